Background: an optimization exercise with open tools, aiming at small area. Do not read the settings as production practice. RTL that was checked went through simulation tests only; none was proved equivalent to the original. Runs are listed by start time; runs that overlapped did not see each other's results, and the first one shown may already differ from the original design. Not every run is shown, and edits may drop behaviour that the tests do not exercise. No functional check of the RTL was part of runs 3 to 9. No activity file was given, so power comes from the tool's default toggle rates.

<file path="design/flow/run.sh">
#!/bin/bash
# synth_recipe.tcl (not shown) runs the flow's synth.tcl, then flattens the netlist and writes it again
# the make line also repeats each setting of config.mk as NAME=value (left out here)
make -C /OpenROAD-flow-scripts/flow DESIGN_CONFIG=/design/flow/config.mk WORK_HOME=/design/flow/orfs CLKGATE_MAP_FILE= SYNTH_SCRIPT=/design/flow/synth_recipe.tcl finish
</file>
<file path="design/flow/config.mk">
export PLATFORM = sky130hd
export DESIGN_NAME = axi_timer_averager
export DESIGN_NICKNAME = axi_timer_averager
export VERILOG_FILES = /design/flow/design.v
export SDC_FILE = /design/flow/constraint.sdc
export NUM_CORES = 4
export LEC_CHECK = 0
export CAP_MARGIN = 20
export CELL_PAD_IN_SITES_DETAIL_PLACEMENT = 1
export CELL_PAD_IN_SITES_GLOBAL_PLACEMENT = 2
export CORE_MARGIN = 2
export CORE_UTILIZATION = 35
export GPL_ROUTABILITY_DRIVEN = 1
export SLEW_MARGIN = 20
</file>
<file path="design/flow/constraint.sdc">
create_clock -name core_clock -period 8.0 [get_ports {CLK}]
set_input_delay 1.6000 -clock core_clock [delete_from_list [all_inputs] [get_ports {CLK}]]
set_output_delay 1.6000 -clock core_clock [all_outputs]
set_load 0.01 [all_outputs]
</file>
<file path="design/flow/design.v">
`timescale 1ns / 1ps
module axi_timer_averager_functional (
    input  logic        CLK            ,
    input  logic        RESET          ,
    input  logic        START_TIMER    ,
    input  logic        STOP_TIMER     ,
    input  logic        AVG_MSMT_ENABLE,
    input  logic [ 4:0] AVG_MSMT_LIMIT ,
    output logic [31:0] MSMT_VALUE     ,
    output logic        MSMT_VALID     ,
    output logic [63:0] AVG_MSMT_VALUE ,
    output logic [31:0] MSMT_COUNT     ,
    input  logic [ 3:0] LOAD_EN        ,
    input  logic [31:0] LOAD_DATA      ,
    input  logic [ 3:0] LOAD_STRB      
);
    function automatic logic [31:0] merge_bytes(input logic [31:0] old_value, input logic [31:0] new_value, input logic [3:0] strb);
        for (int b = 0; b < 4; b++)
            merge_bytes[b*8 +: 8] = strb[b] ? new_value[b*8 +: 8] : old_value[b*8 +: 8];
    endfunction
    logic d_start_timer;
    logic start_event  ;
    logic d_stop_timer;
    logic stop_event  ;
    localparam logic IDLE_ST = 1'b0;
    localparam logic MSMT_ST = 1'b1;
    logic [31:0] measurement_value;
    logic current_state;
    logic [31:0] avg_msmt_count;
    logic [31:0] avg_msmt_limit;
    logic [63:0] avg_msmt_value        ;
    logic [63:0] avg_msmt_value_shifted;
    logic        avg_msmt_value_valid  ;
    logic [31:0] avg_msmt_limit_rom [0:31];
    always_comb begin
        for (int i = 0; i < 32; i++)
            avg_msmt_limit_rom[i] = 32'h00000001 << i;
    end
    logic d_avg_msmt_enable;
    logic avg_msmt_event;
    always_ff @(posedge CLK) begin : MSMT_COUNT_processing  
        if (RESET)
            MSMT_COUNT <= 32'd1;
        else
            MSMT_COUNT <= avg_msmt_count + 1;
    end 
    always_comb begin 
        MSMT_VALUE = measurement_value;
    end 
    always_ff @(posedge CLK) begin 
        if (RESET)
            d_start_timer <= 1'b0;
        else
            d_start_timer <= START_TIMER ;
    end 
    always_ff @(posedge CLK) begin 
        if (RESET) begin 
            start_event <= 1'b0;
        end else if (!d_start_timer & START_TIMER) begin 
            start_event <= 1'b1;
        end else begin 
            start_event <= 1'b0;
        end 
    end 
    always_ff @(posedge CLK) begin 
        if (RESET)
            d_stop_timer <= 1'b0;
        else
            d_stop_timer <= STOP_TIMER;
    end 
    always_ff @(posedge CLK) begin 
        if (RESET) begin 
            stop_event <= 1'b0;
        end else if (!d_stop_timer & STOP_TIMER) begin 
            stop_event <= 1'b1;
        end else begin 
            stop_event <= 1'b0;
        end 
    end 
    always_ff @(posedge CLK) begin : current_state_processing 
        if (RESET) begin 
            current_state <= IDLE_ST;
        end else begin 
            case (current_state)
                IDLE_ST : 
                    if (start_event) begin 
                        current_state <= MSMT_ST;
                    end else begin 
                        current_state <= current_state;
                    end 
                MSMT_ST : 
                    if (stop_event) begin 
                        current_state <= IDLE_ST;
                    end else begin 
                        current_state <= current_state;
                    end 
                default : 
                    current_state <= current_state;
            endcase  
        end 
    end 
    always_ff @(posedge CLK) begin : measurement_value_processing 
        if (RESET) begin 
            measurement_value <= '0;
        end else if (LOAD_EN[3]) begin 
            measurement_value <= merge_bytes(measurement_value, LOAD_DATA, LOAD_STRB);
        end else begin 
            case (current_state)
                MSMT_ST : 
                    measurement_value <= measurement_value + 1;
                default : 
                    measurement_value <= '0;
            endcase  
        end 
    end 
    always_ff @(posedge CLK) begin : MSMT_VALID_processing 
        if (RESET) begin 
            MSMT_VALID <= 1'b0;
        end else begin 
            case (current_state) 
                MSMT_ST : 
                    if (stop_event) begin 
                        MSMT_VALID <= 1'b1;
                    end else begin 
                        MSMT_VALID <= 1'b0;
                    end 
                default : 
                    MSMT_VALID <= 1'b0;
            endcase  
        end 
    end 
    always_ff @(posedge CLK) begin : avg_msmt_count_processing 
        if (RESET) begin 
            avg_msmt_count <= '0;
        end else if (LOAD_EN[2]) begin 
            avg_msmt_count <= merge_bytes(avg_msmt_count, LOAD_DATA, LOAD_STRB);
        end else if ((avg_msmt_count == avg_msmt_limit) | !AVG_MSMT_ENABLE) begin 
            avg_msmt_count <= '0;
        end else begin 
            if (MSMT_VALID) begin 
                avg_msmt_count <= avg_msmt_count + 1;
            end else begin 
                avg_msmt_count <= avg_msmt_count;
            end 
        end 
    end 
    always_ff @(posedge CLK) begin : d_avg_msmt_enable_processing 
        if (RESET)
            d_avg_msmt_enable <= 1'b0;
        else
            d_avg_msmt_enable <= AVG_MSMT_ENABLE;
    end 
    always_ff @(posedge CLK) begin 
        if (RESET) begin 
            avg_msmt_event <= 1'b0;
        end else if (AVG_MSMT_ENABLE & !d_avg_msmt_enable) begin 
            avg_msmt_event <= 1'b1;
        end else begin 
            avg_msmt_event <= 1'b0;
        end 
    end 
    always_ff @(posedge CLK) begin : avg_msmt_limit_processing 
        if (RESET) begin 
            avg_msmt_limit <= '0;
        end else if (avg_msmt_event) begin 
            avg_msmt_limit <= avg_msmt_limit_rom[AVG_MSMT_LIMIT];
        end else begin 
            avg_msmt_limit <= avg_msmt_limit;
        end 
    end 
    always_ff @(posedge CLK) begin : avg_msmt_value_processing 
        if (RESET) begin 
            avg_msmt_value <= '0;
        end else if (LOAD_EN[0]) begin 
            avg_msmt_value[31:0] <= merge_bytes(avg_msmt_value[31:0], LOAD_DATA, LOAD_STRB);
        end else if (LOAD_EN[1]) begin 
            avg_msmt_value[63:32] <= merge_bytes(avg_msmt_value[63:32], LOAD_DATA, LOAD_STRB);
        end else if (avg_msmt_limit == avg_msmt_count) begin 
            avg_msmt_value <= '0;
        end else begin 
            if (AVG_MSMT_ENABLE) begin 
                if (MSMT_VALID) begin 
                        avg_msmt_value <= avg_msmt_value + measurement_value;
                end else begin 
                    avg_msmt_value <= avg_msmt_value;
                end 
            end else begin 
                avg_msmt_value <= '0;
            end 
        end 
    end 
    always_ff @(posedge CLK) begin : avg_msmt_value_shifted_processing 
        if (RESET) begin 
            avg_msmt_value_shifted <= '0;
        end else begin 
            case (AVG_MSMT_LIMIT) 
                5'h00   : avg_msmt_value_shifted <= avg_msmt_value[63:0];
                5'h01   : avg_msmt_value_shifted <= avg_msmt_value[63:1];
                5'h02   : avg_msmt_value_shifted <= avg_msmt_value[63:2];
                5'h03   : avg_msmt_value_shifted <= avg_msmt_value[63:3];
                5'h04   : avg_msmt_value_shifted <= avg_msmt_value[63:4];
                5'h05   : avg_msmt_value_shifted <= avg_msmt_value[63:5];
                5'h06   : avg_msmt_value_shifted <= avg_msmt_value[63:6];
                5'h07   : avg_msmt_value_shifted <= avg_msmt_value[63:7];
                5'h08   : avg_msmt_value_shifted <= avg_msmt_value[63:8];
                5'h09   : avg_msmt_value_shifted <= avg_msmt_value[63:9];
                5'h0a   : avg_msmt_value_shifted <= avg_msmt_value[63:10];
                5'h0b   : avg_msmt_value_shifted <= avg_msmt_value[63:11];
                5'h0c   : avg_msmt_value_shifted <= avg_msmt_value[63:12];
                5'h0d   : avg_msmt_value_shifted <= avg_msmt_value[63:13];
                5'h0e   : avg_msmt_value_shifted <= avg_msmt_value[63:14];
                5'h0f   : avg_msmt_value_shifted <= avg_msmt_value[63:15];
                5'h10   : avg_msmt_value_shifted <= avg_msmt_value[63:16];
                5'h11   : avg_msmt_value_shifted <= avg_msmt_value[63:17];
                5'h12   : avg_msmt_value_shifted <= avg_msmt_value[63:18];
                5'h13   : avg_msmt_value_shifted <= avg_msmt_value[63:19];
                5'h14   : avg_msmt_value_shifted <= avg_msmt_value[63:20];
                5'h15   : avg_msmt_value_shifted <= avg_msmt_value[63:21];
                5'h16   : avg_msmt_value_shifted <= avg_msmt_value[63:22];
                5'h17   : avg_msmt_value_shifted <= avg_msmt_value[63:23];
                5'h18   : avg_msmt_value_shifted <= avg_msmt_value[63:24];
                5'h19   : avg_msmt_value_shifted <= avg_msmt_value[63:25];
                5'h1a   : avg_msmt_value_shifted <= avg_msmt_value[63:26];
                5'h1b   : avg_msmt_value_shifted <= avg_msmt_value[63:27];
                5'h1c   : avg_msmt_value_shifted <= avg_msmt_value[63:28];
                5'h1d   : avg_msmt_value_shifted <= avg_msmt_value[63:29];
                5'h1e   : avg_msmt_value_shifted <= avg_msmt_value[63:30];
                5'h1f   : avg_msmt_value_shifted <= avg_msmt_value[63:31];
                default : avg_msmt_value_shifted <= avg_msmt_value[63:31];
            endcase  
        end 
    end 
    always_ff @(posedge CLK) begin : avg_msmt_value_valid_processing 
        if (RESET) begin 
            avg_msmt_value_valid <= 1'b0;
        end else if (avg_msmt_count == avg_msmt_limit) begin 
            avg_msmt_value_valid <= 1'b1;
        end else begin 
            avg_msmt_value_valid <= 1'b0;
        end 
    end
    always_ff @(posedge CLK) begin 
        if (RESET) begin 
            AVG_MSMT_VALUE <= '0;
        end else if (avg_msmt_value_valid) begin 
            AVG_MSMT_VALUE <= avg_msmt_value_shifted;
        end else begin 
            AVG_MSMT_VALUE <= AVG_MSMT_VALUE;
        end 
    end 
endmodule
`timescale 1 ns / 1 ps
module axi_timer_averager #(
    parameter integer DEFAULT_SAMPLES_SERIE = 2,
    parameter integer S_AXI_LITE_DATA_WIDTH = 32  ,
    parameter integer S_AXI_LITE_ADDR_WIDTH = 32
) (
    input  logic                                 CLK               ,
    input  logic                                 RESETN            ,
    input  logic [    S_AXI_LITE_ADDR_WIDTH-1:0] S_AXI_LITE_AWADDR ,
    input  logic [                          2:0] S_AXI_LITE_AWPROT ,
    input  logic                                 S_AXI_LITE_AWVALID,
    output logic                                 S_AXI_LITE_AWREADY,
    input  logic [    S_AXI_LITE_DATA_WIDTH-1:0] S_AXI_LITE_WDATA  ,
    input  logic [(S_AXI_LITE_DATA_WIDTH/8)-1:0] S_AXI_LITE_WSTRB  ,
    input  logic                                 S_AXI_LITE_WVALID ,
    output logic                                 S_AXI_LITE_WREADY ,
    output logic [                          1:0] S_AXI_LITE_BRESP  ,
    output logic                                 S_AXI_LITE_BVALID ,
    input  logic                                 S_AXI_LITE_BREADY ,
    input  logic [    S_AXI_LITE_ADDR_WIDTH-1:0] S_AXI_LITE_ARADDR ,
    input  logic [                          2:0] S_AXI_LITE_ARPROT ,
    input  logic                                 S_AXI_LITE_ARVALID,
    output logic                                 S_AXI_LITE_ARREADY,
    output logic [    S_AXI_LITE_DATA_WIDTH-1:0] S_AXI_LITE_RDATA  ,
    output logic [                          1:0] S_AXI_LITE_RRESP  ,
    output logic                                 S_AXI_LITE_RVALID ,
    input  logic                                 S_AXI_LITE_RREADY ,
    output logic [                         31:0] MSMT_VALUE        ,
    output logic                                 MSMT_VALID        ,
    input  logic                                 INTR
);
    logic [S_AXI_LITE_ADDR_WIDTH-1:0] axi_awaddr ;
    logic                             axi_awready;
    logic                             axi_wready ;
    logic [                      1:0] axi_bresp  ;
    logic                             axi_bvalid ;
    logic [S_AXI_LITE_ADDR_WIDTH-1:0] axi_araddr ;
    logic                             axi_arready;
    logic [S_AXI_LITE_DATA_WIDTH-1:0] axi_rdata  ;
    logic [                      1:0] axi_rresp  ;
    logic                             axi_rvalid ;
    localparam integer ADDR_LSB          = (S_AXI_LITE_DATA_WIDTH/32) + 1;
    localparam integer OPT_MEM_ADDR_BITS = 5                             ;
    logic                                                            slv_reg_rden                          ;
    logic                                                            slv_reg_wren                          ;
    logic [S_AXI_LITE_DATA_WIDTH-1:0]                                reg_data_out                          ;
    logic                                                            aw_en                                 ;
    logic        start_timer       ;
    logic        stop_timer        ;
    logic        avg_msmt_enable   ;
    logic [ 4:0] avg_msmt_limit    ;
    logic [31:0] msmt_count_reg    ;
    logic [63:0] avg_msmt_value_reg;
    logic [ 3:0] load_en           ;
    always_comb begin : S_AXI_LITE_processing 
        S_AXI_LITE_AWREADY = axi_awready;
        S_AXI_LITE_WREADY  = axi_wready;
        S_AXI_LITE_BRESP   = axi_bresp;
        S_AXI_LITE_BVALID  = axi_bvalid;
        S_AXI_LITE_ARREADY = axi_arready;
        S_AXI_LITE_RDATA   = axi_rdata;
        S_AXI_LITE_RRESP   = axi_rresp;
    end 
    always_ff @( posedge CLK ) begin : S_AXI_LITE_RVALID_proc
        if (~RESETN)
            S_AXI_LITE_RVALID <= 1'b0;
        else
            S_AXI_LITE_RVALID <= axi_rvalid;
    end 
    always_ff @( posedge CLK ) begin : axi_awready_proc
        if (~RESETN)
            axi_awready <= 1'b0;
        else    
            if (~axi_awready & S_AXI_LITE_AWVALID & S_AXI_LITE_WVALID & aw_en)
                axi_awready <= 1'b1;
            else 
                if (S_AXI_LITE_BREADY & axi_bvalid)
                    axi_awready <= 1'b0;
                else
                    axi_awready <= 1'b0;
    end       
    always_ff @( posedge CLK ) begin : aw_en_proc
        if (~RESETN)
            aw_en <= 1'b1;
        else
            if (~axi_awready & S_AXI_LITE_AWVALID & S_AXI_LITE_WVALID & aw_en)
                aw_en <= 1'b0;
            else 
                if (S_AXI_LITE_BREADY & axi_bvalid)
                    aw_en <= 1'b1;
    end       
    always_ff @( posedge CLK ) begin : axi_awaddr_proc
        if (~RESETN)
            axi_awaddr <= '0;
        else
            if (~axi_awready & S_AXI_LITE_AWVALID & S_AXI_LITE_WVALID & aw_en)
                axi_awaddr <= S_AXI_LITE_AWADDR;
    end       
    always_ff @( posedge CLK ) begin : axi_wready_proc
        if (~RESETN)
            axi_wready <= 1'b0;
        else    
            if (~axi_wready & S_AXI_LITE_WVALID & S_AXI_LITE_AWVALID & aw_en )
                axi_wready <= 1'b1;
            else
                axi_wready <= 1'b0;
    end       
    always_comb begin : slv_reg_wren_processing  
        slv_reg_wren = axi_wready & S_AXI_LITE_WVALID & axi_awready & S_AXI_LITE_AWVALID;
    end
    always_ff @( posedge CLK ) begin : axi_bvalid_proc
        if (~RESETN)
            axi_bvalid  <= 1'b0;
        else
            if (axi_awready & S_AXI_LITE_AWVALID & ~axi_bvalid & axi_wready & S_AXI_LITE_WVALID)
                axi_bvalid <= 1'b1;
            else
                if (S_AXI_LITE_BREADY & axi_bvalid)
                    axi_bvalid <= 1'b0; 
    end   
    always_ff @( posedge CLK ) begin : axi_bresp_proc
        if (~RESETN)
            axi_bresp   <= 2'b0;
        else
            if (axi_awready & S_AXI_LITE_AWVALID & ~axi_bvalid & axi_wready & S_AXI_LITE_WVALID)
                axi_bresp  <= 2'b0;  
    end   
    always_ff @( posedge CLK ) begin : axi_arready_proc
        if (~RESETN)
            axi_arready <= 1'b0;
        else    
            if (~axi_arready & S_AXI_LITE_ARVALID)
                axi_arready <= 1'b1;
            else
                axi_arready <= 1'b0;
    end       
    always_ff @( posedge CLK ) begin : axi_araddr_proc
        if (~RESETN)
            axi_araddr  <= 32'b0;
        else    
            if (~axi_arready & S_AXI_LITE_ARVALID)
                axi_araddr  <= S_AXI_LITE_ARADDR;
    end       
    always_ff @( posedge CLK ) begin : axi_rvalid_proc
        if (~RESETN)
            axi_rvalid <= 1'b0;
        else
            if (axi_arready & S_AXI_LITE_ARVALID & ~axi_rvalid)
                axi_rvalid <= 1'b1;
            else 
                if (axi_rvalid & S_AXI_LITE_RREADY)
                    axi_rvalid <= 1'b0;
    end    
    always_ff @( posedge CLK ) begin : axi_rresp_proc
        if (~RESETN)
            axi_rresp  <= '0;
        else
            if (axi_arready & S_AXI_LITE_ARVALID & ~axi_rvalid)
                axi_rresp  <= 2'b0;  
    end    
    always_ff @(posedge CLK) begin : slv_reg_rden_proc
        if (~RESETN)
            slv_reg_rden <= 1'b0;
        else
            slv_reg_rden <= axi_arready & S_AXI_LITE_ARVALID & ~axi_rvalid;
    end 
    always_ff @(posedge CLK) begin
        if (~RESETN)
            reg_data_out <= '0;
        else
        case ( axi_araddr[ADDR_LSB+OPT_MEM_ADDR_BITS:ADDR_LSB] )
            8'h00   : reg_data_out <= {31'b0, stop_timer};
            8'h01   : reg_data_out <= {16'b0, 3'b0, avg_msmt_limit, 7'b0, avg_msmt_enable};
            8'h02   : reg_data_out <= avg_msmt_value_reg[31:0];
            8'h03   : reg_data_out <= avg_msmt_value_reg[63:32];
            8'h04   : reg_data_out <= msmt_count_reg[31:0];
            default : reg_data_out <= '0;
        endcase
    end
    always_ff @(posedge CLK) begin
        if (~RESETN)
            axi_rdata <= '0;
        else if (slv_reg_rden)
            axi_rdata <= reg_data_out;      
    end    
    always_ff @(posedge CLK) begin : stop_timer_processing 
        if (~RESETN) begin 
            stop_timer <= 1'b0;
        end else begin 
            if (slv_reg_wren) begin 
                if (axi_awaddr[ADDR_LSB + OPT_MEM_ADDR_BITS : ADDR_LSB] == 0) begin 
                    if (S_AXI_LITE_WSTRB[0]) begin 
                        stop_timer <= S_AXI_LITE_WDATA[0];
                    end else begin 
                        stop_timer <= 1'b0;
                    end 
                end else begin 
                    stop_timer <= 1'b0;
                end 
            end else begin 
                stop_timer <= 1'b0;
            end 
        end 
    end 
    always_ff @(posedge CLK) begin : avg_msmt_enable_processing 
        if (~RESETN) begin 
            avg_msmt_enable <= 1'b0;
        end else begin 
            if (slv_reg_wren) begin 
                if (axi_awaddr[ADDR_LSB + OPT_MEM_ADDR_BITS : ADDR_LSB] == 1) begin 
                    if (S_AXI_LITE_WSTRB[0]) begin 
                        avg_msmt_enable <= S_AXI_LITE_WDATA[0];
                    end else begin 
                        avg_msmt_enable <= avg_msmt_enable;
                    end 
                end else begin 
                    avg_msmt_enable <= avg_msmt_enable;
                end 
            end else begin 
                avg_msmt_enable <= avg_msmt_enable;
            end 
        end 
    end 
    always_ff @(posedge CLK) begin : avg_msmt_limit_processing 
        if (~RESETN) begin 
            avg_msmt_limit <= DEFAULT_SAMPLES_SERIE;
        end else begin 
            if (slv_reg_wren) begin 
                if (axi_awaddr[ADDR_LSB + OPT_MEM_ADDR_BITS : ADDR_LSB] == 1) begin 
                    if (S_AXI_LITE_WSTRB[1]) begin 
                        avg_msmt_limit <= S_AXI_LITE_WDATA[12:8];
                    end else begin 
                        avg_msmt_limit <= avg_msmt_limit;
                    end 
                end else begin 
                    avg_msmt_limit <= avg_msmt_limit;
                end 
            end else begin 
                avg_msmt_limit <= avg_msmt_limit;
            end 
        end 
    end 
    always_ff @(posedge CLK) begin : start_timer_processing 
        if (~RESETN)
            start_timer <= 1'b0;
        else
            start_timer <= INTR;
    end 
    always_comb begin : load_en_processing 
        load_en[0] = slv_reg_wren & (axi_awaddr[ADDR_LSB + OPT_MEM_ADDR_BITS : ADDR_LSB] == 2);
        load_en[1] = slv_reg_wren & (axi_awaddr[ADDR_LSB + OPT_MEM_ADDR_BITS : ADDR_LSB] == 3);
        load_en[2] = slv_reg_wren & (axi_awaddr[ADDR_LSB + OPT_MEM_ADDR_BITS : ADDR_LSB] == 4);
        load_en[3] = slv_reg_wren & (axi_awaddr[ADDR_LSB + OPT_MEM_ADDR_BITS : ADDR_LSB] == 5);
    end
    axi_timer_averager_functional axi_timer_averager_functional_inst (
        .CLK            (CLK               ),
        .RESET          (~RESETN           ),
        .START_TIMER    (start_timer       ),
        .STOP_TIMER     (stop_timer        ),
        .AVG_MSMT_ENABLE(avg_msmt_enable   ),
        .AVG_MSMT_LIMIT (avg_msmt_limit    ),
        .MSMT_VALUE     (MSMT_VALUE        ),
        .MSMT_VALID     (MSMT_VALID        ),
        .AVG_MSMT_VALUE (avg_msmt_value_reg),
        .MSMT_COUNT     (msmt_count_reg    ),
        .LOAD_EN        (load_en           ),
        .LOAD_DATA      (S_AXI_LITE_WDATA  ),
        .LOAD_STRB      (S_AXI_LITE_WSTRB  )
    );
endmodule
</file>
==> run summary, run 1 <==
WL final=164,000 um; DRC=0; family with the most delay on the worst path=simple AND/OR/NAND/NOR gates; #FFs+latches synth=about 420; Syn Inst Count=3,579; antenna viol nets, final=0; post-CTS resize count=0; Mapped Area=28,400 um^2; post-route cell area=31,900 um^2; Post-synth ARST share=0%; first-pass GRT wire length=237,000 um; die area=83,500 um^2; Post-synth EDFFs=0; max cap viols=0; Peak VDD IR=approximately 0.00015 V; sequential fraction of the synthesis area=between 20% and 30%; setup ws final=3.54 ns; CP peak stage delay=0.77 ns; nets@finish=3,516; DP HPWL=~97,000 um; RSZ-0062 raised after global routing=false; Critical Path RT=approximately 8.5 ns; Hold Fails Final Rpt=0; DR vias/cell=7.35; CP startpoint kind=input pin; worst skew pair latency=0.65 ns; total number of vias=32,852; commonest non-fill, non-tap cells in the layout=416 x dfxtp_1, 391 x nor2_1, 257 x a22oi_1; worst-path maximum fanout=36; crit-path cells=clkdlybuf4s50_1 -> nand4_1 -> or3_1 -> nor2_4 -> nand2_1 -> o21ai_1 -> nand2_1 -> o311ai_1 -> a31oi_1; Layout area overhead=12.3%; Slew Limit Headroom=11.1%; initial antenna violation count=16; commonest non-fill, non-tap cell in the layout=dfxtp_1; Distinct cells, synth=94; Post-DP Area=30,100 um^2; IO buf count=125; Syn Area/Cell=7.94 um^2; Place WS=2.89 ns; pwr dens=150 nW/um^2; TritonCTS clock tree=yes; Setup TNS=0 ns; Yosys Warn Count=3; clock root buffer=clkbuf_16; CTS max path bufs=3; achievable frequency=224 MHz; Hold-fix buffers, CTS=0; Detailed Route Iter0 Violations=between 4,000 and 5,000; worst path bufs/invs=1; DIE WIDTH=between 200 and 300 um; cell mode on critical path=nand2_1; CP Depth=9; total gr overflow=0; global placement routability congestion=0.887; drt wl/cell=approximately 37 um; path depth of the worst reg2reg path=7; layout cell share with drive strength beyond 1=8.30%; vias in the first global route=33,451; Least-Margin Pin Slew=1.33 ns; Num Clock Sinks=421; final setup fails=0; Slowest cell on crit path=nor2_4; Pins Over Slew Limit=0; Cells on Worst Hold Path=1; htree depth=2; gr usage total=38.0%; Worst-path clk slew=0.06 ns; placement row count=around 100; largest net degree at the start of global routing=183; period utilisation layout=a little under three fifths; critical path arrival=a little under 5 ns; worst hold path class=reg2reg; Initial Util=35.3%; Layout Skew=0.0441 ns; minimum clock period=4.46 ns; leakage power total=10.9 nW; status=finished clean; post-CTS setup buffers=0; CP Capture Type=flop; WS Path Type=in2reg; # IOs=188; Num CTS Buffers=51; die height=289 um; drt pass-1 iters=9; ys flop type=dfxtp_1; core box area=80,400 um^2
[per-stage QoR]
step	total power (W)	utilization [%]	hold slack, ns	instances
6_report	0.00479	39.7	0.389	4470
5_1_grt	0.00495	39.7	0.398	4468
4_1_cts	0.00484	39.6	0.394	4466
3_5_place_dp	0.00235	37.4	0.381	4372
3_3_place_gp	0.00234	37.4	0.372	4372
2_1_floorplan	0.00224	-	0.367	3582
[layer usage]
layer / global-route usage (%) / wire length (um)
met1: 48.0 / 64500
met2: 58.3 / 71400
met3: 11.1 / 18600
met4: 19.9 / 9510
met5: 1.08 / 180
[cell usage after synthesis (all sizes together), types with 43 or more instances]
cell type,instances,area [um^2]
clkbuf,393,1480
xor2,48,420
nor2,427,1620
nor3,96,485
a21oi,133,669
o21ai,100,515
nand4,141,882
nand3,86,435
a22oi,257,1930
a22o,210,1840
and3,46,288
buf,101,460
a211oi,46,358
mux2i,161,1610
nand2,143,539
xnor2,43,377
a221oi,226,1980
dfxtp,421,8430
a222oi,78,781
[area by class of cell]
cell class	instances	area, um^2
antenna	2	5.00
fill	9421	48500
inverter	29	116
timing repair buffer	226	2020
clock buffer	68	1430
sequential	421	8440
clock inverter	26	352
tap	1060	1330
multi-input combinational	2638	18200
[final timing paths]
kind	start	slack, ns	to
max	S_AXI_LITE_WVALID	3.54	flop
min	axi_timer_averager_functional_inst.d_start_timer	0.39	axi_timer_averager_functional_inst.start_event
max reg2reg	avg_msmt_limit[1]	3.56	flop
min reg2reg	axi_timer_averager_functional_inst.d_start_timer	0.39	axi_timer_averager_functional_inst.start_event
[logic make-up after synthesis]
logic type	after synthesis	synth area share, %
xor gates and xnor gates	91	2.80
DFF	421	29.7
and+or+nand+nor	1078	18.4
muxes	163	5.75
AOI/OAI and AO/OA	1267	34.6
adders and majority gates	35	1.57
other	1	0.0132
buffers and inverters	523	7.20
[power by group]
group | internal, W | total (W) | switching, W
clock network | 0.00146 | 0.00249 | 0.00103
registers | 0.00210 | 0.00211 | 0.0000107
logic | 0.0000550 | 0.000188 | 0.000133
[worst reg2reg max path: cells and delay by family, from the launching register on]
kind                   cells  cell delay, ns
AO/OA/AOI/OAI              2            1.27
buffers and inverters      1            0.65
flip-flops                 1            0.39
AND/OR/NAND/NOR            4            1.91
==> inputs of run 2 (changes only) <==
==> design/flow/design.v (replaced) <==
`timescale 1ns / 1ps
module axi_timer_averager_functional (
    input  logic        CLK            ,
    input  logic        RESET          ,
    input  logic        START_TIMER    ,
    input  logic        STOP_TIMER     ,
    input  logic        AVG_MSMT_ENABLE,
    input  logic [ 4:0] AVG_MSMT_LIMIT ,
    output logic [31:0] MSMT_VALUE     ,
    output logic        MSMT_VALID     ,
    output logic [63:0] AVG_RAW        ,
    output logic [ 4:0] AVG_SHIFT      ,
    output logic        AVG_READY      ,
    output logic [31:0] MSMT_COUNT     ,
    input  logic [ 3:0] LOAD_EN        ,
    input  logic [31:0] LOAD_DATA      ,
    input  logic [ 3:0] LOAD_STRB
);
    function automatic logic [31:0] merge_bytes(input logic [31:0] old_value, input logic [31:0] new_value, input logic [3:0] strb);
        for (int b = 0; b < 4; b++)
            merge_bytes[b*8 +: 8] = strb[b] ? new_value[b*8 +: 8] : old_value[b*8 +: 8];
    endfunction
    logic        d_start_timer;
    logic        start_event  ;
    logic        stop_event   ;
    logic        current_state;
    logic [31:0] measurement_value;
    logic [31:0] avg_msmt_count;
    logic [31:0] avg_msmt_count_inc;
    logic        d_avg_msmt_enable;
    logic        avg_msmt_event;
    logic        limit_zero;
    logic [ 4:0] limit_exp;
    logic        limit_hit;
    logic [63:0] avg_msmt_value;
    assign MSMT_VALUE         = measurement_value;
    assign avg_msmt_count_inc = avg_msmt_count + 32'd1;
    assign MSMT_COUNT         = avg_msmt_count_inc;
    assign limit_hit          = limit_zero ? (avg_msmt_count == 32'd0)
                                           : (avg_msmt_count == (32'd1 << limit_exp));
    always_ff @(posedge CLK) begin
        if (RESET) begin
            d_start_timer <= 1'b0;
            start_event   <= 1'b0;
            stop_event    <= 1'b0;
        end else begin
            d_start_timer <= START_TIMER;
            start_event   <= START_TIMER & ~d_start_timer;
            stop_event    <= STOP_TIMER;
        end
    end
    always_ff @(posedge CLK) begin
        if (RESET)
            current_state <= 1'b0;
        else if (current_state)
            current_state <= ~stop_event;
        else
            current_state <= start_event;
    end
    always_ff @(posedge CLK) begin
        if (RESET)
            MSMT_VALID <= 1'b0;
        else
            MSMT_VALID <= current_state & stop_event;
    end
    always_ff @(posedge CLK) begin
        if (LOAD_EN[3])
            measurement_value <= merge_bytes(measurement_value, LOAD_DATA, LOAD_STRB);
        else if (current_state)
            measurement_value <= measurement_value + 32'd1;
        else
            measurement_value <= '0;
    end
    always_ff @(posedge CLK) begin
        if (LOAD_EN[2])
            avg_msmt_count <= merge_bytes(avg_msmt_count, LOAD_DATA, LOAD_STRB);
        else if (limit_hit | ~AVG_MSMT_ENABLE)
            avg_msmt_count <= '0;
        else if (MSMT_VALID)
            avg_msmt_count <= avg_msmt_count_inc;
    end
    always_ff @(posedge CLK) begin
        if (RESET) begin
            d_avg_msmt_enable <= 1'b0;
            avg_msmt_event    <= 1'b0;
        end else begin
            d_avg_msmt_enable <= AVG_MSMT_ENABLE;
            avg_msmt_event    <= AVG_MSMT_ENABLE & ~d_avg_msmt_enable;
        end
    end
    always_ff @(posedge CLK) begin
        if (RESET)
            limit_zero <= 1'b1;
        else if (avg_msmt_event)
            limit_zero <= 1'b0;
    end
    always_ff @(posedge CLK) begin
        if (avg_msmt_event)
            limit_exp <= AVG_MSMT_LIMIT;
    end
    always_ff @(posedge CLK) begin
        if (LOAD_EN[0])
            avg_msmt_value[31:0] <= merge_bytes(avg_msmt_value[31:0], LOAD_DATA, LOAD_STRB);
        else if (LOAD_EN[1])
            avg_msmt_value[63:32] <= merge_bytes(avg_msmt_value[63:32], LOAD_DATA, LOAD_STRB);
        else if (limit_hit | ~AVG_MSMT_ENABLE)
            avg_msmt_value <= '0;
        else if (MSMT_VALID)
            avg_msmt_value <= avg_msmt_value + {32'd0, measurement_value};
    end
    always_ff @(posedge CLK) begin
        if (limit_hit) begin
            AVG_RAW   <= avg_msmt_value;
            AVG_SHIFT <= AVG_MSMT_LIMIT;
        end
    end
    always_ff @(posedge CLK) begin
        if (RESET)
            AVG_READY <= 1'b0;
        else
            AVG_READY <= 1'b1;
    end
endmodule
`timescale 1 ns / 1 ps
module axi_timer_averager #(
    parameter integer DEFAULT_SAMPLES_SERIE = 2,
    parameter integer S_AXI_LITE_DATA_WIDTH = 32  ,
    parameter integer S_AXI_LITE_ADDR_WIDTH = 32
) (
    input  logic                                 CLK               ,
    input  logic                                 RESETN            ,
    input  logic [    S_AXI_LITE_ADDR_WIDTH-1:0] S_AXI_LITE_AWADDR ,
    input  logic [                          2:0] S_AXI_LITE_AWPROT ,
    input  logic                                 S_AXI_LITE_AWVALID,
    output logic                                 S_AXI_LITE_AWREADY,
    input  logic [    S_AXI_LITE_DATA_WIDTH-1:0] S_AXI_LITE_WDATA  ,
    input  logic [(S_AXI_LITE_DATA_WIDTH/8)-1:0] S_AXI_LITE_WSTRB  ,
    input  logic                                 S_AXI_LITE_WVALID ,
    output logic                                 S_AXI_LITE_WREADY ,
    output logic [                          1:0] S_AXI_LITE_BRESP  ,
    output logic                                 S_AXI_LITE_BVALID ,
    input  logic                                 S_AXI_LITE_BREADY ,
    input  logic [    S_AXI_LITE_ADDR_WIDTH-1:0] S_AXI_LITE_ARADDR ,
    input  logic [                          2:0] S_AXI_LITE_ARPROT ,
    input  logic                                 S_AXI_LITE_ARVALID,
    output logic                                 S_AXI_LITE_ARREADY,
    output logic [    S_AXI_LITE_DATA_WIDTH-1:0] S_AXI_LITE_RDATA  ,
    output logic [                          1:0] S_AXI_LITE_RRESP  ,
    output logic                                 S_AXI_LITE_RVALID ,
    input  logic                                 S_AXI_LITE_RREADY ,
    output logic [                         31:0] MSMT_VALUE        ,
    output logic                                 MSMT_VALID        ,
    input  logic                                 INTR
);
    logic        axi_awready;    
    logic        aw_en      ;
    logic [ 2:0] wr_sel     ;    
    logic        axi_bvalid ;
    logic        axi_arready;
    logic        axi_rvalid ;
    logic [31:0] axi_rdata  ;
    logic        aw_start   ;
    logic        ar_start   ;
    logic        slv_reg_wren;
    logic        start_timer    ;
    logic        stop_timer     ;
    logic        stop_timer_d   ;
    logic        avg_msmt_enable;
    logic        avg_msmt_enable_d;
    logic [ 4:0] avg_msmt_limit ;
    logic [ 4:0] avg_msmt_limit_d;
    logic [ 3:0] load_en        ;
    logic [63:0] avg_raw   ;
    logic [ 4:0] avg_shift ;
    logic        avg_ready ;
    logic [31:0] msmt_count;
    logic [31:0] avg_word  ;
    assign S_AXI_LITE_AWREADY = axi_awready;
    assign S_AXI_LITE_WREADY  = axi_awready;
    assign S_AXI_LITE_BRESP   = 2'b00;
    assign S_AXI_LITE_BVALID  = axi_bvalid;
    assign S_AXI_LITE_ARREADY = axi_arready;
    assign S_AXI_LITE_RDATA   = axi_rdata;
    assign S_AXI_LITE_RRESP   = 2'b00;
    assign aw_start     = ~axi_awready & S_AXI_LITE_AWVALID & S_AXI_LITE_WVALID & aw_en;
    assign slv_reg_wren = axi_awready & S_AXI_LITE_WVALID & S_AXI_LITE_AWVALID;
    always_ff @(posedge CLK) begin
        if (~RESETN)
            axi_awready <= 1'b0;
        else
            axi_awready <= aw_start;
    end
    always_ff @(posedge CLK) begin
        if (~RESETN)
            aw_en <= 1'b1;
        else if (aw_start)
            aw_en <= 1'b0;
        else if (S_AXI_LITE_BREADY & axi_bvalid)
            aw_en <= 1'b1;
    end
    always_ff @(posedge CLK) begin
        if (aw_start)
            wr_sel <= (S_AXI_LITE_AWADDR[7:2] < 6'd6) ? S_AXI_LITE_AWADDR[4:2] : 3'd7;
    end
    always_ff @(posedge CLK) begin
        if (~RESETN)
            axi_bvalid <= 1'b0;
        else if (slv_reg_wren & ~axi_bvalid)
            axi_bvalid <= 1'b1;
        else if (S_AXI_LITE_BREADY & axi_bvalid)
            axi_bvalid <= 1'b0;
    end
    assign stop_timer_d = slv_reg_wren & (wr_sel == 3'd0) & S_AXI_LITE_WSTRB[0] & S_AXI_LITE_WDATA[0];
    always_comb begin
        avg_msmt_enable_d = avg_msmt_enable;
        avg_msmt_limit_d  = avg_msmt_limit;
        if (slv_reg_wren & (wr_sel == 3'd1)) begin
            if (S_AXI_LITE_WSTRB[0]) avg_msmt_enable_d = S_AXI_LITE_WDATA[0];
            if (S_AXI_LITE_WSTRB[1]) avg_msmt_limit_d  = S_AXI_LITE_WDATA[12:8];
        end
    end
    always_ff @(posedge CLK) begin
        if (~RESETN) begin
            stop_timer      <= 1'b0;
            avg_msmt_enable <= 1'b0;
            avg_msmt_limit  <= 5'(DEFAULT_SAMPLES_SERIE);
            start_timer     <= 1'b0;
        end else begin
            stop_timer      <= stop_timer_d;
            avg_msmt_enable <= avg_msmt_enable_d;
            avg_msmt_limit  <= avg_msmt_limit_d;
            start_timer     <= INTR;
        end
    end
    assign load_en[0] = slv_reg_wren & (wr_sel == 3'd2);
    assign load_en[1] = slv_reg_wren & (wr_sel == 3'd3);
    assign load_en[2] = slv_reg_wren & (wr_sel == 3'd4);
    assign load_en[3] = slv_reg_wren & (wr_sel == 3'd5);
    assign ar_start = ~axi_arready & S_AXI_LITE_ARVALID;
    always_ff @(posedge CLK) begin
        if (~RESETN)
            axi_arready <= 1'b0;
        else
            axi_arready <= ar_start;
    end
    always_ff @(posedge CLK) begin
        if (~RESETN)
            axi_rvalid <= 1'b0;
        else if (axi_arready & S_AXI_LITE_ARVALID & ~axi_rvalid)
            axi_rvalid <= 1'b1;
        else if (axi_rvalid & S_AXI_LITE_RREADY)
            axi_rvalid <= 1'b0;
    end
    always_ff @(posedge CLK) begin
        if (~RESETN)
            S_AXI_LITE_RVALID <= 1'b0;
        else
            S_AXI_LITE_RVALID <= axi_rvalid;
    end
    assign avg_word = avg_ready ? 32'({avg_raw} >> {S_AXI_LITE_ARADDR[2], avg_shift}) : 32'd0;
    always_ff @(posedge CLK) begin
        if (ar_start) begin
            case (S_AXI_LITE_ARADDR[7:2])
                6'd0    : axi_rdata <= {31'b0, stop_timer_d};
                6'd1    : axi_rdata <= {19'b0, avg_msmt_limit_d, 7'b0, avg_msmt_enable_d};
                6'd2    : axi_rdata <= avg_word;
                6'd3    : axi_rdata <= avg_word;
                6'd4    : axi_rdata <= msmt_count;
                default : axi_rdata <= '0;
            endcase
        end
    end
    axi_timer_averager_functional axi_timer_averager_functional_inst (
        .CLK            (CLK               ),
        .RESET          (~RESETN           ),
        .START_TIMER    (start_timer       ),
        .STOP_TIMER     (stop_timer        ),
        .AVG_MSMT_ENABLE(avg_msmt_enable   ),
        .AVG_MSMT_LIMIT (avg_msmt_limit    ),
        .MSMT_VALUE     (MSMT_VALUE        ),
        .MSMT_VALID     (MSMT_VALID        ),
        .AVG_RAW        (avg_raw           ),
        .AVG_SHIFT      (avg_shift         ),
        .AVG_READY      (avg_ready         ),
        .MSMT_COUNT     (msmt_count        ),
        .LOAD_EN        (load_en           ),
        .LOAD_DATA      (S_AXI_LITE_WDATA  ),
        .LOAD_STRB      (S_AXI_LITE_WSTRB  )
    );
endmodule
==> run 2 against run 1 <==
Compared with the run above:
- hold slack lost 0.0050 ns
- first-iteration DRC count shrank 79%
- total power shrank 29%
- combinational power grew 83%
- cell area shrank 35%
- die area shrank 37%
- clock power shrank 39%
- critical path type is now reg2reg
- largest cell class unchanged
- largest power group is now registers
==> run summary, run 2 <==
DP HPWL=50,600 um; antenna viol nets, final=0; Post-synth top cells=251 x nand2_1, 237 x edfxtp_1, 139 x o21ai_0; WS Path Type=reg2reg; global placement routability congestion=0.868; layout cell share with drive strength beyond 1=between 10% and 20%; setup ws final=2.89 ns; Antenna diodes=0; Hold-fix buffers, CTS=0; Synth Area in Adders=under 10%; minimum clock period=between 5 and 6 ns; IO buf count=between 100 and 150; Setup TNS=0 ns; Critical Path RT=8.31 ns; Cells on Worst Hold Path=1; Syn Area/Cell=roughly 10 um^2; die area=52,900 um^2; CP Capture Type=flop; DRC=0; leakage power total=a little over 7 nW; worst hold path class=reg2reg; nets@finish=about 2,000; Layout area overhead=15.2%; core box area=around 50,000 um^2; xor/xnor share of the synthesized area=under 10%; achievable frequency=196 MHz; RSZ-0062 raised after global routing=false; Detailed Route Iter0 Violations=between 900 and 1,000; Yosys Warn Count=2; total power after layout=between 0.003 and 0.004 W; htree depth=2; DR vias/cell=5.76; post-route cell area=20,600 um^2; largest family of logic cells by synthesized area=simple AND/OR/NAND/NOR gates; Pins Over Slew Limit=0; gr usage total=24.5%; max cap viols=0; pwr dens=165 nW/um^2; Synth top area share=39.8%; initial antenna violation count=0; Post-DP Area=19,500 um^2; CTS max path bufs=3; total number of vias=14,471; post-CTS resize count=0; leading area contributor after synthesis=edfxtp_1; first-pass GRT wire length=97,100 um; Mapped Area=17,900 um^2; total gr overflow=0; ys flop type=edfxtp_1; Initial Util=35.6%; # IOs=188; TritonCTS clock tree=yes; Compound-Gate Fraction of Synth Area=~15%; Post-synth EDFFs=237; critical path arrival=5.42 ns; path depth of the worst reg2reg path=11; Num CTS Buffers=34; WL final=approximately 65,000 um; period utilisation layout=a little under two thirds; Peak VDD IR=between 0.0001 and 0.00015 V; Place WS=2.92 ns; Worst-path clk slew=0.06 ns; worst-path maximum fanout=71; sequential fraction of the synthesis area=42.3%; die height=about 230 um; Post-synth ARST share=0%; Hold Fails Final Rpt=0; clock root buffer=clkbuf_16; Distinct cells, synth=83; post-synthesis simple-gate area fraction=between 10% and 20%; most common cell in the netlist=nand2_1; Least-Margin Pin Slew=0.981 ns; post-CTS setup buffers=0; vias in the first global route=14,859; Layout Skew=0.0238 ns; DIE WIDTH=~230 um; commonest non-fill, non-tap cells in the layout=251 x nand2_1, 237 x edfxtp_1, 139 x o21ai_0; largest net degree at the start of global routing=72; Num Clock Sinks=260; drt pass-1 iters=5; mux cell area share after synthesis=15.0%; status=finished clean; Synth area leaders=edfxtp_1 40%, mux4_2 7.6%, nand2_1 5.3%, mux2i_1 4.1%, o21ai_0 3.9%; CP startpoint kind=flop; commonest non-fill, non-tap cell in the layout=nand2_1; drt wl/cell=26.0 um; Slew Limit Headroom=32.9%; Largest regs=axi_timer_averager_functional_inst.AVG_RAW: 64 flops, axi_timer_averager_functional_inst.avg_msmt_value: 64 flops; final setup fails=0; placement row count=between 80 and 90; #FFs+latches synth=260; worst skew pair latency=approximately 0.55 ns; Syn Inst Count=1,765
## run 2: power breakdown
group	total, W	internal, W	leakage [nW]	switching [W]
logic	0.000344	0.000146	3.68	0.000198
clock network	0.00152	0.000906	0.522	0.000612
registers	0.00154	0.00151	2.98	0.0000324
## run 2: final cells by class
type / count / area (um^2)
Inverter: 47 / 176
Timing Repair Buffer: 139 / 1360
Tap cell: 672 / 841
Clock inverter: 9 / 82.6
Multi-Input combinational cell: 1334 / 9570
Fill cell: 5559 / 29700
Clock buffer: 51 / 1010
Sequential cell: 260 / 7580
## run 2: logic make-up (layout without fill, tap and decap cells)
group | Yosys count | in the layout
compound gates | 409 | 409
xor+xnor | 120 | 120
fa+ha+maj | 36 | 36
buf+inv | 174 | 246
flops | 260 | 260
mux | 186 | 186
other cells | 1 | 4
simple gates | 579 | 579
## run 2: path summary, 6_finish.rpt
kind                                                         start  slack, ns                                             end
setup / recovery   axi_timer_averager_functional_inst.limit_exp[4]       2.89                                            flop
hold / removal    axi_timer_averager_functional_inst.d_start_timer       0.38  axi_timer_averager_functional_inst.start_event
setup reg to reg   axi_timer_averager_functional_inst.limit_exp[4]       2.89                                            flop
hold reg to reg   axi_timer_averager_functional_inst.d_start_timer       0.38  axi_timer_averager_functional_inst.start_event
## run 2: per-layer routing
| layer | routed length (um) | vias up | track usage [%] |
|---|---|---|---|
| li1 | - | 6744 | - |
| met1 | 30000 | 7301 | 33.3 |
| met2 | 30100 | 339 | 39.3 |
| met3 | 3250 | 87 | 4.72 |
| met4 | 2020 | 0 | 7.82 |
| met5 | 0 | - | 0 |
## run 2: metrics by stage
stage	utilization [%]	hold slack, ns	std cells
2_1_floorplan	-	0.367	1768
3_3_place_gp	38.8	0.375	2452
3_5_place_dp	38.8	0.381	2452
4_1_cts	41.0	0.387	2512
5_1_grt	41.0	0.409	2512
6_report	41.0	0.384	2512
## run 2: worst max-delay path, stage by stage, from the launching register on
cell,delay (ns)
edfxtp_1,0.91
or3b_1,0.49
o21a_1,0.20
o32ai_1,0.14
o21ai_0,0.19
nand4b_1,0.32
o41ai_4,0.38
buf_4,0.71
or2_2,0.30
buf_4,0.61
nor2_2,0.27
a22o_1,0.27
==> inputs of run 3 (changes only) <==
--- a/design/flow/design.v
+++ b/design/flow/design.v
@@ -20,6 +20,26 @@
         for (int b = 0; b < 4; b++)
             merge_bytes[b*8 +: 8] = strb[b] ? new_value[b*8 +: 8] : old_value[b*8 +: 8];
     endfunction
+    function automatic logic [31:0] inc32(input logic [31:0] a);
+        logic c;
+        c = 1'b1;
+        for (int i = 0; i < 32; i++) begin
+            inc32[i] = a[i] ^ c;
+            c = c & a[i];
+        end
+    endfunction
+    function automatic logic [63:0] add64_32(input logic [63:0] a, input logic [31:0] b);
+        logic c;
+        c = 1'b0;
+        for (int i = 0; i < 32; i++) begin
+            add64_32[i] = a[i] ^ b[i] ^ c;
+            c = (a[i] & b[i]) | (c & (a[i] ^ b[i]));
+        end
+        for (int i = 32; i < 64; i++) begin
+            add64_32[i] = a[i] ^ c;
+            c = c & a[i];
+        end
+    endfunction
     logic        d_start_timer;
     logic        start_event  ;
     logic        stop_event   ;
@@ -34,7 +54,7 @@
     logic        limit_hit;
     logic [63:0] avg_msmt_value;
     assign MSMT_VALUE         = measurement_value;
-    assign avg_msmt_count_inc = avg_msmt_count + 32'd1;
+    assign avg_msmt_count_inc = inc32(avg_msmt_count);
     assign MSMT_COUNT         = avg_msmt_count_inc;
     assign limit_hit          = limit_zero ? (avg_msmt_count == 32'd0)
                                            : (avg_msmt_count == (32'd1 << limit_exp));
@@ -67,7 +87,7 @@
         if (LOAD_EN[3])
             measurement_value <= merge_bytes(measurement_value, LOAD_DATA, LOAD_STRB);
         else if (current_state)
-            measurement_value <= measurement_value + 32'd1;
+            measurement_value <= inc32(measurement_value);
         else
             measurement_value <= '0;
     end
@@ -106,7 +126,7 @@
         else if (limit_hit | ~AVG_MSMT_ENABLE)
             avg_msmt_value <= '0;
         else if (MSMT_VALID)
-            avg_msmt_value <= avg_msmt_value + {32'd0, measurement_value};
+            avg_msmt_value <= add64_32(avg_msmt_value, measurement_value);
     end
     always_ff @(posedge CLK) begin
         if (limit_hit) begin
==> run 3 against run 2 <==
Compared with the run above:
- setup slack lost 11 ns
- largest power group unchanged
- first-iteration DRC count grew 11%
- count of clock-buffer cells in the layout shrank 12
- sequential power is essentially flat
- final cell count shrank 6.6%
- hold slack lost 0.00090 ns
- clock power shrank 11%
- flip-flop and latch count is the same
- combinational power grew 4%
- core utilization grew 1.6 points
- now fails the layout checks on negative setup slack
- non-clock buffer count grew 59
- area after synthesis shrank 4.2%
==> run summary, run 3 <==
status=finished with violations; Failed Checks=negative setup slack; core box area=48,600 um^2; Critical Path RT=8.36 ns; Peak VDD IR=0.000138 V; minimum clock period=between 15 and 20 ns; DR vias/cell=5.69; Worst-path clk slew=0.06 ns; Distinct cells, synth=75; Multi-input gate area=9300 um^2; Largest regs=axi_timer_averager_functional_inst.AVG_RAW: 64 flops, axi_timer_averager_functional_inst.avg_msmt_value: 64 flops; xor/xnor share of the synthesized area=0.204%; mux cell area share after synthesis=13.8%; Detailed Route Iter0 Violations=1,091; drt wl/cell=26.7 um; Initial Util=between 30% and 40%; IO buf count=125; Slew Limit Headroom=approximately a third; leading area contributor after synthesis=edfxtp_1; CTS max path bufs=3; Antenna diodes=0; Hold Fails Final Rpt=0; pwr dens=157 nW/um^2; CP startpoint kind=flop; initial antenna violation count=0; worst hold path class=reg2reg; Synth area leaders=edfxtp_1 42%, mux4_2 8.0%, ha_1 6.8%, nand2_1 5.8%, mux2i_1 4.3%; commonest non-fill, non-tap cell in the layout=nand2_1; DRC=0; first-pass GRT wire length=92,600 um; ys flop type=edfxtp_1; sequential fraction of the synthesis area=44.2%; CP peak stage delay=0.37 ns; nets@finish=around 1,900; Syn Area/Cell=between 10 and 15 um^2; total power after layout=0.00325 W; Num Clock Sinks=260; most common cell in the netlist=nand2_1; Place WS=-8.07 ns; achievable frequency=between 60 and 70 MHz; WL final=62,600 um; Synth top area share=41.5%; WS Path Type=reg2reg; Least-Margin Pin Slew=1.02 ns; gr usage total=24.8%; global placement routability congestion=0.856; clock root buffer=clkbuf_16; leakage power total=7.84 nW; Yosys Warn Count=2; Num CTS Buffers=31; post-synthesis simple-gate area fraction=13.9%; # IOs=around 190; Syn Inst Count=1,585; critical path arrival=16.20 ns; antenna viol nets, final=0; largest net degree at the start of global routing=74; Post-synth ARST share=0%; drt pass-1 iters=7; setup ws final=-7.84 ns; TritonCTS clock tree=yes; commonest non-fill, non-tap cells in the layout=263 x nand2_1, 237 x edfxtp_1, 129 x o21ai_0; Pins Over Slew Limit=0; Layout Skew=roughly 0.011 ns; largest family of logic cells by synthesized area=simple AND/OR/NAND/NOR gates; final setup fails=44; met1 global-route usage=36.7%; global route hottest layer=met2; DIE WIDTH=225 um; total gr overflow=0; total number of vias=13,364; DP HPWL=between 40,000 and 50,000 um; layout cell share with drive strength beyond 1=between 10% and 20%; Post-DP Area=19,700 um^2; Layout area overhead=20.9%; fill count=5,251; CP Capture Type=flop; vias in the first global route=13,758; worst skew pair latency=~0.60 ns; die area=50,800 um^2; Synth Area in Adders=10.4%; Post-synth EDFFs=237; max cap viols=0; Slowest cell on crit path=fa_2; die height=225 um; Post-synth top cells=264 x nand2_1, 237 x edfxtp_1, 130 x o21ai_0; #FFs+latches synth=260; post-route cell area=20,700 um^2; Mapped Area=17,100 um^2; period utilisation layout=198%; total area of sequential cells=between 7000 and 8000 um^2; RSZ-0062 raised after global routing=true; met2 Track Usage GR=38.7%; global routing met3 resource utilization=around 2.4%; post-CTS setup buffers=0; Compound-Gate Fraction of Synth Area=12.6%; htree depth=1; worst-path maximum fanout=2; Fin Hold WS=0.383 ns; placement row count=81
## run 3: cell types whose count changed in the layout (fill, tap and decap cells not counted), moves of 37 or more
cell,before,now
xnor2_1,75,0
buf_4,14,72
nor2_1,103,47
o31ai_1,53,5
xor2_1,45,4
inv_1,46,83
## run 3: cell type report
class	count	area share (%)
inverters	87	1.58
flip-flops and latches	260	36.5
repair buffers	198	8.71
multi-input cells	1123	44.8
well taps	622	3.75
clock buffers	39	4.08
clock inverters	18	0.495
## run 3: worst max-delay path: cells and delay by family (launching register included)
family / cells / cell delay [ns]
flip-flops: 1 / 0.36
adder cells (fa/ha/maj): 63 / 14.87
AO/OA/AOI/OAI: 1 / 0.19
XOR/XNOR: 1 / 0.07
buffers and inverters: 2 / 0.10
## run 3: timing repair
item / in CTS / in global routing
gates cloned: 0 / 0
gates resized for setup: 6 / 6
hold buffers: 0 / 0
pin swaps: 5 / 7
setup endpoints to repair: 44 / 44
## run 3: kinds of logic after synthesis
family | after synthesis
multiplexers | 158
AO/OA/AOI/OAI | 338
XOR/XNOR | 4
flip-flops | 260
AND/OR/NAND/NOR | 495
buffers and inverters | 205
other | 1
adder cells (fa/ha/maj) | 124
## run 3: through the flow
| stage | TNS (ns) | util (%) | std cells |
|---|---|---|---|
| final | -215.25 | 42.6 | 2347 |
| after global routing | -229.83 | 42.6 | 2347 |
| after CTS | -219.62 | 42.5 | 2346 |
| after detailed placement | -219.70 | 40.5 | 2289 |
| after global placement | -214.85 | 40.5 | 2289 |
| after floorplan | -201.88 | - | 1588 |
## run 3: power by group
group,internal (W),switching (W)
Combinational,0.000138,0.000219
Clock,0.000746,0.000600
Sequential,0.00151,0.0000394
## run 3: path summary, 6_finish.rpt
path                                                                        to  cells past startpoint                                              from  slack [ns]
worst min-delay path            axi_timer_averager_functional_inst.start_event                      1  axi_timer_averager_functional_inst.d_start_timer        0.38
worst max-delay path                                                      flop                     67                                              flop       -7.84
worst min register to register  axi_timer_averager_functional_inst.start_event                      1  axi_timer_averager_functional_inst.d_start_timer        0.38
worst max register to register                                            flop                     67                                              flop       -7.84
## run 3: layer usage
metal / wire [um] / vias up
met3: 2620 / 76
met5: 0 / -
met4: 1800 / 0
met1: 30200 / 6775
li1: - / 6160
met2: 28000 / 353
==> inputs of run 4 (changes only) <==
--- a/design/flow/config.mk
+++ b/design/flow/config.mk
@@ -5,6 +5,7 @@
 export SDC_FILE = /design/flow/constraint.sdc
 export NUM_CORES = 4
 export LEC_CHECK = 0
+export ABC_AREA = 1
 export CAP_MARGIN = 20
 export CELL_PAD_IN_SITES_DETAIL_PLACEMENT = 1
 export CELL_PAD_IN_SITES_GLOBAL_PLACEMENT = 2
==> run 4 against run 3 <==
Compared with the run above:
- the layout still fails its checks (negative setup slack)
- core utilization increased by 0.69 points
- flip-flop and latch count unchanged
- synthesized cell count increased by 24%
- sequential share of layout area increased by 0.95 points
- combinational power increased by 4%
- setup slack got worse by 0.032 ns
- critical path type unchanged
- die area decreased by 3.1%
- total power increased by 2.6%
==> run summary, run 4 <==
switch share=25.4%; Logic pwr share=11.1%; Flop pwr share=roughly 46%; Num CTS Buffers=31; die area=~50,000 um^2; Worst-path clk slew=0.06 ns; Hold-fix buffers, CTS=0; commonest non-fill, non-tap cells in the layout=556 x nand2_1, 237 x edfxtp_1, 187 x inv_1; Place WS=-8.00 ns; largest net degree at the start of global routing=70; Hold Fails Final Rpt=0; leading area contributor after synthesis=edfxtp_1; Initial Util=between 30% and 40%; Distinct cells, synth=between 40 and 50; Mapped Area=16,600 um^2; Post-synth EDFFs=237; Pins Over Slew Limit=0; sequential fraction of the synthesis area=45.6%; pwr dens=165 nW/um^2; Antenna diodes=0; worst hold path class=reg2reg; post-layout util=43.3%; Failed Checks=negative setup slack; total gr overflow=0; placement row count=slightly below 80; Fin Hold WS=0.386 ns; DRC=0; core box area=46,700 um^2; Synth area leaders=edfxtp_1 43%, nand2_1 13%, ha_1 7.0%, inv_1 5.1%, o21ai_0 4.9%; fill count=5,487; clock root buffer=clkbuf_16; nets@finish=2,320; status=finished with violations; IO buf count=125; minimum clock period=roughly 16 ns; CP startpoint kind=flop; Least-Margin Pin Slew=1.07 ns; achievable frequency=63.0 MHz; Synth top area share=between 40 and 50%; Net Switching=0.000845 W; worst skew pair latency=0.57 ns; period utilisation layout=198%; leakage power total=8.33 nW; Layout Skew=0.00987 ns; TritonCTS clock tree=yes; Largest regs=axi_timer_averager_functional_inst.AVG_RAW: 64 flops, axi_timer_averager_functional_inst.avg_msmt_value: 64 flops; # IOs=188; die height=222 um; WS Path Type=reg2reg; final setup fails=44; DP HPWL=about 47,000 um; htree depth=1; first-pass GRT wire length=91,000 um; gr usage total=24.7%; WL final=61,000 um; commonest non-fill, non-tap cell in the layout=nand2_1; post-CTS setup buffers=0; Detailed Route Iter0 Violations=1,014; post-route cell area=20,200 um^2; layout cell share with drive strength beyond 1=12.5%; setup ws final=-7.87 ns; Peak VDD IR=approximately 0.00015 V; global placement routability congestion=0.858; CP peak stage delay=0.37 ns; Slowest cell on crit path=fa_2; DIE WIDTH=222 um; Slew Limit Headroom=28.3%; CP Capture Type=flop; Num Clock Sinks=260; drt pass-1 iters=16; Critical Path RT=a little over 8 ns; worst-path maximum fanout=2; CTS max path bufs=3; most common cell in the netlist=nand2_1; total number of vias=14,167; Int Power=approximately 0.0025 W; max cap viols=0; Post-synth ARST share=0%; antenna viol nets, final=0; critical path arrival=around 16 ns; initial antenna violation count=2; Post-DP Area=19,100 um^2; Setup TNS=-215.40 ns; Syn Area/Cell=between 8 and 9 um^2; vias in the first global route=around 14,000; DR vias/cell=5.22; Clock power frac=a little over two fifths; ys flop type=edfxtp_1; Syn Inst Count=roughly 2,000; #FFs+latches synth=260; Layout area overhead=21.7%; Yosys Warn Count=2; RSZ-0062 raised after global routing=true; drt wl/cell=22.5 um; Post-synth top cells=556 x nand2_1, 237 x edfxtp_1, 224 x inv_1
==> run 4: cell count changes in the layout (fill, tap and decap cells not counted), sizes merged, moves of 29 or more <==
cell and delta:
nand2 +292, mux4 -61, o22ai +100, nand3 +131, nor2 +56, mux2i -54
a22o -29, inv +142
==> run 4: final timing paths <==
check        start                                           endpoint  slack (ns)  depth (start not counted)
max reg2reg   flop                                               flop       -7.87                         67
min           flop  axi_timer_averager_functional_inst.avg_msmt_event        0.39                          1
min reg2reg   flop  axi_timer_averager_functional_inst.avg_msmt_event        0.39                          1
max           flop                                               flop       -7.87                         67
==> run 4: worst max-delay path: cells and delay by family, from the launching register on <==
kind | cells | cell delay [ns]
buffers and inverters | 2 | 0.10
adders and majority gates | 63 | 14.89
AOI/OAI and AO/OA | 1 | 0.10
xor gates and xnor gates | 1 | 0.11
DFF | 1 | 0.36
==> run 4: logic make-up (layout without fill, tap and decap cells) <==
logic type	after synthesis	count (layout)	share of synthesized area, %
simple gates	885	885	22.7
buf+inv	348	484	8.46
compound gates	327	327	11.1
flops	260	260	45.6
fa+ha+maj	124	124	10.7
mux	20	20	1.21
xor+xnor	2	2	0.106
other cells	1	4	0.0226
==> run 4: metrics by stage <==
| stage | total power [W] | cells |
|---|---|---|
| floorplan | 0.00175 | 1970 |
| global placement | 0.00193 | 2656 |
| detailed placement | 0.00193 | 2656 |
| CTS | 0.00337 | 2713 |
| global route | 0.00346 | 2713 |
| finish | 0.00333 | 2713 |
==> run 4: timing repair <==
action / CTS / global route
pin swaps: 5 / 3
resized for setup: 11 / 8
endpoints found under the hold margin: 0 / 0
endpoints found under the setup margin: 44 / 44
==> run 4: layout make-up <==
class                      instances  area [um^2]  area share, %
clock buffer                      43          851           4.21
clock inverter                    14          170          0.842
inverter                         231          867           4.29
multi-input combinational       1362         8200           40.6
sequential                       260         7580           37.5
tap                              607          759           3.76
timing repair buffer             196         1780           8.83
==> run 4: power groups by stage <==
stage	registers [W]	logic, W	clock network [W]
2_1_floorplan	0.00155	0.000197	0
3_3_place_gp	0.00156	0.000371	0
3_5_place_dp	0.00156	0.000372	0
4_1_cts	0.00153	0.000374	0.00147
5_1_grt	0.00153	0.000409	0.00151
6_report	0.00153	0.000371	0.00143
==> run 4: metal layers <==
metal	global-route usage [%]	vias to the layer above	wire length [um]
met5	0	-	0
met2	39.6	308	27700
met1	35.2	6913	29000
li1	-	6892	-
met3	2.86	54	2930
met4	6.93	0	1420
==> inputs of run 5 (changes only) <==
--- a/design/flow/design.v
+++ b/design/flow/design.v
@@ -29,15 +29,27 @@
         end
     endfunction
     function automatic logic [63:0] add64_32(input logic [63:0] a, input logic [31:0] b);
-        logic c;
-        c = 1'b0;
-        for (int i = 0; i < 32; i++) begin
-            add64_32[i] = a[i] ^ b[i] ^ c;
-            c = (a[i] & b[i]) | (c & (a[i] ^ b[i]));
+        logic [31:0] s0;
+        logic [ 4:0] cb;
+        logic        c, q;
+        cb[0] = 1'b0;
+        for (int k = 0; k < 4; k++) begin
+            c = 1'b0;
+            for (int i = 8*k; i < 8*k + 8; i++) begin
+                s0[i] = a[i] ^ b[i] ^ c;
+                c = (a[i] & b[i]) | (c & (a[i] ^ b[i]));
+            end
+            q = cb[k];
+            for (int i = 8*k; i < 8*k + 8; i++) begin
+                add64_32[i] = s0[i] ^ q;
+                q = q & s0[i];
+            end
+            cb[k+1] = c | q;
         end
+        q = 1'b1;
         for (int i = 32; i < 64; i++) begin
-            add64_32[i] = a[i] ^ c;
-            c = c & a[i];
+            add64_32[i] = a[i] ^ (cb[4] & q);
+            q = q & a[i];
         end
     endfunction
     logic        d_start_timer;
--- a/design/flow/config.mk
+++ b/design/flow/config.mk
@@ -5,7 +5,6 @@
 export SDC_FILE = /design/flow/constraint.sdc
 export NUM_CORES = 4
 export LEC_CHECK = 0
-export ABC_AREA = 1
 export CAP_MARGIN = 20
 export CELL_PAD_IN_SITES_DETAIL_PLACEMENT = 1
 export CELL_PAD_IN_SITES_GLOBAL_PLACEMENT = 2
==> run 5 against run 4 <==
Compared with the run above:
- now clean on timing, DRC and antenna
- maximum frequency is 100% higher
- clock skew grew 0.0071 ns
- non-clock buffer count decreased by 22
- total power increased by 2.6%
- core utilization shrank 0.85 points
==> run summary, run 5 <==
total power after layout=0.00342 W; global routing met3 resource utilization=3.09%; die area=approximately 53,000 um^2; Slew Limit Headroom=about a quarter; Syn Area/Cell=10.7 um^2; total gr overflow=0; drt pass-1 iters=5; antenna viol nets, final=0; layout cell share with drive strength beyond 1=16.1%; Int Power=0.00254 W; Layout Skew=0.0170 ns; achievable frequency=128 MHz; minimum clock period=7.83 ns; CP startpoint kind=flop; core box area=50,200 um^2; DP HPWL=between 40,000 and 50,000 um; pwr dens=161 nW/um^2; Synth area leaders=edfxtp_1 40%, mux4_2 7.7%, ha_1 6.3%, nand2_1 4.9%, o21ai_0 3.8%; global placement routability congestion=slightly above 0.9; CP peak stage delay=0.36 ns; vias in the first global route=14,504; CP Capture Type=flop; first-pass GRT wire length=97,400 um; Detailed Route Iter0 Violations=approximately 1,300; post-layout util=42.5%; most common cell in the netlist=edfxtp_1; cell mode on critical path=ha_4; Place WS=-0.505 ns; CTS max path bufs=3; Hold-fix buffers, CTS=0; WL final=65,700 um; family with the most delay on the worst path=adder cells; Largest regs=axi_timer_averager_functional_inst.AVG_RAW: 64 flops, axi_timer_averager_functional_inst.avg_msmt_value: 64 flops; DR vias/cell=between 5 and 6; met2 Track Usage GR=about 40%; met1 global-route usage=34.7%; Multi-input gate area=9760 um^2; gr usage total=24.8%; setup ws final=0.168 ns; Flop pwr share=45.1%; Worst-path clk slew=around 0.060 ns; Clock power frac=44.6%; Post-synth ARST share=0%; Num CTS Buffers=35; initial antenna violation count=0; Peak VDD IR=0.000104 V; worst skew pair latency=0.56 ns; Synth top area share=about two fifths; Initial Util=35.5%; max cap viols=0; ys flop type=edfxtp_1; DIE WIDTH=229 um; commonest non-fill, non-tap cells in the layout=237 x edfxtp_1, 232 x nand2_1, 136 x o21ai_0; leakage power total=7.94 nW; Antenna diodes=0; largest net degree at the start of global routing=between 70 and 80; worst hold path class=reg2reg; die height=229 um; Num Clock Sinks=260; fill count=5,381; htree depth=2; final setup fails=0; Logic pwr share=10.3%; switch share=roughly a quarter; Pins Over Slew Limit=0; RSZ-0062 raised after global routing=true; Post-synth EDFFs=237; leading area contributor after synthesis=edfxtp_1; sequential fraction of the synthesis area=42.6%; worst-path maximum fanout=5; Distinct cells, synth=81; period utilisation layout=97.9%; total area of sequential cells=7580 um^2; Mapped Area=17,800 um^2; commonest non-fill, non-tap cell in the layout=edfxtp_1; WS Path Type=reg2reg; total number of vias=14,000; Slowest cell on crit path=edfxtp_1; DRC=0; global route hottest layer=met2; IO buf count=125; #FFs+latches synth=260; Syn Inst Count=1,657; # IOs=188; Layout area overhead=19.7%; critical path arrival=8.14 ns; status=finished clean; clock root buffer=clkbuf_16; Fin Hold WS=0.383 ns; worst path bufs/invs=4; Post-synth top cells=237 x edfxtp_1, 233 x nand2_1, 136 x o21ai_0; Setup TNS=0 ns; placement row count=82; Critical Path RT=8.31 ns; Yosys Warn Count=2; drt wl/cell=26.9 um; Least-Margin Pin Slew=1.14 ns; Net Switching=approximately 0.00088 W; nets@finish=1,978; Hold Fails Final Rpt=0; TritonCTS clock tree=yes
## run 5: cell types whose count changed after synthesis, sizes merged, moves of 28 or more
cell / previous run / this run
inv: 230 / 96
mux2i: 20 / 59
mux2: 0 / 44
nand4: 26 / 54
nand2: 556 / 233
mux4: 0 / 61
o22ai: 101 / 8
nand3: 158 / 46
## run 5: worst paths after layout
path	end	start	slack, ns	cells past startpoint
min reg2reg	axi_timer_averager_functional_inst.start_event	axi_timer_averager_functional_inst.d_start_timer	0.38	1
min	axi_timer_averager_functional_inst.start_event	axi_timer_averager_functional_inst.d_start_timer	0.38	1
max	flop	flop	0.17	43
max reg2reg	flop	flop	0.17	43
## run 5: metal layers
layer / wire length [um] / up-vias
met4: 1890 / 0
met5: 0 / -
li1: - / 6396
met2: 30700 / 371
met3: 2920 / 87
met1: 30200 / 7146
## run 5: logic make-up (layout without fill, tap and decap cells)
family / count (synthesis) / after routing / synth area share, %
and+or+nand+nor: 547 / 547 / 15.3
AOI/OAI and AO/OA: 310 / 310 / 11.5
DFF: 260 / 260 / 42.6
buffers and inverters: 222 / 331 / 5.52
muxes: 164 / 164 / 13.8
adders and majority gates: 118 / 118 / 9.48
xor gates and xnor gates: 35 / 35 / 1.72
other: 1 / 4 / 0.0211
## run 5: final cells by class
class                      count  area share (%)
multi-input combinational   1178            45.8
clock inverter                17           0.558
sequential                   260            35.6
timing repair buffer         174            7.86
tap                          672            3.95
inverter                      97            1.71
clock buffer                  43            4.55
## run 5: what timing repair did
item	4_1_cts	5_1_grt
endpoints found under the hold margin	0	0
pin swaps	19	27
setup buffers	0	2
gates resized for setup	55	20
setup endpoints to repair	32	28
gates cloned	1	0
## run 5: per-stage QoR
stage                     std cells  cell area [um^2]
after floorplan                1660             17900
after global placement         2377             19700
after detailed placement       2378             19700
after CTS                      2439             21200
after global routing           2441             21300
final                          2441             21300
## run 5: power by group through the flow
stage | clock (W) | combinational [W] | sequential [W]
global placement | 0 | 0.000346 | 0.00157
finish | 0.00153 | 0.000351 | 0.00154
global route | 0.00161 | 0.000372 | 0.00155
detailed placement | 0 | 0.000347 | 0.00157
CTS | 0.00156 | 0.000349 | 0.00154
floorplan | 0 | 0.000185 | 0.00156
==> inputs of run 6 (changes only) <==
--- a/design/flow/design.v
+++ b/design/flow/design.v
@@ -20,37 +20,33 @@
         for (int b = 0; b < 4; b++)
             merge_bytes[b*8 +: 8] = strb[b] ? new_value[b*8 +: 8] : old_value[b*8 +: 8];
     endfunction
-    function automatic logic [31:0] inc32(input logic [31:0] a);
-        logic c;
-        c = 1'b1;
+    function automatic logic [31:0] inc32(input logic [31:0] a, input logic c);
         for (int i = 0; i < 32; i++) begin
             inc32[i] = a[i] ^ c;
             c = c & a[i];
         end
     endfunction
-    function automatic logic [63:0] add64_32(input logic [63:0] a, input logic [31:0] b);
+    function automatic logic [32:0] add32(input logic [31:0] a, input logic [31:0] b);
         logic [31:0] s0;
         logic [ 4:0] cb;
-        logic        c, q;
+        logic        c, q, p;
         cb[0] = 1'b0;
         for (int k = 0; k < 4; k++) begin
             c = 1'b0;
+            p = 1'b1;
             for (int i = 8*k; i < 8*k + 8; i++) begin
                 s0[i] = a[i] ^ b[i] ^ c;
                 c = (a[i] & b[i]) | (c & (a[i] ^ b[i]));
+                p = p & s0[i];
             end
             q = cb[k];
             for (int i = 8*k; i < 8*k + 8; i++) begin
-                add64_32[i] = s0[i] ^ q;
+                add32[i] = s0[i] ^ q;
                 q = q & s0[i];
             end
-            cb[k+1] = c | q;
-        end
-        q = 1'b1;
-        for (int i = 32; i < 64; i++) begin
-            add64_32[i] = a[i] ^ (cb[4] & q);
-            q = q & a[i];
+            cb[k+1] = c | (cb[k] & p);
         end
+        add32[32] = cb[4];
     endfunction
     logic        d_start_timer;
     logic        start_event  ;
@@ -64,12 +60,18 @@
     logic        limit_zero;
     logic [ 4:0] limit_exp;
     logic        limit_hit;
-    logic [63:0] avg_msmt_value;
+    logic        avg_clear;
+    logic [31:0] acc_lo;
+    logic [31:0] acc_hi;
+    logic        acc_carry;
+    logic [31:0] acc_hi_sum;
+    logic [32:0] acc_lo_sum;
     assign MSMT_VALUE         = measurement_value;
-    assign avg_msmt_count_inc = inc32(avg_msmt_count);
+    assign avg_msmt_count_inc = inc32(avg_msmt_count, 1'b1);
     assign MSMT_COUNT         = avg_msmt_count_inc;
     assign limit_hit          = limit_zero ? (avg_msmt_count == 32'd0)
                                            : (avg_msmt_count == (32'd1 << limit_exp));
+    assign avg_clear          = limit_hit | ~AVG_MSMT_ENABLE;
     always_ff @(posedge CLK) begin
         if (RESET) begin
             d_start_timer <= 1'b0;
@@ -99,14 +101,14 @@
         if (LOAD_EN[3])
             measurement_value <= merge_bytes(measurement_value, LOAD_DATA, LOAD_STRB);
         else if (current_state)
-            measurement_value <= inc32(measurement_value);
+            measurement_value <= inc32(measurement_value, 1'b1);
         else
             measurement_value <= '0;
     end
     always_ff @(posedge CLK) begin
         if (LOAD_EN[2])
             avg_msmt_count <= merge_bytes(avg_msmt_count, LOAD_DATA, LOAD_STRB);
-        else if (limit_hit | ~AVG_MSMT_ENABLE)
+        else if (avg_clear)
             avg_msmt_count <= '0;
         else if (MSMT_VALID)
             avg_msmt_count <= avg_msmt_count_inc;
@@ -130,19 +132,32 @@
         if (avg_msmt_event)
             limit_exp <= AVG_MSMT_LIMIT;
     end
+    assign acc_hi_sum = inc32(acc_hi, acc_carry);
+    assign acc_lo_sum = add32(acc_lo, measurement_value);
     always_ff @(posedge CLK) begin
         if (LOAD_EN[0])
-            avg_msmt_value[31:0] <= merge_bytes(avg_msmt_value[31:0], LOAD_DATA, LOAD_STRB);
+            acc_lo <= merge_bytes(acc_lo, LOAD_DATA, LOAD_STRB);
         else if (LOAD_EN[1])
-            avg_msmt_value[63:32] <= merge_bytes(avg_msmt_value[63:32], LOAD_DATA, LOAD_STRB);
-        else if (limit_hit | ~AVG_MSMT_ENABLE)
-            avg_msmt_value <= '0;
+            acc_lo <= acc_lo;
+        else if (avg_clear)
+            acc_lo <= '0;
         else if (MSMT_VALID)
-            avg_msmt_value <= add64_32(avg_msmt_value, measurement_value);
+            acc_lo <= acc_lo_sum[31:0];
+    end
+    always_ff @(posedge CLK) begin
+        if (LOAD_EN[1])
+            acc_hi <= merge_bytes(acc_hi_sum, LOAD_DATA, LOAD_STRB);
+        else if (~LOAD_EN[0] & avg_clear)
+            acc_hi <= '0;
+        else
+            acc_hi <= acc_hi_sum;
+    end
+    always_ff @(posedge CLK) begin
+        acc_carry <= ~LOAD_EN[0] & ~LOAD_EN[1] & ~avg_clear & MSMT_VALID & acc_lo_sum[32];
     end
     always_ff @(posedge CLK) begin
         if (limit_hit) begin
-            AVG_RAW   <= avg_msmt_value;
+            AVG_RAW   <= {acc_hi_sum, acc_lo};
             AVG_SHIFT <= AVG_MSMT_LIMIT;
         end
     end
==> run 6 against run 5 <==
Compared with the run above:
- routed wire length is 9.6% lower
- sequential power hardly changed
- still clean on timing, DRC and antenna
- critical path type unchanged
- hold slack hardly changed
- critical path depth is 9 lower
- core utilization is 0.69 points lower
==> run summary, run 6 <==
CP peak stage delay=0.31 ns; DRC=0; Post-synth EDFFs=205; critical path arrival=around 7.5 ns; post-route cell area=18,900 um^2; Post-synth top cells=295 x nand2_1, 205 x edfxtp_1, 90 x inv_1; Synth area leaders=edfxtp_1 39%, mux4_2 7.1%, dfxtp_1 7.0%, nand2_1 6.9%, mux2i_1 4.8%; Peak VDD IR=0.000117 V; TritonCTS clock tree=yes; DR vias/cell=5.61; Worst-path clk slew=0.06 ns; max reg flops=between 60 and 70; antenna viol nets, final=0; Setup TNS=0 ns; die area=roughly 47,000 um^2; Layout Skew=0.0248 ns; status=finished clean; Largest Register=axi_timer_averager_functional_inst.AVG_RAW; Critical Path RT=8.47 ns; final setup fails=0; worst path bufs/invs=0; gr usage total=25.5%; CTS max path bufs=3; largest net degree at the start of global routing=69; global placement routability congestion=0.887; Num CTS Buffers=34; clock root buffer=clkbuf_16; first-pass GRT wire length=between 80,000 and 90,000 um; nets@finish=1,793; Least-Margin Pin Slew=1.08 ns; Hold-fix buffers, CTS=0; # IOs=188; Hold Fails Final Rpt=0; initial antenna violation count=1; commonest non-fill, non-tap cells in the layout=293 x nand2_1, 205 x edfxtp_1, 125 x clkdlybuf4s50_1; die height=218 um; #FFs+latches synth=around 260; pwr dens=approximately 190 nW/um^2; Post-DP Area=17,700 um^2; drt pass-1 iters=5; worst skew pair latency=roughly 0.56 ns; Yosys Warn Count=2; placement row count=78; cell mode on critical path=ha_1; vias in the first global route=12,886; family with the most delay on the worst path=adder cells; WS Path Type=reg2reg; layout cell share with drive strength beyond 1=10.9%; Fin Hold WS=0.383 ns; Num Clock Sinks=approximately 260; Layout area overhead=18.2%; Mapped Area=about 16,000 um^2; worst hold path class=reg2reg; Pins Over Slew Limit=0; htree depth=2; WL final=59,300 um; post-layout util=41.8%; most common cell in the netlist=nand2_1; Syn Inst Count=1,517; leakage power total=7.11 nW; sequential fraction of the synthesis area=45.6%; Antenna diodes=0; post-CTS resize count=0; max cap viols=0; Slowest cell on crit path=dfxtp_1; CP Capture Type=flop; core box area=45,200 um^2; Distinct cells, synth=74; Detailed Route Iter0 Violations=848; period utilisation layout=88.0%; IO buf count=125; DP HPWL=44,800 um; total number of vias=approximately 12,000; Syn Area/Cell=10.5 um^2; post-CTS setup buffers=0; Initial Util=35.3%; achievable frequency=about 140 MHz; DIE WIDTH=218 um; worst-path maximum fanout=2; total gr overflow=0; leading area contributor after synthesis=edfxtp_1; total power after layout=0.00352 W; RSZ-0062 raised after global routing=false; commonest non-fill, non-tap cell in the layout=nand2_1; drt wl/cell=26.7 um; Slew Limit Headroom=28.1%; Post-synth ARST share=0%; CP startpoint kind=flop; minimum clock period=7.04 ns; Synth top area share=between 30% and 40%; ys flop type=edfxtp_1
==> run 6: per-layer routing <==
layer | part of all wire (%) | wire length [um] | GRT usage, % | vias up
li1 | - | - | - | 5764
met1 | 47 | 28100 | 36.8 | 6306
met2 | 45 | 26700 | 39.6 | 320
met3 | 4.6 | 2710 | 3.60 | 79
met4 | 3.1 | 1850 | 7.85 | 0
met5 | 0 | 0 | 0 | -
==> run 6: layout make-up <==
cell class | count | area (um^2)
Sequential cell | 261 | 7280
Tap cell | 600 | 751
Clock inverter | 21 | 244
Timing Repair Buffer | 147 | 1420
Fill cell | 4924 | 26300
Multi-Input combinational cell | 1060 | 7930
Inverter | 91 | 342
Clock buffer | 41 | 918
==> run 6: worst paths after layout <==
kind	from	endpoint	slack, ns	cells past startpoint
worst max-delay path	axi_timer_averager_functional_inst.acc_carry	axi_timer_averager_functional_inst.acc_hi[31]	0.96	34
worst min-delay path	flop	axi_timer_averager_functional_inst.avg_msmt_event	0.38	1
worst max register to register	axi_timer_averager_functional_inst.acc_carry	axi_timer_averager_functional_inst.acc_hi[31]	0.96	34
worst min register to register	flop	axi_timer_averager_functional_inst.avg_msmt_event	0.38	1
==> run 6: power by group <==
part | leakage, nW | total [W] | switching [W] | internal (W)
Combinational | 3.69 | 0.000372 | 0.000221 | 0.000151
Sequential | 2.85 | 0.00154 | 0.0000382 | 0.00150
Clock | 0.567 | 0.00161 | 0.000645 | 0.000961
==> run 6: per-stage QoR <==
| stage | cells | worst slack (ns) |
|---|---|---|
| after floorplan | 1520 | 1.45 |
| after global placement | 2159 | 1.01 |
| after detailed placement | 2159 | 0.942 |
| after CTS | 2221 | 0.879 |
| after global routing | 2221 | 0.525 |
| final | 2221 | 0.959 |
==> run 6: logic make-up (layout without fill, tap and decap cells) <==
logic type / after synthesis / count (layout) / synth area share (%)
multiplexers: 159 / 159 / 14.1
AND/OR/NAND/NOR: 518 / 518 / 15.1
AO/OA/AOI/OAI: 291 / 291 / 12.0
buffers and inverters: 199 / 300 / 5.02
other: 1 / 4 / 0.0235
flip-flops: 261 / 261 / 45.6
XOR/XNOR: 4 / 4 / 0.219
adder cells (fa/ha/maj): 84 / 84 / 7.90
==> inputs of run 7 (changes only) <==
--- a/design/flow/design.v
+++ b/design/flow/design.v
@@ -27,26 +27,7 @@
         end
     endfunction
     function automatic logic [32:0] add32(input logic [31:0] a, input logic [31:0] b);
-        logic [31:0] s0;
-        logic [ 4:0] cb;
-        logic        c, q, p;
-        cb[0] = 1'b0;
-        for (int k = 0; k < 4; k++) begin
-            c = 1'b0;
-            p = 1'b1;
-            for (int i = 8*k; i < 8*k + 8; i++) begin
-                s0[i] = a[i] ^ b[i] ^ c;
-                c = (a[i] & b[i]) | (c & (a[i] ^ b[i]));
-                p = p & s0[i];
-            end
-            q = cb[k];
-            for (int i = 8*k; i < 8*k + 8; i++) begin
-                add32[i] = s0[i] ^ q;
-                q = q & s0[i];
-            end
-            cb[k+1] = c | (cb[k] & p);
-        end
-        add32[32] = cb[4];
+        add32 = {1'b0, a} + {1'b0, b};
     endfunction
     logic        d_start_timer;
     logic        start_event  ;
==> run 7 against run 6 <==
Compared with the run above:
- still clean on timing, DRC and antenna
- first-iteration DRC count is 13% higher
- die area rose by 3.4%
- via count grew 4.7%
- synthesized cell count grew 0.46%
- clock power about the same
- hold slack got worse by 0.0043 ns
- cell area grew 3.1%
- highest routed layer unchanged
==> run summary, run 7 <==
WS Path Type=reg2reg; leakage power total=7.66 nW; worst hold path class=reg2reg; Synth top area share=between 30% and 40%; Flop pwr share=between 40% and 50%; CP Depth=34; placement row count=about 80; cell mode on critical path=ha_1; ys flop type=edfxtp_1; commonest non-fill, non-tap cell in the layout=edfxtp_1; Least-Margin Pin Slew=1.03 ns; htree depth=2; core box area=approximately 47,000 um^2; Antenna diodes=0; DP HPWL=46,200 um; Num Clock Sinks=between 200 and 300; Initial Util=a little over a third; WHS Endpoint=axi_timer_averager_functional_inst.avg_msmt_event; status=finished clean; sequential fraction of the synthesis area=about 44%; #FFs+latches synth=about 260; path depth of the worst reg2reg path=34; worst path bufs/invs=0; DR vias/cell=5.82; TritonCTS clock tree=yes; Detailed Route Iter0 Violations=roughly 960; family with the most delay on the worst path=adder cells; initial antenna violation count=2; Post-synth ARST share=0%; clock root buffer=clkbuf_16; critical path arrival=7.05 ns; switch share=25.5%; Yosys Warn Count=2; r2r startpoint=axi_timer_averager_functional_inst.acc_carry; IO buf count=roughly 130; drt wl/cell=27.4 um; antenna viol nets, final=0; CP startpoint kind=flop; R2R Setup Slk=1.41 ns; DIE WIDTH=221 um; Hold-fix buffers, CTS=0; Clock power frac=~45%; worst skew pair latency=between 0.5 and 0.6 ns; gr usage total=approximately a quarter; Mapped Area=around 17,000 um^2; Post-Layout Cell Count=2,242; Layout Skew=0.0275 ns; die area=around 50,000 um^2; max cap viols=0; most common cell in the netlist=edfxtp_1; Num CTS Buffers=34; CTS max path bufs=3; Net Switching=0.000910 W; vias in the first global route=13,301; pwr dens=184 nW/um^2; achievable frequency=approximately 150 MHz; Peak VDD IR=around 0.00011 V; total gr overflow=0; Cells on Worst Hold Path=1; Crit Reg-Reg Endpoint=axi_timer_averager_functional_inst.acc_hi[31]; Logic pwr share=11.5%; Slew Limit Headroom=31.6%; Worst-path clk slew=roughly 0.06 ns; # IOs=approximately 190; post-CTS resize count=0; max reg flops=64; total number of vias=13,049; CP peak stage delay=roughly 0.30 ns; RSZ-0062 raised after global routing=false; minimum clock period=between 6 and 7 ns; leading area contributor after synthesis=edfxtp_1; drt pass-1 iters=5; Post-synth top cells=205 x edfxtp_1, 203 x nand2_1, 104 x nor2_1; Setup TNS=0 ns; Synth area leaders=edfxtp_1 37%, mux4_2 8.5%, dfxtp_1 6.8%, mux2i_1 6.2%, ha_1 4.8%; final setup fails=0; Syn Inst Count=around 1,500; placed cell count=approximately 2,200; Layout area overhead=17.8%; commonest non-fill, non-tap cells in the layout=205 x edfxtp_1, 203 x nand2_1, 125 x clkdlybuf4s50_1; layout cell share with drive strength beyond 1=around an eighth; WL final=61,400 um; period utilisation layout=82.4%; Hold Fails Final Rpt=0; Pins Over Slew Limit=0; largest net degree at the start of global routing=70; Int Power=between 0.002 and 0.003 W; Slowest cell on crit path=dfxtp_1; Distinct cells, synth=79; Syn Area/Cell=10.8 um^2; post-CTS setup buffers=0; first-pass GRT wire length=90,700 um; Post-synth EDFFs=205; DRC=0; Fin Hold WS=between 0.3 and 0.4 ns; CP Capture Type=flop; global placement routability congestion=0.883; nets@finish=1,787; Largest Register=axi_timer_averager_functional_inst.AVG_RAW; die height=roughly 220 um; worst-path maximum fanout=2; Critical Path RT=8.46 ns
[run 7: kinds of logic (layout without fill, tap and decap cells)]
family | after synthesis | in the layout | synth area share (%)
adders and majority gates | 64 | 64 | 4.89
AOI/OAI and AO/OA | 330 | 330 | 13.3
muxes | 208 | 208 | 17.6
other | 1 | 4 | 0.0227
xor gates and xnor gates | 30 | 30 | 1.59
DFF | 261 | 261 | 44.0
buffers and inverters | 124 | 232 | 3.35
and+or+nand+nor | 506 | 506 | 15.2
[run 7: how the worst max path moves through the flow]
stage | start | to | slack (ns)
finish | axi_timer_averager_functional_inst.acc_carry | axi_timer_averager_functional_inst.acc_hi[31] | 1.41
global route | axi_timer_averager_functional_inst.acc_carry | axi_timer_averager_functional_inst.acc_hi[31] | 1.03
CTS | axi_timer_averager_functional_inst.acc_carry | axi_timer_averager_functional_inst.acc_hi[31] | 1.36
detailed placement | axi_timer_averager_functional_inst.acc_carry | axi_timer_averager_functional_inst.acc_hi[31] | 1.40
global placement | axi_timer_averager_functional_inst.acc_carry | axi_timer_averager_functional_inst.acc_hi[31] | 1.40
floorplan | axi_timer_averager_functional_inst.acc_carry | axi_timer_averager_functional_inst.acc_hi[31] | 1.95
[run 7: worst reg2reg max path: cells and delay by family (launching register included)]
family	cells	cell delay [ns]
flops	1	0.30
simple gates	1	0.08
compound gates	1	0.13
xor+xnor	1	0.19
fa+ha+maj	31	5.82
[run 7: power by group through the flow]
stage	clock network [W]	logic (W)	registers, W
after floorplan	0	0.000226	0.00156
after global placement	0	0.000408	0.00157
after detailed placement	0	0.000408	0.00158
after CTS	0.00165	0.000410	0.00155
after global routing	0.00170	0.000438	0.00155
final	0.00162	0.000410	0.00155
[run 7: per-stage QoR]
step	worst slack (ns)	util (%)	cell area [um^2]	power, W
global placement	1.40	39.3	18300	0.00198
detailed placement	1.40	39.3	18300	0.00198
CTS	1.36	41.8	19500	0.00361
finish	1.41	41.8	19500	0.00357
global route	1.03	41.8	19500	0.00369
floorplan	1.95	-	16500	0.00179
[run 7: layout make-up]
class                      count  area (um^2)
multi-input combinational   1142         8730
inverter                      18         67.6
tap                          607          759
clock inverter                12          163
timing repair buffer         152         1450
sequential                   261         7280
clock buffer                  50         1010
fill                        5043        27100
[run 7: layer usage]
layer | GRT usage (%) | wire [um]
met1 | 35.5 | 29400
met2 | 38.9 | 27600
met3 | 3.36 | 2500
met4 | 8.66 | 1910
met5 | 0 | 0
==> inputs of run 8 (changes only) <==
--- a/design/flow/design.v
+++ b/design/flow/design.v
@@ -20,14 +20,35 @@
         for (int b = 0; b < 4; b++)
             merge_bytes[b*8 +: 8] = strb[b] ? new_value[b*8 +: 8] : old_value[b*8 +: 8];
     endfunction
-    function automatic logic [31:0] inc32(input logic [31:0] a, input logic c);
+    function automatic logic [31:0] inc32(input logic [31:0] a, input logic cin);
+        logic c;
+        c = cin;
         for (int i = 0; i < 32; i++) begin
             inc32[i] = a[i] ^ c;
             c = c & a[i];
         end
     endfunction
     function automatic logic [32:0] add32(input logic [31:0] a, input logic [31:0] b);
-        add32 = {1'b0, a} + {1'b0, b};
+        logic [31:0] s0;
+        logic [ 4:0] cb;
+        logic        c, q, p;
+        cb[0] = 1'b0;
+        for (int k = 0; k < 4; k++) begin
+            c = 1'b0;
+            p = 1'b1;
+            for (int i = 8*k; i < 8*k + 8; i++) begin
+                s0[i] = a[i] ^ b[i] ^ c;
+                c = (a[i] & b[i]) | (c & (a[i] ^ b[i]));
+                p = p & s0[i];
+            end
+            q = cb[k];
+            for (int i = 8*k; i < 8*k + 8; i++) begin
+                add32[i] = s0[i] ^ q;
+                q = q & s0[i];
+            end
+            cb[k+1] = c | (cb[k] & p);
+        end
+        add32[32] = cb[4];
     endfunction
     logic        d_start_timer;
     logic        start_event  ;
==> run 8 against run 7 <==
Compared with the run above:
- still clean
- clock power fell by 12%
- synthesized cell count increased by 2.9%
- register-to-register slack lost 0.54 ns
- largest power group is now registers
==> run summary, run 8 <==
drt pass-1 iters=4; Post-synth top cells=205 x edfxtp_1, 194 x nand2_1, 117 x ha_1; #FFs+latches synth=261; Detailed Route Iter0 Violations=877; worst hold path class=reg2reg; DR vias/cell=5.55; CP startpoint kind=flop; minimum clock period=roughly 7.1 ns; Int Power=0.00245 W; WS Path Type=reg2reg; IO buf count=125; period utilisation layout=89.1%; leakage power total=7.90 nW; max cap viols=0; post-CTS setup buffers=0; sequential fraction of the synthesis area=42.1%; largest net degree at the start of global routing=70; Distinct cells, synth=77; die area=51,200 um^2; Peak VDD IR=0.000157 V; nets@finish=1,896; Pins Over Slew Limit=0; Slowest cell on crit path=dfxtp_1; Hold-fix buffers, CTS=0; Layout area overhead=16.3%; post-synthesis simple-gate area fraction=12.8%; Mapped Area=between 15,000 and 20,000 um^2; placement row count=81; Antenna diodes=0; first-pass GRT wire length=89,200 um; Flop pwr share=46.7%; die height=226 um; post-route cell area=around 20,000 um^2; # IOs=188; antenna viol nets, final=0; Cells on Worst Hold Path=1; Multi-input gate area=9210 um^2; Num CTS Buffers=31; htree depth=1; achievable frequency=140 MHz; Setup TNS=0 ns; Compound-Gate Fraction of Synth Area=between 10% and 20%; initial antenna violation count=1; mux cell area share after synthesis=16.6%; DIE WIDTH=226 um; fill count=5,296; Post-DP Area=between 15,000 and 20,000 um^2; Fin Hold WS=about 0.38 ns; worst path bufs/invs=0; CP peak stage delay=0.30 ns; pwr dens=161 nW/um^2; Syn Area/Cell=11.0 um^2; Initial Util=35.4%; Slew Limit Headroom=29.5%; global placement routability congestion=0.854; Hold Fails Final Rpt=0; RSZ-0062 raised after global routing=false; core box area=roughly 49,000 um^2; largest family of logic cells by synthesized area=multiplexers; Synth area leaders=edfxtp_1 36%, mux4_2 8.7%, ha_1 8.5%, dfxtp_1 6.5%, mux2i_1 4.9%; Worst-path clk slew=0.06 ns; post-layout util=41.2%; path depth of the worst reg2reg path=34; CP Capture Type=flop; clock root buffer=clkbuf_16; WL final=just under 60,000 um; drt wl/cell=25.5 um; Largest Register=axi_timer_averager_functional_inst.AVG_RAW; most common cell in the netlist=edfxtp_1; Yosys Warn Count=2; Synth Area in Adders=11.7%; CP Depth=34; commonest non-fill, non-tap cell in the layout=edfxtp_1; Num Clock Sinks=261; CTS max path bufs=3; Least-Margin Pin Slew=around 1.1 ns; vias in the first global route=13,674; max reg flops=64; Synth top area share=35.6%; Clock power frac=43.9%; cell mode on critical path=ha_1; total gr overflow=0; TritonCTS clock tree=yes; worst skew pair latency=0.58 ns; status=finished clean; commonest non-fill, non-tap cells in the layout=205 x edfxtp_1, 193 x nand2_1, 125 x clkdlybuf4s50_1; post-CTS resize count=0; ys flop type=edfxtp_1; Syn Inst Count=1,568; Layout Skew=0.0106 ns; leading area contributor after synthesis=edfxtp_1; Critical Path RT=8.49 ns; worst-path maximum fanout=2; switch share=24.6%; Post-synth ARST share=0%; layout cell share with drive strength beyond 1=12.8%; DP HPWL=45,800 um; critical path arrival=around 7.6 ns; final setup fails=0; Post-synth EDFFs=205; total number of vias=12,919; xor/xnor share of the synthesized area=less than 1%; Logic pwr share=9.4%; Net Switching=0.000798 W; gr usage total=23.7%; total area of sequential cells=a little over 7000 um^2; family with the most delay on the worst path=adder cells; DRC=0
==> run 8: cell families (layout without fill, tap and decap cells) <==
| group | Yosys count | count (layout) |
|---|---|---|
| buffers and inverters | 204 | 295 |
| multiplexers | 197 | 197 |
| flip-flops | 261 | 261 |
| XOR/XNOR | 7 | 7 |
| AO/OA/AOI/OAI | 307 | 307 |
| other | 1 | 4 |
| AND/OR/NAND/NOR | 446 | 446 |
| adder cells (fa/ha/maj) | 145 | 145 |
==> run 8: layout make-up <==
class / instances / area share [%]
Multi-Input combinational cell: 1106 / 45.8
Timing Repair Buffer: 147 / 7.15
Clock buffer: 46 / 4.60
Sequential cell: 261 / 36.2
Clock inverter: 12 / 0.454
Inverter: 90 / 1.68
Tap cell: 664 / 4.13
==> run 8: metrics by stage <==
stage	setup WS, ns	std cells	total power [W]
after floorplan	1.39	1571	0.00170
after global placement	0.914	2266	0.00185
after detailed placement	0.863	2267	0.00185
after CTS	0.828	2325	0.00328
after global routing	0.532	2326	0.00336
final	0.871	2326	0.00325
==> run 8: power by group through the flow <==
stage | Sequential, W | Clock (W) | Combinational, W
finish | 0.00152 | 0.00142 | 0.000304
global route | 0.00152 | 0.00151 | 0.000326
CTS | 0.00152 | 0.00146 | 0.000305
detailed placement | 0.00155 | 0 | 0.000303
global placement | 0.00154 | 0 | 0.000303
floorplan | 0.00154 | 0 | 0.000164
==> run 8: path summary, 6_finish.rpt <==
check	startpoint	endpoint	slack (ns)
setup reg to reg	axi_timer_averager_functional_inst.acc_carry	axi_timer_averager_functional_inst.acc_hi[31]	0.87
hold / removal	flop	axi_timer_averager_functional_inst.avg_msmt_event	0.38
hold reg to reg	flop	axi_timer_averager_functional_inst.avg_msmt_event	0.38
setup / recovery	axi_timer_averager_functional_inst.acc_carry	axi_timer_averager_functional_inst.acc_hi[31]	0.87
==> run 8: layer usage <==
layer	part of all wire [%]	vias up	global-route usage, %
li1	-	6045	-
met1	47	6519	33.3
met2	46	274	38.4
met3	3.4	79	2.45
met4	3.1	2	7.51
met5	0.022	-	0
==> inputs of run 9 (changes only) <==
--- a/design/flow/design.v
+++ b/design/flow/design.v
@@ -29,26 +29,7 @@
         end
     endfunction
     function automatic logic [32:0] add32(input logic [31:0] a, input logic [31:0] b);
-        logic [31:0] s0;
-        logic [ 4:0] cb;
-        logic        c, q, p;
-        cb[0] = 1'b0;
-        for (int k = 0; k < 4; k++) begin
-            c = 1'b0;
-            p = 1'b1;
-            for (int i = 8*k; i < 8*k + 8; i++) begin
-                s0[i] = a[i] ^ b[i] ^ c;
-                c = (a[i] & b[i]) | (c & (a[i] ^ b[i]));
-                p = p & s0[i];
-            end
-            q = cb[k];
-            for (int i = 8*k; i < 8*k + 8; i++) begin
-                add32[i] = s0[i] ^ q;
-                q = q & s0[i];
-            end
-            cb[k+1] = c | (cb[k] & p);
-        end
-        add32[32] = cb[4];
+        add32 = {1'b0, a} + {1'b0, b};
     endfunction
     logic        d_start_timer;
     logic        start_event  ;
==> run 9 against run 8 <==
Compared with the run above:
- hold slack better by 0.0042 ns
- clock power is 5% higher
- first-iteration DRC count is 8.7% lower
- largest cell class unchanged
==> run summary, run 9 <==
status=finished clean; path depth of the worst reg2reg path=32; Synth top area share=approximately 36%; vias in the first global route=roughly 13,000; Int Power=0.00251 W; Hold-fix buffers, CTS=0; Crit Reg-Reg Endpoint=axi_rdata[31]; RSZ-0062 raised after global routing=false; global placement routability congestion=0.844; leading area contributor after synthesis=edfxtp_1; gr usage total=23.6%; DR vias/cell=5.73; Flop pwr share=45.3%; WL final=59,500 um; Cells on Worst Hold Path=1; worst skew pair latency=0.56 ns; Num Clock Sinks=about 260; switch share=about 25%; cell mode on critical path=ha_1; initial antenna violation count=0; TritonCTS clock tree=yes; final setup fails=0; nets@finish=1,873; worst hold path class=reg2reg; drt pass-1 iters=5; post-CTS resize count=0; post-route cell area=19,900 um^2; Critical Path RT=~8.3 ns; Mapped Area=17,100 um^2; Place WS=1.15 ns; period utilisation layout=85.8%; clock root buffer=clkbuf_16; # IOs=188; setup ws final=1.13 ns; Detailed Route Iter0 Violations=between 800 and 900; WS Path Type=reg2reg; Metal-1 WL=roughly 28,000 um; CP Capture Type=flop; Post-synth top cells=234 x nand2_1, 205 x edfxtp_1, 124 x ha_1; Slowest cell on crit path=edfxtp_1; Least-Margin Pin Slew=0.985 ns; core box area=47,900 um^2; Post-DP Area=18,900 um^2; die area=50,600 um^2; max reg flops=64; Worst-path clk slew=0.06 ns; Logic pwr share=10.3%; leakage power total=between 8 and 9 nW; antenna viol nets, final=0; Setup TNS=0 ns; sequential fraction of the synthesis area=42.6%; most common cell in the netlist=nand2_1; Num CTS Buffers=34; Hold Fails Final Rpt=0; Largest Register=axi_timer_averager_functional_inst.AVG_RAW; Syn Area/Cell=roughly 11 um^2; CP startpoint kind=flop; commonest non-fill, non-tap cell in the layout=nand2_1; critical path arrival=7.13 ns; Antenna diodes=0; #FFs+latches synth=261; worst-path maximum fanout=3; total gr overflow=0; Distinct cells, synth=73; Layout Skew=between 0.03 and 0.04 ns; Pins Over Slew Limit=0; DP HPWL=46,200 um; IO buf count=125; achievable frequency=146 MHz; placement row count=80; Layout area overhead=16.6%; Post-synth ARST share=0%; Net Switching=0.000847 W; ys flop type=edfxtp_1; Peak VDD IR=approximately 0.00012 V; Slew Limit Headroom=34.4%; max cap viols=0; R2R Setup Slk=1.13 ns; die height=225 um; Initial Util=35.7%; htree depth=2; Clock power frac=44.5%; DRC=0; post-CTS setup buffers=0; highest routed layer=met4; layout cell share with drive strength beyond 1=between 10% and 20%; routed wl met3=1830 um; fill count=5,176; WHS Endpoint=axi_timer_averager_functional_inst.avg_msmt_event; total number of vias=about 13,000; routed wl met2=between 20,000 and 30,000 um; Yosys Warn Count=2; CTS max path bufs=3; CP peak stage delay=0.52 ns; drt wl/cell=26.2 um; DIE WIDTH=225 um; Post-synth EDFFs=205; Synth area leaders=edfxtp_1 36%, mux4_2 9.1%, ha_1 9.1%, dfxtp_1 6.6%, nand2_1 5.1%; largest net degree at the start of global routing=70; Syn Inst Count=1,559; first-pass GRT wire length=88,300 um; minimum clock period=6.87 ns; pwr dens=169 nW/um^2; commonest non-fill, non-tap cells in the layout=234 x nand2_1, 205 x edfxtp_1, 125 x clkdlybuf4s50_1
## run 9: layout make-up
cell class              instances  area, um^2  area share [%]
multi-input cells            1169        9310            46.7
flip-flops and latches        261        7280            36.5
repair buffers                151        1450            7.26
clock buffers                  46         960            4.82
well taps                     615         769            3.86
clock inverters                15         104           0.521
inverters                      17        63.8           0.320
## run 9: power by group through the flow
stage	registers [W]	logic, W	clock network [W]
floorplan	0.00154	0.000195	0
global placement	0.00155	0.000344	0
detailed placement	0.00155	0.000345	0
CTS	0.00152	0.000347	0.00153
global route	0.00152	0.000369	0.00158
finish	0.00152	0.000346	0.00149
## run 9: cells by family after synthesis
kind of cell,count (synthesis),synth area share (%)
DFF,261,42.6
adders and majority gates,125,9.19
other,1,0.0219
and+or+nand+nor,474,12.9
buffers and inverters,132,3.24
muxes,182,16.1
AOI/OAI and AO/OA,352,14.4
xor gates and xnor gates,32,1.64
## run 9: critical path: cells and delay by family, from the launching register on
| family | cells | cell delay, ns |
|---|---|---|
| flip-flops | 1 | 0.52 |
| AO/OA/AOI/OAI | 1 | 0.15 |
| XOR/XNOR | 1 | 0.25 |
| adder cells (fa/ha/maj) | 30 | 5.63 |
## run 9: metal layers
metal	vias up	track usage (%)
met5	-	0
met4	0	6.81
met3	59	2.92
met2	240	39.4
met1	6586	32.1
li1	6156	-
## run 9: worst max-delay path by stage
stage / startpoint / end / slack (ns)
global route: flop / axi_rdata[31] / 0.88
CTS: flop / axi_rdata[31] / 1.08
finish: flop / axi_rdata[31] / 1.13
detailed placement: flop / axi_rdata[31] / 1.15
global placement: flop / axi_rdata[31] / 1.19
floorplan: flop / flop / 1.80
## run 9: through the flow
step | power, W | hold WS (ns) | std cells | util (%)
2_1_floorplan | 0.00173 | 0.367 | 1562 | -
3_3_place_gp | 0.00189 | 0.380 | 2213 | 39.3
3_5_place_dp | 0.00189 | 0.377 | 2213 | 39.3
4_1_cts | 0.00340 | 0.389 | 2274 | 41.6
5_1_grt | 0.00347 | 0.407 | 2274 | 41.6
6_report | 0.00336 | 0.387 | 2274 | 41.6
==> inputs of run 10 (changes only) <==
--- a/design/flow/design.v
+++ b/design/flow/design.v
@@ -52,8 +52,20 @@
     assign MSMT_VALUE         = measurement_value;
     assign avg_msmt_count_inc = inc32(avg_msmt_count, 1'b1);
     assign MSMT_COUNT         = avg_msmt_count_inc;
-    assign limit_hit          = limit_zero ? (avg_msmt_count == 32'd0)
-                                           : (avg_msmt_count == (32'd1 << limit_exp));
+    logic [3:0] byte_nz;
+    logic [3:0] byte_sel;
+    logic [7:0] bit_sel;
+    logic [7:0] sel_byte;
+    always_comb begin
+        for (int g = 0; g < 4; g++) begin
+            byte_nz[g]  = |avg_msmt_count[8*g +: 8];
+            byte_sel[g] = ~limit_zero & (limit_exp[4:3] == 2'(g));
+        end
+        for (int k = 0; k < 8; k++)
+            bit_sel[k] = ~limit_zero & (limit_exp[2:0] == 3'(k));
+    end
+    assign sel_byte  = avg_msmt_count[8*limit_exp[4:3] +: 8];
+    assign limit_hit = ~|(byte_nz & ~byte_sel) & (sel_byte == bit_sel);
     assign avg_clear          = limit_hit | ~AVG_MSMT_ENABLE;
     always_ff @(posedge CLK) begin
         if (RESET) begin
@@ -112,7 +124,9 @@
             limit_zero <= 1'b0;
     end
     always_ff @(posedge CLK) begin
-        if (avg_msmt_event)
+        if (RESET)
+            limit_exp <= '0;
+        else if (avg_msmt_event)
             limit_exp <= AVG_MSMT_LIMIT;
     end
     assign acc_hi_sum = inc32(acc_hi, acc_carry);
@@ -287,7 +301,13 @@
         else
             S_AXI_LITE_RVALID <= axi_rvalid;
     end
-    assign avg_word = avg_ready ? 32'({avg_raw} >> {S_AXI_LITE_ARADDR[2], avg_shift}) : 32'd0;
+    logic [62:0] avg_sh32;
+    logic [46:0] avg_sh16;
+    logic [34:0] avg_sh4;
+    assign avg_sh32 = S_AXI_LITE_ARADDR[2] ? {31'b0, avg_raw[63:32]} : avg_raw[62:0];
+    assign avg_sh16 = avg_shift[4] ? avg_sh32[62:16] : avg_sh32[46:0];
+    assign avg_sh4  = 35'(avg_sh16 >> {avg_shift[3:2], 2'b0});
+    assign avg_word = avg_ready ? 32'(avg_sh4 >> avg_shift[1:0]) : 32'd0;
     always_ff @(posedge CLK) begin
         if (ar_start) begin
             case (S_AXI_LITE_ARADDR[7:2])
==> run 10 against run 9 <==
Compared with the run above:
- still clean on timing, DRC and antenna
- combinational power decreased by 5%
- clock power barely moved
- area after synthesis fell by 4.2%
- critical path depth unchanged
- via count fell by 5.4%
- global-route usage rose by 0.80 points
- largest cell class unchanged
- highest routed layer is now met5
==> run summary, run 10 <==
status=finished clean; DP HPWL=between 40,000 and 50,000 um; Num CTS Buffers=34; initial antenna violation count=3; drt wl/cell=between 20 and 30 um; pwr dens=175 nW/um^2; vias in the first global route=12,579; WL final=~58,000 um; antenna viol nets, final=0; Post-synth top cells=211 x nand2_1, 200 x edfxtp_1, 124 x ha_1; Least-Margin Pin Slew=1.04 ns; # IOs=between 150 and 200; core box area=46,400 um^2; Distinct cells, synth=77; Layout Skew=roughly 0.018 ns; total number of vias=12,343; clock root buffer=clkbuf_16; Cells on Worst Hold Path=1; post-CTS resize count=0; Yosys Warn Count=2; R2R Setup Slk=0.96 ns; Initial Util=35.3%; first-pass GRT wire length=85,400 um; path depth of the worst reg2reg path=32; period utilisation layout=87.9%; Mapped Area=16,400 um^2; ys flop type=edfxtp_1; Pins Over Slew Limit=0; Largest Register=axi_timer_averager_functional_inst.AVG_RAW; cell mode on critical path=ha_1; Detailed Route Iter0 Violations=765; setup ws final=slightly below 1 ns; DR vias/cell=5.51; sequential fraction of the synthesis area=44.2%; post-route cell area=19,200 um^2; DIE WIDTH=220 um; worst skew pair latency=0.54 ns; Post-synth EDFFs=200; global placement routability congestion=0.821; placed cell count=2,176; achievable frequency=142 MHz; Setup TNS=0 ns; Num Clock Sinks=261; CP peak stage delay=0.50 ns; CTS max path bufs=3; nets@finish=approximately 1,800; gr usage total=approximately 24%; TritonCTS clock tree=yes; WS Path Type=reg2reg; CP startpoint kind=flop; Syn Area/Cell=approximately 11 um^2; placement row count=79; leading area contributor after synthesis=edfxtp_1; Post-DP Area=approximately 18,000 um^2; Crit Reg-Reg Endpoint=axi_rdata[31]; max reg flops=64; leakage power total=~7.6 nW; Slowest cell on crit path=edfxtp_1; minimum clock period=between 7 and 8 ns; DRC=0; RSZ-0062 raised after global routing=false; final setup fails=0; IO buf count=125; Hold Fails Final Rpt=0; fill count=roughly 5,000; #FFs+latches synth=261; Syn Inst Count=1,521; most common cell in the netlist=nand2_1; largest net degree at the start of global routing=70; max cap viols=0; Synth area leaders=edfxtp_1 37%, ha_1 9.5%, dfxtp_1 7.5%, mux4_2 6.3%, mux2i_1 6.2%; worst hold path class=reg2reg; Synth top area share=36.7%; critical path arrival=7.29 ns; Worst-path clk slew=0.06 ns; Post-Layout Cell Count=2,239; post-CTS setup buffers=0; drt pass-1 iters=5; commonest non-fill, non-tap cells in the layout=210 x nand2_1, 200 x edfxtp_1, 124 x ha_1, 124 x clkdlybuf4s50_1, 110 x o21ai_0; total gr overflow=0; Place WS=1.07 ns; htree depth=2; Hold-fix buffers, CTS=0; WHS Endpoint=axi_timer_averager_functional_inst.avg_msmt_event; total power after layout=about 0.0034 W; Slew Limit Headroom=around 31%; commonest non-fill, non-tap cell in the layout=nand2_1; Layout area overhead=17.4%; worst-path maximum fanout=5; Post-synth ARST share=0%; die area=48,500 um^2; Peak VDD IR=0.000136 V; CP Capture Type=flop; Critical Path RT=8.26 ns; die height=220 um; layout cell share with drive strength beyond 1=11.3%
## run 10: cell count changes in the layout (fill, tap and decap cells not counted), moves of 23 or more
cell     before  now
nor2_1       68  109
nand2_1     234  210
a32o_1       32    0
mux2i_1      62  101
mux4_2       69   46
mux2_2       51   21
## run 10: worst max-delay path by stage
stage          slack (ns)            end  startpoint  depth (start not counted)
6_report             0.96  axi_rdata[31]        flop                         32
5_1_grt              0.55  axi_rdata[31]        flop                         32
4_1_cts               1.0  axi_rdata[31]        flop                         32
3_5_place_dp         1.07  axi_rdata[31]        flop                         32
3_3_place_gp         1.05  axi_rdata[31]        flop                         32
2_1_floorplan        1.79           flop        flop                         33
## run 10: final cells by class
type | count | area, um^2 | share of cell area, %
multi-input cells | 1135 | 8630 | 44.9
flip-flops and latches | 261 | 7230 | 37.6
repair buffers | 144 | 1390 | 7.23
clock buffers | 51 | 1030 | 5.35
well taps | 607 | 759 | 3.95
inverters | 29 | 109 | 0.567
clock inverters | 11 | 66.3 | 0.345
diodes | 1 | 2.50 | 0.0130
## run 10: stage by stage
stage / util, % / hold slack [ns]
finish: 41.4 / 0.381
global route: 41.4 / 0.403
CTS: 41.4 / 0.384
detailed placement: 39.1 / 0.376
global placement: 39.1 / 0.372
floorplan: - / 0.367
## run 10: cell families (layout without fill, tap and decap cells)
family | after synthesis | in the layout | share of synthesized area (%)
DFF | 261 | 261 | 44.2
xor gates and xnor gates | 27 | 27 | 1.44
buffers and inverters | 128 | 235 | 3.53
AOI/OAI and AO/OA | 307 | 307 | 12.5
muxes | 168 | 168 | 14.0
adders and majority gates | 125 | 125 | 9.60
other | 1 | 5 | 0.0229
and+or+nand+nor | 504 | 504 | 14.8
## run 10: metal layers
layer  track usage (%)  wire [um]  share of wire [%]  up-vias
li1                  -          -                  -     5899
met1              34.7      27800                 48     6154
met2              38.8      26800                 46      227
met3              3.56       2130                3.7       59
met4              6.42       1340                2.3        4
met5                 0         23              0.040        -
## run 10: worst max-delay path, delay by kind of cell, from the launching register on
kind | cells | cell delay [ns]
adders and majority gates | 30 | 5.62
DFF | 1 | 0.50
AOI/OAI and AO/OA | 1 | 0.15
xor gates and xnor gates | 1 | 0.48
## run 10: power by group
group	internal [W]	switching [W]
Sequential	0.00149	0.0000439
Combinational	0.000140	0.000189
Clock	0.000892	0.000605
==> inputs of run 11 (changes only) <==
--- a/design/flow/design.v
+++ b/design/flow/design.v
@@ -124,9 +124,7 @@
             limit_zero <= 1'b0;
     end
     always_ff @(posedge CLK) begin
-        if (RESET)
-            limit_exp <= '0;
-        else if (avg_msmt_event)
+        if (avg_msmt_event)
             limit_exp <= AVG_MSMT_LIMIT;
     end
     assign acc_hi_sum = inc32(acc_hi, acc_carry);
==> run 11 against run 10 <==
Compared with the run above:
- synthesized cell count shrank 6.6%
- largest power group unchanged
- register-to-register slack gained 0.24 ns
- total power grew 0.46%
==> run summary, run 11 <==
status=finished clean; Post-synth EDFFs=205; worst path bufs/invs=0; Layout Skew=0.0281 ns; first-pass GRT wire length=79,500 um; leakage power total=between 7 and 8 nW; die area=45,700 um^2; Post-Layout Cell Count=2,127; Int Power=0.00253 W; die height=~210 um; # IOs=188; Post-DP Area=~17,000 um^2; Syn Inst Count=1,421; Num CTS Buffers=34; Hold Fails Final Rpt=0; CP Capture Type=flop; drt pass-1 iters=5; worst skew pair latency=0.56 ns; Least-Margin Pin Slew=~1.1 ns; achievable frequency=147 MHz; gr usage total=24.0%; most common cell in the netlist=nand2_1; Synth area leaders=edfxtp_1 40%, ha_1 10%, dfxtp_1 7.3%, mux2i_1 5.7%, nand2_1 5.5%; Largest Register=axi_timer_averager_functional_inst.AVG_RAW; DP HPWL=41,700 um; CP peak stage delay=roughly 0.56 ns; CP startpoint kind=flop; Initial Util=between 30% and 40%; initial antenna violation count=0; DRC=0; Mapped Area=15,400 um^2; WL final=between 50,000 and 60,000 um; post-CTS resize count=0; post-CTS setup buffers=0; drt wl/cell=25.3 um; Logic pwr share=9.1%; htree depth=2; Post-synth ARST share=0%; leading area contributor after synthesis=edfxtp_1; Hold-fix buffers, CTS=0; WS Path Type=reg2reg; post-route cell area=18,300 um^2; RSZ-0062 raised after global routing=false; minimum clock period=6.80 ns; commonest non-fill, non-tap cell in the layout=nand2_1; cell mode on critical path=ha_1; Critical Path RT=8.28 ns; worst-path maximum fanout=5; Layout area overhead=19.0%; Num Clock Sinks=between 200 and 300; Yosys Warn Count=2; total gr overflow=0; ys flop type=edfxtp_1; CTS max path bufs=3; sequential fraction of the synthesis area=a little under half; max reg flops=64; Clock power frac=between 40% and 50%; family with the most delay on the worst path=adder cells; pwr dens=184 nW/um^2; commonest non-fill, non-tap cells in the layout=224 x nand2_1, 205 x edfxtp_1, 124 x ha_1, 124 x clkdlybuf4s50_1, 91 x o21ai_0; switch share=25.1%; clock root buffer=clkbuf_16; Slowest cell on crit path=edfxtp_1; antenna viol nets, final=0; Net Switching=0.000848 W; vias in the first global route=approximately 12,000; period utilisation layout=84.9%; Slew Limit Headroom=~25%; placed cell count=2,065; DIE WIDTH=roughly 210 um; DR vias/cell=5.51; TritonCTS clock tree=yes; Synth top area share=39.9%; Flop pwr share=around 46%; worst hold path class=reg2reg; global placement routability congestion=0.789; critical path arrival=7.07 ns; Detailed Route Iter0 Violations=752; max cap viols=0; Setup TNS=0 ns; IO buf count=125; largest net degree at the start of global routing=70; nets@finish=between 1,500 and 2,000; placement row count=76; core box area=43,300 um^2; total number of vias=11,725; Peak VDD IR=0.000117 V; Antenna diodes=0; layout cell share with drive strength beyond 1=8.30%; Post-synth top cells=224 x nand2_1, 205 x edfxtp_1, 124 x ha_1; Pins Over Slew Limit=0; Syn Area/Cell=about 11 um^2; final setup fails=0; Worst-path clk slew=0.06 ns; Distinct cells, synth=65; #FFs+latches synth=261
## run 11: cell count changes in the layout (fill, tap and decap cells not counted), sizes merged, moves of 15 or more
cell / before / now
nor3: 53 / 12
mux4: 46 / 27
nor2: 109 / 72
a22o: 25 / 70
nand3: 24 / 39
o21ai: 110 / 91
## run 11: cell type report
cell class	count	area, um^2
fillers	4728	24900
multi-input cells	1054	7740
flip-flops and latches	261	7280
repair buffers	144	1390
clock buffers	54	1050
well taps	585	732
inverters	21	78.8
clock inverters	8	68.8
## run 11: metal layers
layer | GRT usage (%) | vias up | wire length [um]
met4 | 6.70 | 0 | 1390
met3 | 3.81 | 61 | 2190
met5 | 0 | - | 0
met2 | 36.9 | 238 | 23700
met1 | 35.0 | 5882 | 26500
li1 | - | 5544 | -
## run 11: final timing paths
kind | startpoint | depth (start not counted) | slack [ns] | end
setup reg to reg | flop | 32 | 1.20 | flop
setup / recovery | flop | 32 | 1.20 | flop
hold / removal | axi_timer_averager_functional_inst.d_start_timer | 1 | 0.38 | axi_timer_averager_functional_inst.start_event
hold reg to reg | axi_timer_averager_functional_inst.d_start_timer | 1 | 0.38 | axi_timer_averager_functional_inst.start_event
## run 11: worst register-to-register path: cells and delay by family (launching register included)
kind            cells  cell delay, ns
fa+ha+maj          30            5.69
flops               1            0.56
xor+xnor            1            0.21
compound gates      1            0.09
## run 11: cells by family after synthesis
group / share of synthesized area, %
DFF: 47.2
buffers and inverters: 2.83
adders and majority gates: 10.2
and+or+nand+nor: 12.7
xor gates and xnor gates: 1.65
AOI/OAI and AO/OA: 14.3
other: 0.0243
muxes: 11.1
## run 11: power by group through the flow
stage / clock [W] / combinational (W) / sequential [W]
after floorplan: 0 / 0.000176 / 0.00154
after global placement: 0 / 0.000310 / 0.00156
after detailed placement: 0 / 0.000310 / 0.00156
after CTS: 0.00157 / 0.000311 / 0.00154
after global routing: 0.00161 / 0.000335 / 0.00154
final: 0.00153 / 0.000307 / 0.00154
## run 11: per-stage QoR
stage	hold WS, ns	setup slack, ns	utilization (%)	total power [W]
after floorplan	0.367	1.80	-	0.00172
after global placement	0.371	1.28	39.8	0.00187
after detailed placement	0.382	1.26	39.8	0.00187
after CTS	0.392	1.20	42.4	0.00342
after global routing	0.402	0.922	42.4	0.00349
final	0.384	1.20	42.4	0.00338
==> inputs of run 12 (changes only) <==
--- a/design/flow/config.mk
+++ b/design/flow/config.mk
@@ -10,5 +10,7 @@
 export CELL_PAD_IN_SITES_GLOBAL_PLACEMENT = 2
 export CORE_MARGIN = 2
 export CORE_UTILIZATION = 35
+export CTS_BUF_LIST = sky130_fd_sc_hd__clkbuf_8
+export CTS_CLUSTER_SIZE = 30
 export GPL_ROUTABILITY_DRIVEN = 1
 export SLEW_MARGIN = 20
==> run 12 against run 11 <==
Compared with the run above:
- sequential share of layout area up 0.29 points
- clock power down 14%
- critical path depth unchanged
- register-to-register slack worse by 0.02 ns
- first-iteration DRC count down 4.3%
- final cell count up 1.6%
- hold slack worse by 0.0028 ns
==> run summary, run 12 <==
status=finished clean; #FFs+latches synth=261; final setup fails=0; antenna viol nets, final=0; cell mode on critical path=ha_1; Largest Register=axi_timer_averager_functional_inst.AVG_RAW; Synth area leaders=edfxtp_1 40%, ha_1 10%, dfxtp_1 7.3%, mux2i_1 5.7%, nand2_1 5.5%; vias in the first global route=around 12,000; nets@finish=about 1,800; total number of vias=about 12,000; Layout area overhead=18.1%; core box area=43,300 um^2; post-CTS resize count=0; Distinct cells, synth=65; first-pass GRT wire length=79,600 um; layout cell share with drive strength beyond 1=9.33%; Post-synth ARST share=0%; total gr overflow=0; Detailed Route Iter0 Violations=720; setup ws final=1.19 ns; commonest non-fill, non-tap cells in the layout=224 x nand2_1, 205 x edfxtp_1, 124 x ha_1, 124 x clkdlybuf4s50_1, 91 x o21ai_0; Syn Inst Count=1,421; Least-Margin Pin Slew=1.14 ns; commonest non-fill, non-tap cell in the layout=nand2_1; DR vias/cell=5.46; largest net degree at the start of global routing=70; worst-path maximum fanout=5; Post-synth top cells=224 x nand2_1, 205 x edfxtp_1, 124 x ha_1; CP startpoint kind=flop; die area=approximately 46,000 um^2; Num Clock Sinks=261; WS Path Type=reg2reg; Initial Util=35.6%; Multi-input gate area=around 7700 um^2; die height=around 210 um; max cap viols=0; Synth top area share=39.9%; leakage power total=around 7.8 nW; RSZ-0062 raised after global routing=false; pwr dens=~170 nW/um^2; Hold Fails Final Rpt=0; drt pass-1 iters=5; # IOs=around 190; worst hold path class=reg2reg; post-CTS setup buffers=0; Setup TNS=0 ns; placement row count=76; Antenna diodes=0; Peak VDD IR=0.0000916 V; Num CTS Buffers=51; Slew Limit Headroom=23.9%; CP Capture Type=flop; gr usage total=24.0%; family with the most delay on the worst path=adder cells; total area of sequential cells=7280 um^2; DP HPWL=41,700 um; global placement routability congestion=0.789; TritonCTS clock tree=yes; worst skew pair latency=0.65 ns; Slowest cell on crit path=edfxtp_1; drt wl/cell=roughly 25 um; htree depth=2; critical path arrival=7.17 ns; Post-synth EDFFs=205; leading area contributor after synthesis=edfxtp_1; sequential fraction of the synthesis area=a little under half; CP peak stage delay=0.55 ns; Syn Area/Cell=10.8 um^2; minimum clock period=6.81 ns; Yosys Warn Count=2; DRC=0; Worst-path clk slew=0.06 ns; Pins Over Slew Limit=0; DIE WIDTH=roughly 210 um; ys flop type=edfxtp_1; IO buf count=approximately 130; CTS max path bufs=3; Mapped Area=between 15,000 and 20,000 um^2; achievable frequency=147 MHz; fill count=4,788; Hold-fix buffers, CTS=0; most common cell in the netlist=nand2_1; initial antenna violation count=0; max reg flops=64; WL final=54,100 um; Layout Skew=0.0427 ns; Place WS=about 1.3 ns; period utilisation layout=85.1%; Critical Path RT=around 8.4 ns; clock root buffer=clkbuf_8; worst path bufs/invs=0
-- run 12: changes by cell type in the layout (fill, tap and decap cells not counted), sizes merged --
cell and delta:
clkinv +9, bufinv +1, inv +22, clkbuf +2
-- run 12: kinds of logic (layout without fill, tap and decap cells) --
family | Yosys count | in the layout | share of synthesized area [%]
other cells | 1 | 4 | 0.0243
xor+xnor | 29 | 29 | 1.65
simple gates | 436 | 436 | 12.7
mux | 135 | 135 | 11.1
fa+ha+maj | 125 | 125 | 10.2
flops | 261 | 261 | 47.2
buf+inv | 109 | 261 | 2.83
compound gates | 325 | 325 | 14.3
-- run 12: worst paths after layout --
| kind | start | end | slack [ns] | cells past startpoint |
|---|---|---|---|---|
| worst max-delay path | flop | flop | 1.19 | 32 |
| worst min-delay path | axi_timer_averager_functional_inst.d_start_timer | axi_timer_averager_functional_inst.start_event | 0.38 | 1 |
| worst max register to register | flop | flop | 1.19 | 32 |
| worst min register to register | axi_timer_averager_functional_inst.d_start_timer | axi_timer_averager_functional_inst.start_event | 0.38 | 1 |
-- run 12: per-layer routing --
layer | share of wire (%) | global-route usage (%) | up-vias
li1 | - | - | 5587
met1 | 49 | 34.9 | 5896
met2 | 44 | 36.8 | 257
met3 | 4.2 | 3.31 | 63
met4 | 2.6 | 7.93 | 0
met5 | 0 | 0 | -
-- run 12: where the power goes --
| group | total (W) | switching [W] | internal, W |
|---|---|---|---|
| Sequential | 0.00154 | 0.0000405 | 0.00150 |
| Combinational | 0.000308 | 0.000182 | 0.000126 |
| Clock | 0.00131 | 0.000630 | 0.000681 |
-- run 12: final cells by class --
class | instances | area share, %
Clock buffer | 56 | 4.24
Clock inverter | 40 | 1.17
Inverter | 21 | 0.433
Multi-Input combinational cell | 1054 | 42.5
Sequential cell | 261 | 40.0
Tap cell | 585 | 4.02
Timing Repair Buffer | 144 | 7.63
-- run 12: per-stage QoR --
stage | instance area (um^2) | cells | total power (W) | util (%) | hold slack [ns]
after detailed placement | 17200 | 2065 | 0.00187 | 39.8 | 0.382
final | 18200 | 2161 | 0.00316 | 42.1 | 0.381
after floorplan | 15400 | 1424 | 0.00172 | - | 0.367
after CTS | 18200 | 2161 | 0.00320 | 42.1 | 0.387
after global routing | 18200 | 2161 | 0.00328 | 42.1 | 0.397
after global placement | 17200 | 2065 | 0.00187 | 39.8 | 0.371
==> inputs of run 13 (changes only) <==
==> design/flow/flow/run.sh (new file) <==
#!/bin/bash
# Standard ORFS layout with two changes: ports are buffered with the smallest
# buffer, and clock tree synthesis inserts no dummy loads and uses clkbuf_8.
set -uo pipefail
bash standard.sh \
  "BUFFER_PORTS_ARGS=-buffer_cell sky130_fd_sc_hd__buf_1" \
  "CTS_ARGS=-sink_clustering_enable -repair_clock_nets -dont_use_dummy_load -sink_clustering_size 30 -buf_list sky130_fd_sc_hd__clkbuf_8" \
  finish > run_standard.log 2>&1
rc=$?
echo "standard.sh exit $rc"
exit $rc
==> design/flow/standard.sh (new file) <==
#!/bin/bash
# synth_recipe.tcl (not shown) runs the flow's synth.tcl, then flattens the netlist and writes it again
# the make line also repeats each setting of config.mk as NAME=value (left out here)
make -C /OpenROAD-flow-scripts/flow DESIGN_CONFIG=/design/flow/config.mk WORK_HOME=/design/flow/orfs CLKGATE_MAP_FILE= SYNTH_SCRIPT=/design/flow/synth_recipe.tcl "${@:-finish}"
--- a/design/flow/config.mk
+++ b/design/flow/config.mk
@@ -10,7 +10,5 @@
 export CELL_PAD_IN_SITES_GLOBAL_PLACEMENT = 2
 export CORE_MARGIN = 2
 export CORE_UTILIZATION = 35
-export CTS_BUF_LIST = sky130_fd_sc_hd__clkbuf_8
-export CTS_CLUSTER_SIZE = 30
 export GPL_ROUTABILITY_DRIVEN = 1
 export SLEW_MARGIN = 20
removed: design/flow/run.sh
==> run 13 against run 12 <==
Compared with the run above:
- still clean
- flip-flop and latch count unchanged
- synthesized cell count unchanged
- clock power down 18%
- register-to-register slack worse by 0.08 ns
- clock skew up 0.031 ns
- core utilization down 2.5 points
- largest cell class unchanged
==> run summary, run 13 <==
htree depth=2; Fin Hold WS=~0.38 ns; Slowest cell on crit path=edfxtp_1; Layout area overhead=11.2%; Post-synth EDFFs=205; clock root buffer=clkbuf_8; gr usage total=24.3%; Num CTS Buffers=50; minimum clock period=6.89 ns; WS Path Type=reg2reg; CP Capture Type=flop; critical path arrival=7.17 ns; worst hold path class=reg2reg; pwr dens=169 nW/um^2; Synth area leaders=edfxtp_1 40%, ha_1 10%, dfxtp_1 7.3%, mux2i_1 5.7%, nand2_1 5.5%; ys flop type=edfxtp_1; Post-synth ARST share=0%; cell mode on critical path=ha_1; setup ws final=1.11 ns; Worst-path clk slew=0.06 ns; DP HPWL=approximately 42,000 um; Yosys Warn Count=2; #FFs+latches synth=261; fill count=4,817; post-CTS resize count=0; Layout Skew=about 0.073 ns; Least-Margin Pin Slew=about 1.0 ns; total power after layout=roughly 0.0029 W; die height=214 um; Detailed Route Iter0 Violations=790; global placement routability congestion=just over 0.8; # IOs=188; IO buf count=about 130; Critical Path RT=8.28 ns; Pins Over Slew Limit=0; total gr overflow=0; vias in the first global route=12,021; CTS max path bufs=3; DIE WIDTH=around 210 um; drt pass-1 iters=5; worst skew pair latency=0.64 ns; TritonCTS clock tree=yes; largest net degree at the start of global routing=60; leakage power total=approximately 7.3 nW; Setup TNS=0 ns; layout cell share with drive strength beyond 1=8.36%; status=finished clean; initial antenna violation count=2; max cap viols=0; drt wl/cell=roughly 26 um; commonest non-fill, non-tap cell in the layout=nand2_1; Slew Limit Headroom=~30%; Mapped Area=15,400 um^2; period utilisation layout=86.1%; achievable frequency=145 MHz; first-pass GRT wire length=80,200 um; Distinct cells, synth=65; antenna viol nets, final=0; Antenna diodes=0; placement row count=between 70 and 80; Initial Util=~36%; Hold Fails Final Rpt=0; max reg flops=64; die area=about 46,000 um^2; Syn Inst Count=1,421; Peak VDD IR=0.0000886 V; Num Clock Sinks=around 260; DR vias/cell=5.54; post-CTS setup buffers=0; Syn Area/Cell=10.8 um^2; most common cell in the netlist=nand2_1; nets@finish=1,772; worst-path maximum fanout=5; commonest non-fill, non-tap cells in the layout=224 x nand2_1, 205 x edfxtp_1, 124 x ha_1, 124 x buf_1, 91 x o21ai_0; Place WS=~1.2 ns; leading area contributor after synthesis=edfxtp_1; Largest Register=axi_timer_averager_functional_inst.AVG_RAW; core box area=43,300 um^2; Post-synth top cells=224 x nand2_1, 205 x edfxtp_1, 124 x ha_1; DRC=0; Hold-fix buffers, CTS=0; WL final=between 50,000 and 60,000 um; sequential fraction of the synthesis area=47.2%; CP startpoint kind=flop; total number of vias=between 10,000 and 15,000; final setup fails=0; Synth top area share=39.9%; CP peak stage delay=0.55 ns; RSZ-0062 raised after global routing=false
run 13: cell counts after synthesis:
Identical to the previous run, type by type.
run 13: worst paths after layout:
kind | startpoint | to | slack [ns] | cells after the start
max | flop | axi_rdata[30] | 1.11 | 32
min | flop | axi_timer_averager_functional_inst.avg_msmt_event | 0.38 | 1
max reg2reg | flop | axi_rdata[30] | 1.11 | 32
min reg2reg | flop | axi_timer_averager_functional_inst.avg_msmt_event | 0.38 | 1
run 13: layer usage:
metal | vias to the layer above | global-route usage [%] | part of all wire (%)
met4 | 4 | 8.21 | 3.0
met1 | 5833 | 35.6 | 49
met2 | 267 | 36.7 | 44
met3 | 84 | 3.40 | 4.1
met5 | - | 0 | 0.048
li1 | 5541 | - | -
run 13: stage by stage:
stage               utilization (%)  instance area [um^2]  std cells
floorplan                         -                 15400       1424
global placement               38.0                 16400       2066
detailed placement             38.0                 16400       2066
CTS                            39.6                 17100       2116
global route                   39.6                 17100       2116
finish                         39.6                 17100       2116
run 13: cells by family (layout without fill, tap and decap cells):
group | count (synthesis) | after routing | share of synthesized area [%]
AND/OR/NAND/NOR | 436 | 436 | 12.7
AO/OA/AOI/OAI | 325 | 325 | 14.3
flip-flops | 261 | 261 | 47.2
multiplexers | 135 | 135 | 11.1
adder cells (fa/ha/maj) | 125 | 125 | 10.2
buffers and inverters | 109 | 216 | 2.83
XOR/XNOR | 29 | 29 | 1.65
other | 1 | 4 | 0.0243
run 13: layout make-up:
cell class | count | area, um^2 | share of cell area [%]
Multi-Input combinational cell | 1054 | 7740 | 45.2
Sequential cell | 261 | 7280 | 42.5
Tap cell | 585 | 732 | 4.27
Clock buffer | 50 | 688 | 4.02
Timing Repair Buffer | 145 | 621 | 3.62
Inverter | 21 | 78.8 | 0.460
run 13: where the power goes:
part	leakage, nW	internal, W	switching [W]
registers	2.85	0.00150	0.0000373
clock network	0.359	0.000546	0.000539
logic	4.09	0.0000980	0.000186
run 13: critical path, delay by kind of cell, from the launching register on:
family / cells / cell delay, ns
and+or+nand+nor: 1 / 0.07
adders and majority gates: 30 / 5.79
AOI/OAI and AO/OA: 1 / 0.13
DFF: 1 / 0.55
==> inputs of run 14 (changes only) <==
==> design/flow/flow/run.sh (replaced) <==
#!/bin/bash
# Standard ORFS layout with two changes: ports are buffered with the smallest
# buffer, and clock tree synthesis inserts no dummy loads and uses larger
# sink clusters of clkbuf_8.
set -uo pipefail
bash standard.sh \
  "BUFFER_PORTS_ARGS=-buffer_cell sky130_fd_sc_hd__buf_1" \
  "CTS_ARGS=-sink_clustering_enable -repair_clock_nets -dont_use_dummy_load -sink_clustering_size 30 -sink_clustering_max_diameter 100 -buf_list sky130_fd_sc_hd__clkbuf_8" \
  finish > run_standard.log 2>&1
rc=$?
echo "standard.sh exit $rc"
exit $rc
--- a/design/flow/config.mk
+++ b/design/flow/config.mk
@@ -9,6 +9,7 @@
 export CELL_PAD_IN_SITES_DETAIL_PLACEMENT = 1
 export CELL_PAD_IN_SITES_GLOBAL_PLACEMENT = 2
 export CORE_MARGIN = 2
-export CORE_UTILIZATION = 35
+export CORE_UTILIZATION = 60
 export GPL_ROUTABILITY_DRIVEN = 1
+export PLACE_DENSITY = 0.7
 export SLEW_MARGIN = 20
==> run 14 against run 13 <==
Compared with the run above:
- the flow now stops in global placement without I/O
- area after synthesis did not move
- synthesized cell count unchanged
==> run summary, run 14 <==
status=stopped before the end; Fail Step=global placement without I/O; Err=[ERROR GPL-0301] Utilization 101.478 % exceeds 100%.; placement row count=58; sequential fraction of the synthesis area=47.2%; leading area contributor after synthesis=edfxtp_1; Initial Util=61.2%; Synth top area share=39.9%; Synth area leaders=edfxtp_1 40%, ha_1 10%, dfxtp_1 7.3%, mux2i_1 5.7%, nand2_1 5.5%; Syn Inst Count=1,421; Post-synth ARST share=0%; ys flop type=edfxtp_1; DIE WIDTH=around 160 um; Syn Area/Cell=10.8 um^2; Post-synth EDFFs=between 200 and 250; Distinct cells, synth=65; Mapped Area=~15,000 um^2; #FFs+latches synth=261; Yosys Warn Count=2; most common cell in the netlist=nand2_1; Post-synth top cells=224 x nand2_1, 205 x edfxtp_1, 124 x ha_1; die height=164 um
==> run 14: cell counts after synthesis <==
Identical to the previous run, type by type.
==> run 14: cell families after synthesis <==
kind of cell             Yosys count  synth area share (%)
other                              1                0.0243
adder cells (fa/ha/maj)          125                  10.2
AO/OA/AOI/OAI                    325                  14.3
XOR/XNOR                          29                  1.65
multiplexers                     135                  11.1
AND/OR/NAND/NOR                  436                  12.7
buffers and inverters            109                  2.83
flip-flops                       261                  47.2

port drivers added, routing unchanged:
Ports are ideal in the flow. The routed layouts listed here were re-timed in OpenROAD. Step 1: set_driving_cell puts a clkbuf_16 on CLK and a buf_2 on each other input, an assumption about the parent block. Step 2 times the ports against the registers' clock, not the clock port: input delays grow and output delays shrink by t, the midpoint of the rising clock arrivals with the driver on. a / b / c = ideal / step 1 / step 2; a / b = the first two.
run	t (ns)	setup WS [ns]	cell pins on the clock port's net
run 1	0.692	3.539 / 3.563 / 2.874	1
run 2	0.601	2.890 / 2.890 / 2.890	1
run 3	0.653	-7.839 / -7.839 / -7.839	1
run 4	0.627	-7.871 / -7.871 / -7.871	1
run 5	0.613	0.168 / 0.168 / 0.168	1
run 6	0.603	0.959 / 0.959 / 0.959	1
run 7	0.597	1.410 / 1.410 / 1.410	1
run 8	0.640	0.871 / 0.871 / 0.871	1
run 9	0.605	1.133 / 1.133 / 1.133	1
run 10	0.588	0.965 / 0.965 / 0.965	1
run 11	0.601	1.205 / 1.205 / 1.205	1
run 12	0.681	1.189 / 1.189 / 1.189	1
run 13	0.656	1.113 / 1.113 / 1.113	1
For run 1, which loses most, drivers alone change the setup slack by +0.024 ns; drivers and shift together by -0.665 ns.
